From an optimization exercise on the open Yosys and OpenROAD flow, aimed at small area; shortcuts taken in it are not production practice. Only simulation tests tie the RTL to the original design; equivalence was not proved. Runs are listed by start time; runs that overlapped did not see each other's results, and the first one shown may already differ from the original design. Not every run is shown, and edits may drop behaviour that the tests do not exercise. Power is estimated from default activity; no workload was simulated.

<file path="design/flow/config.mk">
export PLATFORM = sky130hd
export DESIGN_NAME = csi_rx_core
export DESIGN_NICKNAME = csi_rx_core
export VERILOG_FILES = /design/flow/design.v
export SDC_FILE = /design/flow/constraint.sdc
export NUM_CORES = 4
export LEC_CHECK = 0
export CAP_MARGIN = 20
export CORE_MARGIN = 2
export CORE_UTILIZATION = 40
export SLEW_MARGIN = 20
</file>
<file path="design/flow/constraint.sdc">
create_clock -name core_clock -period 5.0 [get_ports {clk}]
set_input_delay 1.0000 -clock core_clock [delete_from_list [all_inputs] [get_ports {clk}]]
set_output_delay 1.0000 -clock core_clock [all_outputs]
set_load 0.01 [all_outputs]
</file>
<file path="design/flow/design.v">
`resetall
`timescale 1ns / 1ps
`default_nettype none
module lfsr_crc #
(
    parameter LFSR_WIDTH = 32,
    parameter LFSR_POLY = 32'h04c11db7,
    parameter LFSR_INIT = {LFSR_WIDTH{1'b1}},
    parameter LFSR_CONFIG = "GALOIS",
    parameter REVERSE = 1,
    parameter INVERT = 1,
    parameter DATA_WIDTH = 8,
    parameter STYLE = "AUTO"
)
(
    input  wire                  clk,
    input  wire                  rst,
    input  wire [DATA_WIDTH-1:0] data_in,
    input  wire                  data_in_valid,
    output wire [LFSR_WIDTH-1:0] crc_out
);
function [LFSR_WIDTH-1:0] poly_rev(input [LFSR_WIDTH-1:0] p);
    integer k;
    begin
        for (k = 0; k < LFSR_WIDTH; k = k + 1)
            poly_rev[k] = p[LFSR_WIDTH-1-k];
    end
endfunction
localparam [LFSR_WIDTH-1:0] POLY_REV = poly_rev(LFSR_POLY);
reg [LFSR_WIDTH-1:0] state_reg;
reg [LFSR_WIDTH-1:0] output_reg;
reg [LFSR_WIDTH-1:0] lfsr_state;
assign crc_out = output_reg;
integer i;
reg fb;
reg [LFSR_WIDTH-1:0] s;
always @* begin
    s = state_reg;
    fb = 1'b0;
    for (i = 0; i < DATA_WIDTH; i = i + 1) begin
        if (REVERSE) begin
            fb = s[0] ^ data_in[i];
            s = s >> 1;
            if (fb)
                s = s ^ POLY_REV;
        end else begin
            fb = s[LFSR_WIDTH-1] ^ data_in[DATA_WIDTH-1-i];
            s = s << 1;
            if (fb)
                s = s ^ LFSR_POLY;
        end
    end
    lfsr_state = s;
end
always @(posedge clk) begin
    if (rst) begin
        state_reg <= LFSR_INIT;
        output_reg <= 0;
    end else begin
        if (data_in_valid) begin
            state_reg <= lfsr_state;
            if (INVERT) begin
                output_reg <= ~lfsr_state;
            end else begin
                output_reg <= lfsr_state;
            end
        end
    end
end
endmodule
`resetall
module csi_rx_align_byte (
   input         clock,          
   input         reset,          
   input         enable,         
   input   [7:0] deser_in,       
   input         wait_for_sync,  
   input         packet_done,    
   output reg       found,
   output reg [7:0] data_out,       
   output reg       data_vld        
);                                   
   reg [7:0]  curr_byte;
   reg [7:0]  last_byte;
   reg [7:0]  shifted_byte;
   reg [2:0]  offset;
   reg [2:0]  data_offs;
   always @(posedge clock or posedge reset) begin
      if (reset == 1'b1) begin
         data_vld  <= 1'b0;
         data_offs <= 0;
         curr_byte <= 8'd0;
         last_byte <= 8'd0;
         data_out  <= 8'd0;
      end
      else if (enable == 1'b1) begin
         curr_byte <= deser_in;
         last_byte <= curr_byte;
         data_out  <= shifted_byte;
         if (packet_done == 1'b1) begin
            data_vld  <= found;
         end
         else if ({wait_for_sync, found, data_vld} == 3'b110) begin
            data_vld  <= 1'b1;
            data_offs <= offset;
         end
      end
   end
   localparam [7:0] SYNC = 8'b1011_1000;
   always@* begin
      found  = 1'b0;
      offset = 3'd0;
      if ({curr_byte[0],   last_byte} == {SYNC, 1'd0}) begin
         found  = 1'b1;
         offset = 3'd0;
      end
      if ({curr_byte[1:0], last_byte} == {SYNC, 2'd0}) begin
         found  = 1'b1;
         offset = 3'd1;
      end
      if ({curr_byte[2:0], last_byte} == {SYNC, 3'd0}) begin
         found  = 1'b1;
         offset = 3'd2;
      end
      if ({curr_byte[3:0], last_byte} == {SYNC, 4'd0}) begin
         found  = 1'b1;
         offset = 3'd3;
      end
      if ({curr_byte[4:0], last_byte} == {SYNC, 5'd0}) begin
         found  = 1'b1;
         offset = 3'd4;
      end
      if ({curr_byte[5:0], last_byte} == {SYNC, 6'd0}) begin
         found  = 1'b1;
         offset = 3'd5;
      end
      if ({curr_byte[6:0], last_byte} == {SYNC, 7'd0}) begin
         found  = 1'b1;
         offset = 3'd6;
      end
      if (curr_byte[7:0] == SYNC) begin
         found  = 1'b1;
         offset = 3'd7;
      end
      case (data_offs)
         3'd7   : shifted_byte =  curr_byte;
         3'd6   : shifted_byte = {curr_byte[6:0], last_byte[7]};
         3'd5   : shifted_byte = {curr_byte[5:0], last_byte[7:6]};
         3'd4   : shifted_byte = {curr_byte[4:0], last_byte[7:5]};
         3'd3   : shifted_byte = {curr_byte[3:0], last_byte[7:4]};
         3'd2   : shifted_byte = {curr_byte[2:0], last_byte[7:3]};
         3'd1   : shifted_byte = {curr_byte[1:0], last_byte[7:2]};
         default: shifted_byte = {curr_byte[0],   last_byte[7:1]};
      endcase
   end
endmodule
module csi_rx_align_word #(
	parameter NUM_LANES = 2
)(
   input         byte_clock,       
   input         reset,            
   input         enable,           
   input         packet_done,      
   input         wait_for_sync,    
   input  [(NUM_LANES*8)-1:0] word_in,          
   input  [NUM_LANES-1:0]  valid_in,         
   output	reg packet_done_out,  
   output  reg [(NUM_LANES*8)-1:0] word_out,         
   output  reg valid_out         
);                                
   reg [(NUM_LANES*8)-1:0] word_dly_1;
   reg [(NUM_LANES*8)-1:0] word_dly_2;
   reg [NUM_LANES-1:0]  valid_dly_1;
   reg [NUM_LANES-1:0]  valid_dly_2;
   reg [1:0] taps [0:NUM_LANES-1];
   reg   valid, valid_in_all;
   reg   is_triggered;
   integer i;
   integer k;
   always@* begin
      valid_in_all = &valid_in;  
      is_triggered = 1'b0;
      for (i = 0; i <= NUM_LANES-1; i = i + 1) begin
         if ({valid_in[i], valid_dly_1[i], valid_dly_2[i]} == 3'b111) begin
            is_triggered = 1'b1;
         end
      end
      packet_done_out =  packet_done
                      | (is_triggered & ~valid_in_all);  
   end
  always @(posedge byte_clock or posedge reset) begin
	if (reset == 1'b1) begin
		valid 		 <= 1'b0;
		valid_dly_1 <= 1'b0;
		valid_dly_2 <= 1'b0;
		word_dly_1  <= 0;
		word_dly_2  <= 0;
		valid_out 	 <= 1'b0;
		for (k = 0; k <= NUM_LANES-1; k = k + 1)
			taps[k] <= 2'd0;
	end
	else begin
		word_dly_1  <= word_in;
		word_dly_2  <= word_dly_1;
		valid_dly_1 <= valid_in;
		valid_dly_2 <= valid_dly_1;
		valid_out <= valid;
		if (enable == 1'b1) begin
			if ({valid_in_all, valid, wait_for_sync} == 3'b101) begin
				valid <= 1'b1;
				for ( k = 0; k <= NUM_LANES-1; k = k + 1) begin
					if (valid_dly_2[k] == 1'b1) begin
						taps[k] <= 2'd2;
					end
					else if (valid_dly_1[k] == 1'b1) begin
						taps[k] <= 2'd1;
					end
					else begin
						taps[k] <= 2'd0;
					end
				end
			end
			else if (packet_done == 1'b1) begin
				valid <= 1'b0;
			end
		end
	end
  end
   genvar j;
   generate
      for (j = 0; j <= NUM_LANES-1; j = j + 1) begin
         always @(posedge byte_clock or posedge reset) begin
            if (reset == 1'b1)
               word_out[((j+1)*8)-1:j*8] <= 8'd0;
            else if (valid == 1'b1) begin
               case (taps[j])
                  2'd2   : word_out[((j+1)*8)-1:j*8] <= word_dly_2[((j+1)*8)-1:j*8];
                  2'd1   : word_out[((j+1)*8)-1:j*8] <= word_dly_1[((j+1)*8)-1:j*8];
                  default: word_out[((j+1)*8)-1:j*8] <= word_in   [((j+1)*8)-1:j*8];
               endcase
            end
         end
      end
   endgenerate
endmodule
`timescale 1ns / 1ps
module csi_rx_hdr_ecc (
   input [23:0] data,
   output reg [7:0]  ecc
);
   always@* begin
      ecc[7] = 1'b0;
      ecc[6] = 1'b0;
      ecc[5] = data[10] ^ data[11] ^ data[12] ^ data[13] ^ data[14] ^ data[15]
             ^ data[16] ^ data[17] ^ data[18] ^ data[19] ^ data[21] ^ data[22]
             ^ data[23];
      ecc[4] = data[4]  ^ data[5]  ^ data[6]  ^ data[7]  ^ data[8]  ^ data[9]
             ^ data[16] ^ data[17] ^ data[18] ^ data[19] ^ data[20] ^ data[22]
             ^ data[23];
      ecc[3] = data[1]  ^ data[2]  ^ data[3]  ^ data[7]  ^ data[8]  ^ data[9]
             ^ data[13] ^ data[14] ^ data[15] ^ data[19] ^ data[20] ^ data[21]
             ^ data[23];
      ecc[2] = data[0]  ^ data[2]  ^ data[3]  ^ data[5]  ^ data[6]  ^ data[9]
             ^ data[11] ^ data[12] ^ data[15] ^ data[18] ^ data[20] ^ data[21]
             ^ data[22];
      ecc[1] = data[0]  ^ data[1]  ^ data[3]  ^ data[4]  ^ data[6]  ^ data[8]
             ^ data[10] ^ data[12] ^ data[14] ^ data[17] ^ data[20] ^ data[21]
             ^ data[22] ^ data[23];
      ecc[0] = data[0]  ^ data[1]  ^ data[2]  ^ data[4]  ^ data[5]  ^ data[7]
             ^ data[10] ^ data[11] ^ data[13] ^ data[16] ^ data[20] ^ data[21]
             ^ data[22] ^ data[23];
   end
endmodule
module csi_rx_packet_handler #(
	parameter NUM_LANES = 2
)(
	input clock,
	input reset,
	input enable,
	input [15:0] data,
	input data_valid,
	output sync_wait,					 
	output packet_done,					 
	output [15:0] payload_out,
	output payload_valid,
	output [7:0] good_checksum_cnt,	 
	output [7:0] bad_checksum_cnt		 
);
	reg [2:0] state;
	reg is_hdr;
	reg [31:0] packet_data;
	reg [5:0] packet_type;
	reg [15:0] packet_len;
	reg [15:0] packet_len_q;
	reg [23:0] packet_for_ecc;
	reg long_packet;
	reg valid_packet;
	reg [15:0] bytes_read;
	reg long_packet_reg;  
	reg [15:0] checksum_rx;
	wire lfsr_rst;
	wire[15:0] checksum_calc;
	reg[15:0] checksum_calc_hold;
	reg[7:0] good_checksum_count;
	reg[7:0] bad_checksum_count;
	wire is_allowed_type;
	assign is_allowed_type = (|{packet_type == 6'h2A});	 
	wire [7:0] expected_ecc;
	always @(*) begin
		is_hdr = ({data_valid, state} == 4'hD);
		packet_type = packet_data[5:0];
		packet_len = packet_data[23:8];
		packet_for_ecc = packet_data[23:0];
		valid_packet = ((packet_data[31:24] == expected_ecc) & is_allowed_type) & (packet_data[7:6] == 2'd0);
		long_packet = (packet_type > 6'h0F) & valid_packet;
	end
	csi_rx_hdr_ecc u_ecc(
		.data(packet_for_ecc),
		.ecc(expected_ecc)
	);
	always @(posedge clock or posedge reset) begin
		if (reset == 1'b1) begin
			state <= 3'd0;
			bytes_read <= 1'b0;
			packet_data <= 1'b0;
			packet_len_q <= 1'b0;
			checksum_calc_hold <= 16'd0;
			checksum_rx <= 16'd0;
		end
		else if (enable == 1'b1) begin
			packet_data <= {data, packet_data[31:16]};
			(* full_case, parallel_case *)
			case (state)
				3'd0: state <= 3'd1;
				3'd1: begin
					bytes_read <= 1'b0;
					if (data_valid == 1'b1)
						state <= 3'd6;
				end
				3'd6: begin
					state <= 3'd5;
				end
				3'd5: begin
					packet_len_q <= packet_len;
					if (long_packet == 1'b0)
						state <= 3'd3;
					else
						state <= 3'd7;
				end
				3'd7: state <= 3'd2;
				3'd2:
					if ((bytes_read < (packet_len_q - (16'd1 * NUM_LANES))) && (bytes_read < 16'd8192))
						bytes_read <= bytes_read + (16'd1 * NUM_LANES);
					else
						state <= 3'd3;
				3'd3: begin
					state <= 3'd4;
					if (long_packet_reg) begin
						checksum_calc_hold <= checksum_calc;
						checksum_rx <= packet_data[0+:16]; 
					end
				end
				3'd4: state <= 3'd1;
				default: state <= 3'd0;
			endcase
		end
	end 
	assign sync_wait = (state == 3'd1);
	assign payload_out = (state == 3'd2 ? packet_data[0+:16] : {16 {1'b0}});
	assign packet_done = (state == 3'd3);
	assign payload_valid = (state == 3'd2);	
	assign lfsr_rst = (state == 3'd4) | reset;
	assign bad_checksum_cnt = bad_checksum_count;  
	assign good_checksum_cnt = good_checksum_count;  
	lfsr_crc#(
		.LFSR_WIDTH(16),
		.LFSR_POLY(16'h1021),
		.LFSR_INIT(16'hFFFF),
		.LFSR_CONFIG("GALOIS"),
		.REVERSE(1),
		.INVERT(0),
		.DATA_WIDTH(16),
		.STYLE("AUTO")
	) crc_inst (
		.clk(clock),
		.rst(lfsr_rst),
		.data_in(payload_out),
		.data_in_valid(payload_valid),
		.crc_out(checksum_calc)
	);
	wire count_evt = enable & (state == 3'd3);
	wire long_packet_nxt = long_packet_reg | long_packet;
	wire [15:0] checksum_rx_nxt = long_packet_reg ? packet_data[0+:16] : checksum_rx;
	wire [15:0] checksum_hold_nxt = long_packet_reg ? checksum_calc : checksum_calc_hold;
	always@(posedge clock or posedge reset) begin
		if (reset) begin
			bad_checksum_count <= 0;
			good_checksum_count <= 0;
		end
		else if (count_evt) begin
			if (long_packet_nxt) begin
				if (checksum_rx_nxt != checksum_hold_nxt) bad_checksum_count <= bad_checksum_count +1;
				else good_checksum_count <= good_checksum_count +1;
			end
		end
	end
    always@(posedge clock or posedge reset) begin
		if (reset == 1'b1) begin
			long_packet_reg <= 0;
		end
		else begin
			if (state == 3'd1) long_packet_reg <= 0; 
			else if (long_packet) long_packet_reg <= 1;
		end
    end
endmodule
`timescale 1ns / 1ps
module csi_rx_core #(
    parameter NUM_LANES = 2
)(
    input         clk,             
    input         reset,           
    input         enable,
    input  [7:0]  d0_byte,         
    input  [7:0]  d1_byte,         
    output [15:0] payload_out,     
    output        payload_valid,
    output [7:0]  good_checksum_cnt,
    output [7:0]  bad_checksum_cnt
);
    wire wait_for_sync, byte_packet_done, packet_done;
    wire [NUM_LANES-1:0] byte_valid;
    wire [(NUM_LANES*8)-1:0] byte_align_data;
    wire f0, f1;
    csi_rx_align_byte d0_align_byte_inst (
        .clock           (clk),
        .reset           (reset),
        .enable          (enable),
        .deser_in        (d0_byte),
        .wait_for_sync   (wait_for_sync),
        .packet_done     (byte_packet_done),
        .found           (f0),
        .data_out        (byte_align_data[7:0]),
        .data_vld        (byte_valid[0])
    );
    csi_rx_align_byte d1_align_byte_inst (
        .clock           (clk),
        .reset           (reset),
        .enable          (enable),
        .deser_in        (d1_byte),
        .wait_for_sync   (wait_for_sync),
        .packet_done     (byte_packet_done),
        .found           (f1),
        .data_out        (byte_align_data[15:8]),
        .data_vld        (byte_valid[1])
    );
    wire [(NUM_LANES*8)-1:0] word_data;
    wire word_valid;
    csi_rx_align_word #(
        .NUM_LANES(NUM_LANES)
    ) align_word_inst (
        .byte_clock      (clk),
        .reset           (reset),
        .enable          (enable),
        .packet_done     (packet_done),
        .wait_for_sync   (wait_for_sync),
        .word_in         (byte_align_data),
        .valid_in        (byte_valid),
        .packet_done_out (byte_packet_done),
        .word_out        (word_data),
        .valid_out       (word_valid)
    );
    csi_rx_packet_handler depacket_inst (
        .clock             (clk),
        .reset             (reset),
        .enable            (enable),
        .data              (word_data),
        .data_valid        (word_valid),
        .sync_wait         (wait_for_sync),
        .packet_done       (packet_done),
        .payload_out       (payload_out),
        .payload_valid     (payload_valid),
        .good_checksum_cnt (good_checksum_cnt),
        .bad_checksum_cnt  (bad_checksum_cnt)
    );
endmodule
</file>
<file path="design/flow/run.sh">
#!/bin/bash
# synth_recipe.tcl (not shown) runs the flow's synth.tcl, then flattens the netlist and writes it again
# the make line also repeats each setting of config.mk as NAME=value (left out here)
make -C /OpenROAD-flow-scripts/flow DESIGN_CONFIG=/design/flow/config.mk WORK_HOME=/design/flow/orfs CLKGATE_MAP_FILE= SYNTH_SCRIPT=/design/flow/synth_recipe.tcl finish
</file>
==> impl_metrics.toml, run 1 <==
[worst_setup_path]
path_max_fanout = 5
cpMostUsedCell = "a21oi_1"
arrival_ns = 4.65
cpMaxStageDelayCell = "or4b_4"
critPathBufInv = 0
crit_path_start_kind = "register"
crit_chain = "nor4_1 -> nand2_1 -> or4_1 -> xor2_1 -> ha_1 -> a21oi_1 -> nor2b_1 -> o21ai_0 -> o211ai_1 -> o21a_1 -> a21oi_1 -> or4b_4 -> mux2_1"
worstPathRequired_ns = 5.45
slowest_delay_ns = 0.56
reg2reg_depth = 13
crit_family = "simple AND/OR/NAND/NOR gates"
reg2reg_from = "depacket_inst.packet_len_q[5]$_DFFE_PP0P_"
reg2reg_to = "d1_align_byte_inst.data_offs[2]$_DFFE_PP0P_"
cp-end-kind = "register"
r2r_slack_ns = 0.81
crit_type = "register to register"

[placement]
place_inst = 1730
gp_congestion = 0.840
place_ws_ns = 0.840
dp_hpwl_mm = 21.1
io_buffers = 51

[layout]
drive_above_1_share_pct = 15.8
nets = 1359
largest_reg_flops = 32
final_common_cell = "dfrtp_1"
final_util_pct = 46.4
top_register = "depacket_inst.packet_data"
area_growth_syn_to_layout_pct = 13.8
instances_no_fill = 1786
diodes = 0
nFillCells = 3194
final_cell_mix = "dfrtp_1 (229), mux2_2 (127), xnor2_1 (98)"

[logic_synthesis]
synth-compound-area-share_pct = 11.0
synth_top_family_by_area = "simple AND/OR/NAND/NOR gates"
synth_fp_nets = 1350
ys.flop_type = "dfrtp_1"
synth_edf_count = 0
synthTopCellsByArea = "dfrtp_1 (42%), mux2_2 (10%), xnor2_1 (6.3%)"
syn_area_sq_um = 13700
syn-instance-count = 1305
synth-simple-area-share_pct = 13.3
async_flop_share_pct = 87.7
synth-seq-cells = 261
syn_avg_cell_area_sq_um = 10.5
synthMuxAreaShare_pct = 11.7
synth_area_leader_cell = "dfrtp_1"
synth-xor-area-share_pct = 11.8
synthDistinctLibCells = 71
synth_adder_area_share_pct = 2.37
yosys_warnings = 6
yosysSeqAreaShare_pct = 46.4
synth_top_area_share_pct = 41.7

[timing]
hold_slack_ns = 0.370
slew_violations = 0
rsz0062_at_grt = "no"
setup_ws_ns = 0.805
setup_violations = 0
slew_headroom_pct = 32.2
hold_viol_final = 0
fin_skew_ns = 0.0224
fin_crit_ns = 4.19
clock.fmax_ghz = 0.238
worst_slew_pin_slew_ns = 1.02
finalCritPeriodShare_pct = 83.9

[drt]
wl_per_cell_um = 17.2
drc = 0
dr.pass1.iters = 5
viasPerCell = 5.33
num_vias = 9511
drt_wl_total_mm = 30.7
first_iter_violations = 522
ant_nets = 0

[die]
fp.coreArea_sq_um = 33700
dieArea_sq_um = 35800
ios = 52
fp.dieH_um = 189
fp-row-count = 67
die_w_um = 189
start_util_pct = 40.7

[global_routing]
grt_pass1_vias = 9470
grt_max_degree = 161
top_usage_layer = "met2"
overflow = 0
grtUsageMet3_pct = 2.30
grt_pass1_wl_mm = 50.8
met2_usage_pct = 28.8
grtUsageMet1_pct = 23.9
grt_use_total_pct = 17.4
antenna_found_initial = 0

[min_path]
hold_class = "register to register"
min_to = "align_word_inst.word_dly_1[0]$_DFF_PP0_"
min-delay-start = "d0_align_byte_inst.data_out[0]$_DFFE_PP0P_"
min_path_cells = 0

[flow_run]
maxCapViolCount = 0

[clock_network]
ctsResizeCount = 0
clock-sinks = 261
htreeDepth = 1
cts_buffers = 30
root_buffer = "clkbuf_16"
clockBufferDepth = 3
hold_buffers = 0
clock_latency_ns = 0.57
clk_pin_slew_ns = 0.06
tritoncts = "yes"
post_cts_buffers = 0

[status]
outcome = "timing/DRC/antenna clean"

[pwr]
ir_drop_v = 0.000331
leakage_nw = 6.87
power_density_nw_per_um2 = 532
==> final cells by class <==
type | count | area [sq um] | area share, %
Clock buffer | 40 | 858 | 5.49
Multi-Input combinational cell | 922 | 6880 | 44.0
Inverter | 37 | 143 | 0.913
Timing Repair Buffer | 62 | 603 | 3.86
Clock inverter | 16 | 206 | 1.32
Sequential cell | 261 | 6370 | 40.8
Tap cell | 448 | 561 | 3.59
==> Yosys cell counts (all sizes together) (16+ instances only) <==
library cell	count
dfxtp	32
mux2	130
nand3	22
inv	37
dfrtp	229
clkbuf	65
buf	20
nand2b	16
xnor2	102
ha	26
a21oi	67
o21ai	78
nand2	89
nor2b	18
and2	19
nor2	94
xor2	44
==> per-stage QoR <==
step	cell area, sq um	power (mW)	setup TNS (ns)
global placement	14600	5.94	0
finish	15600	8.32	0
CTS	15600	8.40	0
global route	15600	8.86	0
floorplan	13700	5.35	-8.49
detailed placement	14600	6.04	0
==> how the worst max path moves through the flow <==
stage | end | cells past startpoint | from
finish | d1_align_byte_inst.data_offs[2]$_DFFE_PP0P_ | 13 | depacket_inst.packet_len_q[5]$_DFFE_PP0P_
global route | d1_align_byte_inst.data_offs[1]$_DFFE_PP0P_ | 13 | depacket_inst.packet_len_q[8]$_DFFE_PP0P_
CTS | d1_align_byte_inst.data_offs[0]$_DFFE_PP0P_ | 12 | depacket_inst.packet_len_q[8]$_DFFE_PP0P_
detailed placement | d1_align_byte_inst.data_offs[0]$_DFFE_PP0P_ | 13 | depacket_inst.packet_len_q[5]$_DFFE_PP0P_
global placement | d1_align_byte_inst.data_offs[1]$_DFFE_PP0P_ | 13 | depacket_inst.packet_len_q[10]$_DFFE_PP0P_
floorplan | depacket_inst.crc_inst.output_reg[0]$_SDFFE_PP0P_ | 4 | reset
==> where the power goes <==
part / switching (mW) / internal [mW] / leakage, nW / total [mW]
clock: 0.894 / 1.41 / 0.519 / 2.31
sequential: 0.535 / 2.45 / 3.24 / 2.99
combinational: 1.45 / 1.57 / 3.11 / 3.02
total: 2.88 / 5.44 / 6.87 / 8.32
==> metal layers <==
metal | vias to the layer above | share of wire [%] | wire [um]
met1 | 4662 | 47 | 14300
met4 | 0 | 2.5 | 754
met5 | - | 0 | 0
li1 | 4624 | - | -
met3 | 53 | 3.5 | 1090
met2 | 172 | 47 | 14600
==> cell families (layout without fill, tap and decap cells) <==
group,count (synthesis),count (layout)
compound gates,242,242
xor+xnor,160,160
fa+ha+maj,26,26
buf+inv,122,155
flops,261,261
mux,142,142
simple gates,352,352
==> inputs of run 2 (changes only) <==
==> design/flow/design.v (replaced) <==
`resetall
`timescale 1ns / 1ps
`default_nettype none
module lfsr_crc (
    input  wire        clk,
    input  wire        clr,
    input  wire        set,
    input  wire [15:0] data_in,
    input  wire        data_in_valid,
    output reg  [15:0] crc_out
);
reg [15:0] s;
integer i;
always @* begin
    s = crc_out ^ data_in;
    for (i = 0; i < 16; i = i + 1)
        s = s[0] ? ((s >> 1) ^ 16'h8408) : (s >> 1);
end
always @(posedge clk) begin
    if (clr)
        crc_out <= 16'h0000;
    else if (set)
        crc_out <= 16'hFFFF;
    else if (data_in_valid)
        crc_out <= s;
end
endmodule
`resetall
module csi_rx_align_byte (
   input         clock,
   input         reset,
   input         enable,
   input   [7:0] deser_in,
   input         wait_for_sync,
   input         packet_done,
   output reg       found,
   output reg [7:0] data_out,
   output reg       data_vld
);
   reg [7:0]  curr_byte;
   reg [7:0]  last_byte;
   reg [7:0]  shifted_byte;
   reg [2:0]  offset;
   reg [2:0]  data_offs;
   always @(posedge clock or posedge reset) begin
      if (reset == 1'b1) begin
         data_vld  <= 1'b0;
         data_offs <= 3'd0;
         curr_byte <= 8'd0;
      end
      else if (enable == 1'b1) begin
         curr_byte <= deser_in;
         if (packet_done == 1'b1)
            data_vld  <= found;
         else if ({wait_for_sync, found, data_vld} == 3'b110) begin
            data_vld  <= 1'b1;
            data_offs <= offset;
         end
      end
   end
   always @(posedge clock) begin
      if (enable == 1'b1) begin
         last_byte <= curr_byte;
         data_out  <= shifted_byte;
      end
   end
   wire [15:0] w = {curr_byte, last_byte};
   wire [6:0] m;
   genvar o;
   generate
      for (o = 0; o < 7; o = o + 1) begin : g_m
         assign m[o] = ({w[o+8:0]} == {8'hB8, {(o+1){1'b0}}});
      end
   endgenerate
   wire m7 = (curr_byte == 8'hB8);
   always @* begin
      found  = |{m7, m};
      offset[0] = m[1] | m[3] | m[5] | m7;
      offset[1] = m[2] | m[3] | m[6] | m7;
      offset[2] = m[4] | m[5] | m[6] | m7;
      case (data_offs)
         3'd7   : shifted_byte =  curr_byte;
         3'd6   : shifted_byte = {curr_byte[6:0], last_byte[7]};
         3'd5   : shifted_byte = {curr_byte[5:0], last_byte[7:6]};
         3'd4   : shifted_byte = {curr_byte[4:0], last_byte[7:5]};
         3'd3   : shifted_byte = {curr_byte[3:0], last_byte[7:4]};
         3'd2   : shifted_byte = {curr_byte[2:0], last_byte[7:3]};
         3'd1   : shifted_byte = {curr_byte[1:0], last_byte[7:2]};
         default: shifted_byte = {curr_byte[0],   last_byte[7:1]};
      endcase
   end
endmodule
module csi_rx_align_word #(
   parameter NUM_LANES = 2
)(
   input         byte_clock,
   input         reset,
   input         enable,
   input         packet_done,
   input         wait_for_sync,
   input  [(NUM_LANES*8)-1:0] word_in,
   input  [NUM_LANES-1:0]  valid_in,
   output reg packet_done_out,
   output reg [(NUM_LANES*8)-1:0] word_out,
   output reg valid_out
);
   reg [(NUM_LANES*8)-1:0] word_dly_1;
   reg [(NUM_LANES*8)-1:0] word_dly_2;
   reg [NUM_LANES-1:0]  valid_dly_1;
   reg [NUM_LANES-1:0]  valid_dly_2;
   reg [NUM_LANES-1:0]  tap1;       
   reg [NUM_LANES-1:0]  tap2;       
   reg   valid;
   wire  valid_in_all = &valid_in;
   wire  is_triggered = |(valid_in & valid_dly_1 & valid_dly_2);
   always @* packet_done_out = packet_done | (is_triggered & ~valid_in_all);
   always @(posedge byte_clock or posedge reset) begin
      if (reset == 1'b1) begin
         valid       <= 1'b0;
         valid_dly_1 <= {NUM_LANES{1'b0}};
         valid_dly_2 <= {NUM_LANES{1'b0}};
         valid_out   <= 1'b0;
      end
      else begin
         valid_dly_1 <= valid_in;
         valid_dly_2 <= valid_dly_1;
         valid_out   <= valid;
         if (enable == 1'b1) begin
            if ({valid_in_all, valid, wait_for_sync} == 3'b101)
               valid <= 1'b1;
            else if (packet_done == 1'b1)
               valid <= 1'b0;
         end
      end
   end
   always @(posedge byte_clock) begin
      word_dly_1 <= word_in;
      word_dly_2 <= word_dly_1;
      if (enable == 1'b1 && {valid_in_all, valid, wait_for_sync} == 3'b101) begin
         tap2 <= valid_dly_2;
         tap1 <= valid_dly_1;
      end
   end
   genvar j;
   generate
      for (j = 0; j < NUM_LANES; j = j + 1) begin : g_lane
         always @(posedge byte_clock or posedge reset) begin
            if (reset == 1'b1)
               word_out[j*8 +: 8] <= 8'd0;
            else if (valid == 1'b1)
               word_out[j*8 +: 8] <= tap2[j] ? word_dly_2[j*8 +: 8] :
                                     tap1[j] ? word_dly_1[j*8 +: 8] :
                                               word_in[j*8 +: 8];
         end
      end
   endgenerate
endmodule
`timescale 1ns / 1ps
module csi_rx_packet_handler (
	input clock,
	input reset,
	input enable,
	input [15:0] data,
	input data_valid,
	output sync_wait,
	output packet_done,
	output [15:0] payload_out,
	output payload_valid,
	output reg [7:0] good_checksum_cnt,
	output reg [7:0] bad_checksum_cnt
);
	reg [2:0] state;
	reg [31:0] packet_data;
	reg [12:0] cnt;           
	reg cnt_e;                
	reg long_packet_reg;
	reg hold_bad;             
	wire s1 = (state == 3'd1);
	wire s2 = (state == 3'd2);
	wire s3 = (state == 3'd3);
	wire s4 = (state == 3'd4);
	wire s5 = (state == 3'd5);
	wire s7 = (state == 3'd7);
	function [5:0] hdr_ecc(input [23:0] d);
		begin
			hdr_ecc[5] = d[10]^d[11]^d[12]^d[13]^d[14]^d[15]^d[16]^d[17]^d[18]^d[19]^d[21]^d[22]^d[23];
			hdr_ecc[4] = d[4]^d[5]^d[6]^d[7]^d[8]^d[9]^d[16]^d[17]^d[18]^d[19]^d[20]^d[22]^d[23];
			hdr_ecc[3] = d[1]^d[2]^d[3]^d[7]^d[8]^d[9]^d[13]^d[14]^d[15]^d[19]^d[20]^d[21]^d[23];
			hdr_ecc[2] = d[0]^d[2]^d[3]^d[5]^d[6]^d[9]^d[11]^d[12]^d[15]^d[18]^d[20]^d[21]^d[22];
			hdr_ecc[1] = d[0]^d[1]^d[3]^d[4]^d[6]^d[8]^d[10]^d[12]^d[14]^d[17]^d[20]^d[21]^d[22]^d[23];
			hdr_ecc[0] = d[0]^d[1]^d[2]^d[4]^d[5]^d[7]^d[10]^d[11]^d[13]^d[16]^d[20]^d[21]^d[22]^d[23];
		end
	endfunction
	wire [5:0] ecc_exp = hdr_ecc({packet_data[23:8], 8'h2A});
	wire long_packet = (packet_data[7:0] == 8'h2A) & (packet_data[31:30] == 2'd0)
	                 & (packet_data[29:24] == ecc_exp);
	wire [14:0] wc_u = packet_data[23:9];
	wire wc_e = ~packet_data[8];
	wire wc_sat = (wc_u == 15'd0) | wc_u[14] | wc_u[13] | (wc_u[12] & (|wc_u[11:0]));
	wire cnt_more = (cnt != {12'd0, cnt_e});
	always @(posedge clock or posedge reset) begin
		if (reset == 1'b1)
			state <= 3'd0;
		else if (enable == 1'b1) begin
			case (state)
				3'd0: state <= 3'd1;
				3'd1: if (data_valid) state <= 3'd6;
				3'd6: state <= 3'd5;
				3'd5: state <= long_packet ? 3'd7 : 3'd3;
				3'd7: state <= 3'd2;
				3'd2: if (!cnt_more) state <= 3'd3;
				3'd3: state <= 3'd4;
				default: state <= 3'd1;
			endcase
		end
	end
	always @(posedge clock) begin
		if (enable == 1'b1) begin
			packet_data <= {data, packet_data[31:16]};
			if (s5) begin
				cnt   <= wc_sat ? {1'b1, 11'd0, wc_e} : wc_u[12:0];
				cnt_e <= wc_e;
			end
			else if (s2 & cnt_more)
				cnt <= cnt - 13'd1;
		end
		if (s1) long_packet_reg <= 1'b0;
		else if (long_packet) long_packet_reg <= 1'b1;
	end
	wire [15:0] checksum_calc;
	lfsr_crc crc_inst (
		.clk(clock),
		.clr(s4 | reset),
		.set(s7 & enable),
		.data_in(packet_data[15:0]),
		.data_in_valid(s2),
		.crc_out(checksum_calc)
	);
	wire mism = (packet_data[15:0] != checksum_calc);
	wire count_evt = enable & s3;
	wire cnt_bad = long_packet_reg ? mism : hold_bad;
	always @(posedge clock or posedge reset) begin
		if (reset) begin
			hold_bad <= 1'b0;
			good_checksum_cnt <= 8'd0;
			bad_checksum_cnt <= 8'd0;
		end
		else if (count_evt) begin
			if (long_packet_reg) hold_bad <= mism;
			if (long_packet_reg | long_packet) begin
				if (cnt_bad) bad_checksum_cnt <= bad_checksum_cnt + 8'd1;
				else good_checksum_cnt <= good_checksum_cnt + 8'd1;
			end
		end
	end
	assign sync_wait = s1;
	assign packet_done = s3;
	assign payload_out = packet_data[15:0];
	assign payload_valid = s2;
endmodule
`timescale 1ns / 1ps
module csi_rx_core #(
    parameter NUM_LANES = 2
)(
    input         clk,             
    input         reset,           
    input         enable,
    input  [7:0]  d0_byte,         
    input  [7:0]  d1_byte,         
    output [15:0] payload_out,     
    output        payload_valid,
    output [7:0]  good_checksum_cnt,
    output [7:0]  bad_checksum_cnt
);
    wire wait_for_sync, byte_packet_done, packet_done;
    wire [NUM_LANES-1:0] byte_valid;
    wire [(NUM_LANES*8)-1:0] byte_align_data;
    wire f0, f1;
    csi_rx_align_byte d0_align_byte_inst (
        .clock           (clk),
        .reset           (reset),
        .enable          (enable),
        .deser_in        (d0_byte),
        .wait_for_sync   (wait_for_sync),
        .packet_done     (byte_packet_done),
        .found           (f0),
        .data_out        (byte_align_data[7:0]),
        .data_vld        (byte_valid[0])
    );
    csi_rx_align_byte d1_align_byte_inst (
        .clock           (clk),
        .reset           (reset),
        .enable          (enable),
        .deser_in        (d1_byte),
        .wait_for_sync   (wait_for_sync),
        .packet_done     (byte_packet_done),
        .found           (f1),
        .data_out        (byte_align_data[15:8]),
        .data_vld        (byte_valid[1])
    );
    wire [(NUM_LANES*8)-1:0] word_data;
    wire word_valid;
    csi_rx_align_word #(
        .NUM_LANES(NUM_LANES)
    ) align_word_inst (
        .byte_clock      (clk),
        .reset           (reset),
        .enable          (enable),
        .packet_done     (packet_done),
        .wait_for_sync   (wait_for_sync),
        .word_in         (byte_align_data),
        .valid_in        (byte_valid),
        .packet_done_out (byte_packet_done),
        .word_out        (word_data),
        .valid_out       (word_valid)
    );
    csi_rx_packet_handler depacket_inst (
        .clock             (clk),
        .reset             (reset),
        .enable            (enable),
        .data              (word_data),
        .data_valid        (word_valid),
        .sync_wait         (wait_for_sync),
        .packet_done       (packet_done),
        .payload_out       (payload_out),
        .payload_valid     (payload_valid),
        .good_checksum_cnt (good_checksum_cnt),
        .bad_checksum_cnt  (bad_checksum_cnt)
    );
endmodule
==> run 2 against run 1 <==
  * Still clean on timing, DRC and antenna
  * Sequential power shrank 23%
  * Fmax is 22% higher
  * Critical path depth fell by 10
  * Clock-buffer cell count decreased by 21
  * Area after synthesis fell by 29%
  * Wire length down 35%
  * Die area decreased by 28%
  * Design area decreased by 30%
  * Via count shrank 31%
  * Power is 39% lower
  * Clock skew shrank 0.013 ns
  * First-iteration DRC count shrank 6.3%
  * Largest power group is now registers
  * Highest routed layer unchanged
==> impl_metrics.toml, run 2 <==
[global_routing]
overflow = 0
antenna_found_initial = 0
grt_pass1_vias = 6244
grt_pass1_wl_mm = 33.5
grt_use_total_pct = 16.1
grt_max_degree = 67

[pwr]
leakage_nw = 4.24
power_density_nw_per_um2 = 461
ir_drop_v = 0.000210

[clock_network]
post_cts_buffers = 0
tritoncts = "yes"
root_buffer = "clkbuf_16"
clockBufferDepth = 2
hold_buffers = 0
ctsResizeCount = 0
clock_latency_ns = 0.43
clock-sinks = 197
cts_buffers = 17
clk_pin_slew_ns = 0.07
htreeDepth = 4

[layout]
nets = 917
top_register = "depacket_inst.packet_data"
largest_reg_flops = 32
area_growth_syn_to_layout_pct = 12.5
drive_above_1_share_pct = 10.8
final_common_cell = "edfxtp_1"
nFillCells = 2258
diodes = 0
final_util_pct = 45.5
final_cell_mix = "edfxtp_1 (82), nand2_1 (74), dfrtp_1 (66)"

[die]
dieArea_sq_um = 25700
ios = 52
die_w_um = 160
fp-row-count = 57
start_util_pct = 40.4
fp.coreArea_sq_um = 24200
fp.dieH_um = 160

[placement]
io_buffers = 51
dp_hpwl_mm = 13.8
gp_congestion = 0.852

[status]
outcome = "timing/DRC/antenna clean"

[timing]
slew_violations = 0
clock.fmax_ghz = 0.290
fin_skew_ns = 0.00909
rsz0062_at_grt = "no"
hold_viol_final = 0
slew_headroom_pct = 32.5
fin_crit_ns = 3.45
setup_violations = 0
finalSetupTns_ns = 0
worst_slew_pin_slew_ns = 1.01
finalCritPeriodShare_pct = 69.0

[drt]
drc = 0
dr_wl_met2_mm = 9.49
wl_met3_um = 802
wl_per_cell_um = 16.2
num_vias = 6557
dr.pass1.iters = 5
drt_wl_total_mm = 20.0
first_iter_violations = 489
routed.top_layer = "met4"
ant_nets = 0
drt-met1-wl_mm = 9.34
viasPerCell = 5.32

[logic_synthesis]
syn_area_sq_um = 9770
yosysSeqAreaShare_pct = 52.1
async_flop_share_pct = 33.5
synthDistinctLibCells = 73
syn_avg_cell_area_sq_um = 11.0
ys.flop_type = "edfxtp_1"
synth-seq-cells = 197
synth_edf_count = 82
syn-instance-count = 891
synth_fp_nets = 913
synth_area_leader_cell = "edfxtp_1"
synth_top_area_share_pct = 25.2
yosys_warnings = 4
ys_top_cells_by_count = "edfxtp_1 (82), nand2_1 (74), dfrtp_1 (66), o21ai_0 (60), xnor2_1 (53)"
synthTopCellsByArea = "edfxtp_1 (25%), dfrtp_1 (17%), dfxtp_1 (10%)"
synthMostInstantiatedCell = "edfxtp_1"

[worst_setup_path]
path_max_fanout = 14
crit_family = "buffers and inverters"
crit_path_start_kind = "register"
reg2reg_depth = 7
cpMaxStageDelayCell = "clkdlybuf4s50_1"
crit_chain = "or3_1 -> clkinv_1 -> clkdlybuf4s50_1"
critPathBufInv = 2
worstPathRequired_ns = 4.00
reg2reg_from = "depacket_inst.packet_data[12]$_DFFE_PP_"
crit_type = "register to primary output"
r2r_slack_ns = 2.14
arrival_ns = 2.45
slowest_delay_ns = 0.57
cp-end-kind = "primary output"
reg2reg_to = "depacket_inst.good_checksum_cnt[1]$_DFFE_PP0P_"
cp-startpoint = "depacket_inst.state[0]$_DFFE_PP0P_"

[flow_run]
maxCapViolCount = 0

[min_path]
min-delay-start = "align_word_inst.word_dly_1[13]$_DFF_P_"
min_path_cells = 0
min_to = "align_word_inst.word_dly_2[13]$_DFF_P_"
hold_class = "register to register"
## run 2: cell count changes after synthesis, moves of 15 or more
cell,change
dfrtp_1,-163
mux2_2,-93
edfxtp_1,+82
xnor2_1,-45
nor2_1,-44
a21oi_1,-26
ha_1,-23
and2_1,-18
clkbuf_1,-17
dfxtp_1,+17
inv_1,-17
nand2_1,-15
o21ai_0,-15
## run 2: area by class of cell
cell class | count | area, sq um | area share (%)
flip-flops and latches | 197 | 5090 | 46.4
multi-input cells | 602 | 4260 | 38.7
repair buffers | 56 | 546 | 4.96
clock buffers | 19 | 454 | 4.13
well taps | 324 | 405 | 3.69
clock inverters | 13 | 153 | 1.39
inverters | 21 | 78.8 | 0.717
## run 2: kinds of logic (layout without fill, tap and decap cells)
| family | Yosys count | in the layout | synth area share, % |
|---|---|---|---|
| multiplexers | 64 | 64 | 7.48 |
| AND/OR/NAND/NOR | 256 | 256 | 13.5 |
| buffers and inverters | 92 | 109 | 4.28 |
| AO/OA/AOI/OAI | 176 | 176 | 10.9 |
| adder cells (fa/ha/maj) | 3 | 3 | 0.384 |
| flip-flops | 197 | 197 | 52.1 |
| XOR/XNOR | 103 | 103 | 11.3 |
## run 2: through the flow
step	total power [mW]	worst slack (ns)	instances	hold WS, ns	instance area [sq um]
floorplan	3.39	1.69	891	0.331	9770
global placement	3.69	2.06	1200	0.332	10400
detailed placement	3.70	2.04	1200	0.337	10400
CTS	5.10	1.54	1232	0.353	11000
global route	5.34	1.36	1232	0.357	11000
finish	5.06	1.55	1232	0.350	11000
## run 2: how the worst max path moves through the flow
stage,to,cells past startpoint
2_1_floorplan,depacket_inst.crc_inst.crc_out[7]$_SDFFE_PP0P_,4
3_3_place_gp,depacket_inst.cnt[2]$_DFFE_PP_,5
3_5_place_dp,payload_valid,3
4_1_cts,payload_valid,4
5_1_grt,payload_valid,4
6_report,payload_valid,3
## run 2: per-layer routing
| layer | up-vias | global-route usage (%) |
|---|---|---|
| met5 | - | 0 |
| met4 | 0 | 5.45 |
| met3 | 22 | 3.23 |
| met2 | 143 | 26.0 |
| met1 | 3158 | 22.0 |
| li1 | 3234 | - |
## run 2: where the power goes
part / switching, mW / total (mW) / internal [mW]
Combinational: 0.621 / 1.36 / 0.742
Sequential: 0.305 / 2.31 / 2.01
Clock: 0.682 / 1.39 / 0.704
==> inputs of run 3 (changes only) <==
--- a/design/flow/design.v
+++ b/design/flow/design.v
@@ -4,6 +4,5 @@
 module lfsr_crc (
     input  wire        clk,
-    input  wire        clr,
-    input  wire        set,
+    input  wire        init,
     input  wire [15:0] data_in,
     input  wire        data_in_valid,
@@ -18,7 +17,5 @@
 end
 always @(posedge clk) begin
-    if (clr)
-        crc_out <= 16'h0000;
-    else if (set)
+    if (init)
         crc_out <= 16'hFFFF;
     else if (data_in_valid)
@@ -142,17 +139,24 @@
       end
    end
-   genvar j;
-   generate
-      for (j = 0; j < NUM_LANES; j = j + 1) begin : g_lane
-         always @(posedge byte_clock or posedge reset) begin
-            if (reset == 1'b1)
-               word_out[j*8 +: 8] <= 8'd0;
-            else if (valid == 1'b1)
-               word_out[j*8 +: 8] <= tap2[j] ? word_dly_2[j*8 +: 8] :
-                                     tap1[j] ? word_dly_1[j*8 +: 8] :
-                                               word_in[j*8 +: 8];
-         end
+   reg [(NUM_LANES*8)-1:0] word_nxt;
+   integer j;
+   always @* begin
+      for (j = 0; j < NUM_LANES; j = j + 1)
+         word_nxt[j*8 +: 8] = tap2[j] ? word_dly_2[j*8 +: 8] :
+                              tap1[j] ? word_dly_1[j*8 +: 8] :
+                                        word_in[j*8 +: 8];
+   end
+   always @(posedge byte_clock) begin
+      if (valid == 1'b1) begin
+         word_out[(NUM_LANES*8)-1:2] <= word_nxt[(NUM_LANES*8)-1:2];
+         word_out[0] <= word_nxt[0];
       end
-   endgenerate
+   end
+   always @(posedge byte_clock or posedge reset) begin
+      if (reset == 1'b1)
+         word_out[1] <= 1'b0;
+      else if (valid == 1'b1)
+         word_out[1] <= word_nxt[1];
+   end
 endmodule
 `timescale 1ns / 1ps
@@ -170,4 +174,7 @@
 	output reg [7:0] bad_checksum_cnt
 );
+	localparam [2:0] ST_DONE = 3'b000, ST_WAIT = 3'b001, ST_PAY  = 3'b010,
+	                 ST_ENDL = 3'b011, ST_HDR1 = 3'b100, ST_HDR2 = 3'b101,
+	                 ST_LONG = 3'b110, ST_ENDS = 3'b111;
 	reg [2:0] state;
 	reg [31:0] packet_data;
@@ -176,10 +183,10 @@
 	reg long_packet_reg;
 	reg hold_bad;             
-	wire s1 = (state == 3'd1);
-	wire s2 = (state == 3'd2);
-	wire s3 = (state == 3'd3);
-	wire s4 = (state == 3'd4);
-	wire s5 = (state == 3'd5);
-	wire s7 = (state == 3'd7);
+	wire s_wait = (state == ST_WAIT);
+	wire s_pay  = (state == ST_PAY);
+	wire s_end  = (state[1:0] == 2'b11);
+	wire s_ends = (state == ST_ENDS);
+	wire s_done = (state == ST_DONE);
+	wire s_hdr2 = (state == ST_HDR2);
 	function [5:0] hdr_ecc(input [23:0] d);
 		begin
@@ -201,15 +208,14 @@
 	always @(posedge clock or posedge reset) begin
 		if (reset == 1'b1)
-			state <= 3'd0;
+			state <= ST_DONE;
 		else if (enable == 1'b1) begin
 			case (state)
-				3'd0: state <= 3'd1;
-				3'd1: if (data_valid) state <= 3'd6;
-				3'd6: state <= 3'd5;
-				3'd5: state <= long_packet ? 3'd7 : 3'd3;
-				3'd7: state <= 3'd2;
-				3'd2: if (!cnt_more) state <= 3'd3;
-				3'd3: state <= 3'd4;
-				default: state <= 3'd1;
+				ST_WAIT: if (data_valid) state <= ST_HDR1;
+				ST_HDR1: state <= ST_HDR2;
+				ST_HDR2: state <= long_packet ? ST_LONG : ST_ENDS;
+				ST_LONG: state <= ST_PAY;
+				ST_PAY:  if (!cnt_more) state <= ST_ENDL;
+				ST_DONE: state <= ST_WAIT;
+				default: state <= ST_DONE;    
 			endcase
 		end
@@ -218,12 +224,12 @@
 		if (enable == 1'b1) begin
 			packet_data <= {data, packet_data[31:16]};
-			if (s5) begin
+			if (s_hdr2) begin
 				cnt   <= wc_sat ? {1'b1, 11'd0, wc_e} : wc_u[12:0];
 				cnt_e <= wc_e;
 			end
-			else if (s2 & cnt_more)
+			else if (s_pay & cnt_more)
 				cnt <= cnt - 13'd1;
 		end
-		if (s1) long_packet_reg <= 1'b0;
+		if (s_wait) long_packet_reg <= 1'b0;
 		else if (long_packet) long_packet_reg <= 1'b1;
 	end
@@ -231,12 +237,11 @@
 	lfsr_crc crc_inst (
 		.clk(clock),
-		.clr(s4 | reset),
-		.set(s7 & enable),
+		.init(s_done),
 		.data_in(packet_data[15:0]),
-		.data_in_valid(s2),
+		.data_in_valid(s_pay),
 		.crc_out(checksum_calc)
 	);
-	wire mism = (packet_data[15:0] != checksum_calc);
-	wire count_evt = enable & s3;
+	wire mism = s_ends ? (|packet_data[15:0]) : (packet_data[15:0] != checksum_calc);
+	wire count_evt = enable & s_end;
 	wire cnt_bad = long_packet_reg ? mism : hold_bad;
 	always @(posedge clock or posedge reset) begin
@@ -254,8 +259,8 @@
 		end
 	end
-	assign sync_wait = s1;
-	assign packet_done = s3;
+	assign sync_wait = s_wait;
+	assign packet_done = s_end;
 	assign payload_out = packet_data[15:0];
-	assign payload_valid = s2;
+	assign payload_valid = s_pay;
 endmodule
 `timescale 1ns / 1ps
==> run 3 against run 2 <==
  * Critical path type unchanged
  * Largest power group unchanged
  * Wire length shrank 5.4%
  * Largest cell class unchanged
  * Still clean on timing, DRC and antenna
  * Critical endpoint unchanged
  * Synthesized cell count is 4.7% lower
  * Combinational power grew 4%
  * Power is 1.9% lower
  * Register-to-register slack worse by 0.33 ns
  * Global-route usage is 0.74 points lower
  * Core utilization increased by 0.32 points
==> impl_metrics.toml, run 3 <==
[status]
outcome = "timing/DRC/antenna clean"

[worst_setup_path]
slowest_delay_ns = 0.61
worstPathRequired_ns = 4.00
crit_family = "buffers and inverters"
path_max_fanout = 19
r2r_slack_ns = 1.81
cpMaxStageDelayCell = "clkdlybuf4s50_1"
crit_path_start_kind = "register"
arrival_ns = 2.46
critPathBufInv = 3
cp-end-kind = "primary output"
crit_chain = "nor2_1 -> buf_4 -> nand2_1 -> inv_1 -> clkdlybuf4s50_1"
crit_type = "register to primary output"

[placement]
gp_congestion = 0.817
dp_hpwl_mm = 12.8
place_inst = 1159
dpl_cell_area_sq_um = 10200
io_buffers = 51
place_ws_ns = 1.81

[timing]
setup_ws_ns = 1.54
slew_headroom_pct = 33.9
clock.fmax_ghz = 0.289
slew_violations = 0
finalCritPeriodShare_pct = 69.2
hold_slack_ns = 0.350
setup_violations = 0
rsz0062_at_grt = "no"
finalSetupTns_ns = 0
hold_viol_final = 0
worst_slew_pin_slew_ns = 0.991
fin_skew_ns = 0.0106
fin_crit_ns = 3.46

[clock_network]
htreeDepth = 4
ctsResizeCount = 0
root_buffer = "clkbuf_16"
clockBufferDepth = 2
clock-sinks = 197
clock_latency_ns = 0.45
hold_buffers = 0
clk_pin_slew_ns = 0.07
tritoncts = "yes"
cts_buffers = 17
post_cts_buffers = 0

[drt]
num_vias = 6196
wl_per_cell_um = 15.9
ant_nets = 0
dr.pass1.iters = 6
viasPerCell = 5.20
drc = 0
first_iter_violations = 424
drt_wl_total_mm = 18.9

[logic_synthesis]
synth-compound-area-share_pct = 9.51
synthMostInstantiatedCell = "edfxtp_1"
synth_adder_area_share_pct = 0.646
yosysSeqAreaShare_pct = 53.4
syn_avg_cell_area_sq_um = 11.4
synthDistinctLibCells = 74
syn-instance-count = 849
async_flop_share_pct = 25.9
synthTopCellsByArea = "edfxtp_1 (30%), dfrtp_1 (13%), dfxtp_1 (10%)"
synth-xor-area-share_pct = 10.4
synth_edf_count = 97
synth_top_area_share_pct = 30.1
synthMuxAreaShare_pct = 7.23
yosys_warnings = 4
synth-simple-area-share_pct = 14.2
syn_area_sq_um = 9690
synth-seq-cells = 197
ys.flop_type = "edfxtp_1"
synth_area_leader_cell = "edfxtp_1"
synth_top_family_by_area = "simple AND/OR/NAND/NOR gates"
synth_fp_nets = 873
ys_top_cells_by_count = "edfxtp_1 (97), nand2_1 (93), xnor2_1 (61), o21ai_0 (57), dfrtp_1 (51)"

[layout]
post-route-cell-area_sq_um = 10800
top_register = "depacket_inst.packet_data"
drive_above_1_share_pct = 10.8
diodes = 0
nFillCells = 2209
nets = 883
final_cell_mix = "edfxtp_1 (97), nand2_1 (93), xnor2_1 (61)"
final_common_cell = "edfxtp_1"
final_util_pct = 45.8
regArea_sq_um = 5170
largest_reg_flops = 32
multi_input_area_sq_um = 4070
area_growth_syn_to_layout_pct = 11.6
instances_no_fill = 1191

[pwr]
power_density_nw_per_um2 = 460
leakage_nw = 4.03
power_frac_comb_pct = 28.3
clock_power_share_pct = 27.4
seqPwrFrac_pct = 44.3
intPower_mw = 3.31
power_mw = 4.97
p_sw_mw = 1.66
ir_drop_v = 0.000259
p_sw_share_pct = 33.4

[flow_run]
maxCapViolCount = 0

[global_routing]
grt_pass1_vias = 6123
overflow = 0
grt_max_degree = 68
grt_pass1_wl_mm = 31.8
antenna_found_initial = 0
grt_use_total_pct = 15.4

[die]
start_util_pct = 41.0
ios = 52
die_w_um = 160
fp.coreArea_sq_um = 23600
dieArea_sq_um = 25500
fp.dieH_um = 160
fp-row-count = 56

[min_path]
hold_class = "register to register"
-- run 3: cell count changes after synthesis, moves of 7 or more --
| cell | delta |
|---|---|
| nor2b_1 | +13 |
| a21oi_1 | -10 |
| nand2_1 | +19 |
| edfxtp_1 | +15 |
| nor4_1 | -7 |
| mux2_2 | -11 |
| nand3_1 | -7 |
| dfrtp_1 | -15 |
| nor2_1 | -17 |
| clkbuf_8 | +8 |
| o211ai_1 | +7 |
| xnor2_1 | +8 |
| clkbuf_1 | -12 |
| nor3_1 | -7 |
-- run 3: final timing paths --
| path | start | endpoint | cells past startpoint |
|---|---|---|---|
| max | depacket_inst.state[0]$_DFFE_PP0P_ | payload_valid | 5 |
| min | align_word_inst.word_dly_1[7]$_DFF_P_ | align_word_inst.word_dly_2[7]$_DFF_P_ | 0 |
| max reg2reg | depacket_inst.packet_data[10]$_DFFE_PP_ | depacket_inst.good_checksum_cnt[1]$_DFFE_PP0P_ | 9 |
| min reg2reg | align_word_inst.word_dly_1[7]$_DFF_P_ | align_word_inst.word_dly_2[7]$_DFF_P_ | 0 |
| max in group asynchronous | reset | depacket_inst.state[1]$_DFFE_PP0P_ | 3 |
| min in group asynchronous | reset | d0_align_byte_inst.curr_byte[1]$_DFFE_PP0P_ | 3 |
-- run 3: cell type report --
class / count / share of cell area [%]
Inverter: 16 / 0.556
Tap cell: 319 / 3.69
Timing Repair Buffer: 54 / 4.91
Clock buffer: 18 / 4.06
Multi-Input combinational cell: 573 / 37.6
Clock inverter: 14 / 1.34
Sequential cell: 197 / 47.8
-- run 3: worst reg2reg max path: cells and delay by family (launching register included) --
| kind | cells | cell delay (ns) |
|---|---|---|
| AO/OA/AOI/OAI | 1 | 0.68 |
| buffers and inverters | 1 | 0.08 |
| adder cells (fa/ha/maj) | 1 | 0.34 |
| XOR/XNOR | 3 | 0.77 |
| AND/OR/NAND/NOR | 1 | 0.17 |
| flip-flops | 1 | 0.50 |
| multiplexers | 2 | 0.54 |
-- run 3: metal layers --
metal	track usage [%]	share of wire, %
met5	0	0
met1	20.2	47
met2	25.6	48
met4	6.24	2.1
met3	2.36	3.5
-- run 3: power by group through the flow --
stage          sequential (mW)  clock [mW]  combinational, mW
3_5_place_dp              2.24           0               1.40
4_1_cts                   2.20        1.40               1.41
2_1_floorplan             2.12           0               1.19
5_1_grt                   2.24        1.45               1.55
3_3_place_gp              2.23           0               1.38
6_report                  2.20        1.36               1.41
-- run 3: cell families (layout without fill, tap and decap cells) --
group,count (synthesis),after routing
AO/OA/AOI/OAI,150,150
XOR/XNOR,102,102
adder cells (fa/ha/maj),5,5
buffers and inverters,79,102
flip-flops,197,197
multiplexers,59,59
AND/OR/NAND/NOR,257,257
==> inputs of run 4 (changes only) <==
--- a/design/flow/design.v
+++ b/design/flow/design.v
@@ -4,21 +4,27 @@
 module lfsr_crc (
     input  wire        clk,
-    input  wire        init,
+    input  wire        clr,
+    input  wire        set,
     input  wire [15:0] data_in,
     input  wire        data_in_valid,
-    output reg  [15:0] crc_out
+    output reg  [15:0] crc_out,
+    output reg  [15:0] crc_next
 );
-reg [15:0] s;
-integer i;
-always @* begin
-    s = crc_out ^ data_in;
-    for (i = 0; i < 16; i = i + 1)
-        s = s[0] ? ((s >> 1) ^ 16'h8408) : (s >> 1);
-end
+function [15:0] crc_byte(input [15:0] c, input [7:0] d);
+    reg [7:0] x;
+    begin
+        x = c[7:0] ^ d;
+        x = x ^ {x[3:0], 4'd0};
+        crc_byte = {8'd0, c[15:8]} ^ {x, 8'd0} ^ {5'd0, x, 3'd0} ^ {12'd0, x[7:4]};
+    end
+endfunction
+always @* crc_next = crc_byte(crc_byte(crc_out, data_in[7:0]), data_in[15:8]);
 always @(posedge clk) begin
-    if (init)
+    if (set)
         crc_out <= 16'hFFFF;
+    else if (clr)
+        crc_out <= 16'h0000;
     else if (data_in_valid)
-        crc_out <= s;
+        crc_out <= crc_next;
 end
 endmodule
@@ -40,4 +46,6 @@
    reg [2:0]  offset;
    reg [2:0]  data_offs;
+   reg [10:0] win4;
+   reg [8:0]  win2;
    always @(posedge clock or posedge reset) begin
       if (reset == 1'b1) begin
@@ -64,8 +72,13 @@
    wire [15:0] w = {curr_byte, last_byte};
    wire [6:0] m;
+   wire [15:0] nz;             
+   assign nz[0] = w[0];
    genvar o;
    generate
+      for (o = 1; o < 16; o = o + 1) begin : g_nz
+         assign nz[o] = nz[o-1] | w[o];
+      end
       for (o = 0; o < 7; o = o + 1) begin : g_m
-         assign m[o] = ({w[o+8:0]} == {8'hB8, {(o+1){1'b0}}});
+         assign m[o] = ~nz[o+3] & w[o+4] & w[o+5] & w[o+6] & ~w[o+7] & w[o+8];
       end
    endgenerate
@@ -76,14 +89,7 @@
       offset[1] = m[2] | m[3] | m[6] | m7;
       offset[2] = m[4] | m[5] | m[6] | m7;
-      case (data_offs)
-         3'd7   : shifted_byte =  curr_byte;
-         3'd6   : shifted_byte = {curr_byte[6:0], last_byte[7]};
-         3'd5   : shifted_byte = {curr_byte[5:0], last_byte[7:6]};
-         3'd4   : shifted_byte = {curr_byte[4:0], last_byte[7:5]};
-         3'd3   : shifted_byte = {curr_byte[3:0], last_byte[7:4]};
-         3'd2   : shifted_byte = {curr_byte[2:0], last_byte[7:3]};
-         3'd1   : shifted_byte = {curr_byte[1:0], last_byte[7:2]};
-         default: shifted_byte = {curr_byte[0],   last_byte[7:1]};
-      endcase
+      win4 = data_offs[2] ? {curr_byte[7:0], last_byte[7:5]} : {curr_byte[3:0], last_byte[7:1]};
+      win2 = data_offs[1] ? win4[10:2] : win4[8:0];
+      shifted_byte = data_offs[0] ? win2[8:1] : win2[7:0];
    end
 endmodule
@@ -175,6 +181,6 @@
 );
 	localparam [2:0] ST_DONE = 3'b000, ST_WAIT = 3'b001, ST_PAY  = 3'b010,
-	                 ST_ENDL = 3'b011, ST_HDR1 = 3'b100, ST_HDR2 = 3'b101,
-	                 ST_LONG = 3'b110, ST_ENDS = 3'b111;
+	                 ST_END  = 3'b011, ST_HDR1 = 3'b100, ST_HDR2 = 3'b101,
+	                 ST_LONG = 3'b110;
 	reg [2:0] state;
 	reg [31:0] packet_data;
@@ -185,6 +191,6 @@
 	wire s_wait = (state == ST_WAIT);
 	wire s_pay  = (state == ST_PAY);
-	wire s_end  = (state[1:0] == 2'b11);
-	wire s_ends = (state == ST_ENDS);
+	wire s_end  = (state[1:0] == 2'b11);    
+	wire s_long = (state == ST_LONG);
 	wire s_done = (state == ST_DONE);
 	wire s_hdr2 = (state == ST_HDR2);
@@ -213,7 +219,7 @@
 				ST_WAIT: if (data_valid) state <= ST_HDR1;
 				ST_HDR1: state <= ST_HDR2;
-				ST_HDR2: state <= long_packet ? ST_LONG : ST_ENDS;
+				ST_HDR2: state <= long_packet ? ST_LONG : ST_END;
 				ST_LONG: state <= ST_PAY;
-				ST_PAY:  if (!cnt_more) state <= ST_ENDL;
+				ST_PAY:  if (!cnt_more) state <= ST_END;
 				ST_DONE: state <= ST_WAIT;
 				default: state <= ST_DONE;    
@@ -234,13 +240,15 @@
 		else if (long_packet) long_packet_reg <= 1'b1;
 	end
-	wire [15:0] checksum_calc;
+	wire [15:0] checksum_calc, checksum_next;
 	lfsr_crc crc_inst (
 		.clk(clock),
-		.init(s_done),
+		.clr(s_done),
+		.set(s_long),
 		.data_in(packet_data[15:0]),
 		.data_in_valid(s_pay),
-		.crc_out(checksum_calc)
+		.crc_out(checksum_calc),
+		.crc_next(checksum_next)
 	);
-	wire mism = s_ends ? (|packet_data[15:0]) : (packet_data[15:0] != checksum_calc);
+	wire mism = |checksum_next;
 	wire count_evt = enable & s_end;
 	wire cnt_bad = long_packet_reg ? mism : hold_bad;
--- a/design/flow/config.mk
+++ b/design/flow/config.mk
@@ -8,4 +8,5 @@
 export CAP_MARGIN = 20
 export CORE_MARGIN = 2
-export CORE_UTILIZATION = 40
+export CORE_UTILIZATION = 70
+export CTS_BUF_LIST = sky130_fd_sc_hd__clkbuf_8
 export SLEW_MARGIN = 20
==> run 4 against run 3 <==
  * Still clean
  * Register-to-register slack worse by 0.08 ns
  * Wire length is 4.3% lower
  * Combinational power is 22% higher
  * Fmax is 1.0% higher
  * Die area is 43% lower
  * Clock skew hardly changed
  * First-iteration DRC count is 26% higher
  * Critical path depth is 2 lower
  * Highest routed layer unchanged
==> impl_metrics.toml, run 4 <==
[status]
outcome = "timing/DRC/antenna clean"

[layout]
final_cell_mix = "edfxtp_1 (97), xnor2_1 (64), nand2_1 (59)"
top_register = "depacket_inst.packet_data"
nets = 834
largest_reg_flops = 32
nFillCells = 869
diodes = 0
final_util_pct = 78.1
drive_above_1_share_pct = 10.9
instances_no_fill = 1001
area_growth_syn_to_layout_pct = 9.26
final_common_cell = "edfxtp_1"

[logic_synthesis]
yosysSeqAreaShare_pct = 54.6
yosys_warnings = 4
async_flop_share_pct = 25.9
syn_avg_cell_area_sq_um = 12.0
synthTopCellsByArea = "edfxtp_1 (31%), dfrtp_1 (13%), dfxtp_1 (10%)"
synth-seq-cells = 197
synth_fp_nets = 812
ys.flop_type = "edfxtp_1"
ys_top_cells_by_count = "edfxtp_1 (97), xnor2_1 (64), nand2_1 (59), o21ai_0 (52), dfrtp_1 (51)"
synth_top_area_share_pct = 30.8
synth_area_leader_cell = "edfxtp_1"
synthMostInstantiatedCell = "edfxtp_1"
synthDistinctLibCells = 74
syn-instance-count = 790
syn_area_sq_um = 9460
synth_edf_count = 97

[flow_run]
maxCapViolCount = 0

[drt]
ant_nets = 0
drt_wl_total_mm = 18.1
dr.pass1.iters = 5
num_vias = 5995
wl_per_cell_um = 18.1
first_iter_violations = 535
drc = 0
viasPerCell = 5.99

[timing]
slew_headroom_pct = 27.4
rsz0062_at_grt = "no"
finalSetupTns_ns = 0
hold_viol_final = 0
worst_slew_pin_slew_ns = 1.09
finalCritPeriodShare_pct = 68.5
fin_skew_ns = 0.0108
clock.fmax_ghz = 0.292
fin_crit_ns = 3.43
setup_violations = 0
slew_violations = 0

[clock_network]
post_cts_buffers = 0
cts_buffers = 17
ctsResizeCount = 0
clk_pin_slew_ns = 0.09
root_buffer = "clkbuf_8"
clockBufferDepth = 2
hold_buffers = 0
htreeDepth = 4
clock-sinks = 197
clock_latency_ns = 0.47
tritoncts = "yes"

[global_routing]
grt_pass1_wl_mm = 29.3
overflow = 0
grt_max_degree = 52
antenna_found_initial = 0
grt_use_total_pct = 26.3
grt_pass1_vias = 5961

[placement]
dp_hpwl_mm = 13.1
io_buffers = 51
place_inst = 969
gp_congestion = 0.928

[pwr]
p_sw_mw = 1.68
clock_power_share_pct = 20.9
p_sw_share_pct = 34.2
ir_drop_v = 0.000338
power_mw = 4.91
seqPwrFrac_pct = 44.1
power_density_nw_per_um2 = 475
intPower_mw = 3.23
power_frac_comb_pct = 34.9
leakage_nw = 3.89

[die]
fp-row-count = 42
dieArea_sq_um = 14500
ios = 52
start_util_pct = 71.4
fp.dieH_um = 120
die_w_um = 120
fp.coreArea_sq_um = 13200

[worst_setup_path]
r2r_slack_ns = 1.73
worstPathRequired_ns = 4.00
cpMaxStageDelayCell = "dfrtp_1"
arrival_ns = 2.43
reg2reg_from = "depacket_inst.packet_data[0]$_DFFE_PP_"
crit_chain = "inv_1 -> nor2_1 -> clkdlybuf4s50_1"
slowest_delay_ns = 0.77
crit_type = "register to primary output"
crit_path_start_kind = "register"
crit_family = "buffers and inverters"
path_max_fanout = 20
cp-startpoint = "depacket_inst.state[1]$_DFFE_PP0P_"
cp-end-kind = "primary output"
critPathBufInv = 2

[min_path]
min-delay-start = "align_word_inst.word_dly_1[4]$_DFF_P_"
hold_class = "register to register"
[run 4: area by class of cell]
cell class	count	area, sq um	share of cell area [%]
clock buffers	17	234	2.26
clock inverters	15	168	1.62
inverters	17	65.1	0.629
multi-input cells	525	3950	38.2
flip-flops and latches	197	5170	50.0
well taps	176	220	2.13
repair buffers	54	531	5.13
[run 4: logic make-up (layout without fill, tap and decap cells)]
kind of cell    count (synthesis)  count (layout)  share of synthesized area [%]
compound gates                121             121                           7.96
buf+inv                        68             103                           3.66
simple gates                  219             219                           11.9
mux                            73              73                           8.23
xor+xnor                      109             109                           13.2
flops                         197             197                           54.6
fa+ha+maj                       3               3                          0.397
[run 4: worst register-to-register path: stages, from the launching register on]
cell	delay, ns
edfxtp_1	0.47
xor2_2	0.35
xnor3_4	0.60
xnor2_1	0.38
a21boi_0	0.32
o2111ai_2	0.23
a211oi_4	0.45
mux2_1	0.36
[run 4: power groups by stage]
stage	clock, mW	combinational (mW)	sequential [mW]
after CTS	1.05	1.70	2.17
after floorplan	0	1.44	2.10
after global routing	1.10	1.86	2.20
after detailed placement	0	1.69	2.20
final	1.03	1.72	2.17
after global placement	0	1.66	2.18
[run 4: worst paths after layout]
check / end / cells past startpoint
setup / recovery: payload_valid / 3
hold / removal: align_word_inst.word_dly_2[4]$_DFF_P_ / 0
setup reg to reg: depacket_inst.good_checksum_cnt[1]$_DFFE_PP0P_ / 7
hold reg to reg: align_word_inst.word_dly_2[4]$_DFF_P_ / 0
max in group asynchronous: depacket_inst.state[0]$_DFFE_PP0P_ / 2
min in group asynchronous: d0_align_byte_inst.curr_byte[5]$_DFFE_PP0P_ / 2
[run 4: metrics by stage]
step / hold WS [ns] / area [sq um] / worst slack, ns
final: 0.354 / 10300 / 1.57
after global routing: 0.359 / 10300 / 1.44
after CTS: 0.355 / 10300 / 1.61
after detailed placement: 0.337 / 9930 / 1.77
after global placement: 0.331 / 9930 / 1.86
after floorplan: 0.331 / 9460 / 2.07
[run 4: layer usage]
metal  vias up  share of wire (%)  global-route usage, %
met2       229                 53                   46.8
li1       2868                  -                      -
met5         -                  0                      0
met1      2862                 39                   31.6
met3        36                5.2                   5.42
met4         0                2.6                   10.2
==> inputs of run 5 (changes only) <==
==> design/flow/flow/run.sh (new file) <==
#!/bin/bash
# Standard ORFS layout, with smaller port buffers and a clock tree
# without dummy loads. Make's full output goes to run_standard.log.
set -euo pipefail
export BUFFER_PORTS_ARGS="-buffer_cell sky130_fd_sc_hd__buf_1"
export CTS_ARGS="-sink_clustering_enable -repair_clock_nets -dont_use_dummy_load -buf_list sky130_fd_sc_hd__clkbuf_8"
bash standard.sh > run_standard.log 2>&1
==> design/flow/standard.sh (new file) <==
#!/bin/bash
# synth_recipe.tcl (not shown) runs the flow's synth.tcl, then flattens the netlist and writes it again
# the make line also repeats each setting of config.mk as NAME=value (left out here)
make -C /OpenROAD-flow-scripts/flow DESIGN_CONFIG=/design/flow/config.mk WORK_HOME=/design/flow/orfs CLKGATE_MAP_FILE= SYNTH_SCRIPT=/design/flow/synth_recipe.tcl "${@:-finish}"
removed: design/flow/run.sh
==> run 5 against run 4 <==
  * Wire length fell by 3.0%
  * Core utilization is 3.5 points lower
  * Still clean on timing, DRC and antenna
  * Critical path depth grew 1
  * Combinational power hardly changed
  * Sequential power is essentially flat
==> impl_metrics.toml, run 5 <==
[worst_setup_path]
crit_type = "register to primary output"
crit_chain = "inv_1 -> nand2_1 -> nor2_1 -> buf_1"
crit_cells = 4
path_max_fanout = 14
arrival_ns = 2.30
slowest_delay_ns = 0.54
r2r_slack_ns = 1.72
crit_family = "simple AND/OR/NAND/NOR gates"
critPathCapture = "payload_valid"
cp-end-kind = "primary output"
cp-startpoint = "depacket_inst.state[0]$_DFFE_PP0P_"
cpMaxStageDelayCell = "dfrtp_1"
crit_path_start_kind = "register"
critPathBufInv = 2
worstPathRequired_ns = 4.00
reg2reg_to = "depacket_inst.good_checksum_cnt[1]$_DFFE_PP0P_"
reg2reg_depth = 7
reg2reg_from = "depacket_inst.packet_data[1]$_DFFE_PP_"

[die]
fp.coreArea_sq_um = 13200
ios = 52
fp-row-count = 42
die_w_um = 120
start_util_pct = 71.4
fp.dieH_um = 120
dieArea_sq_um = 14500

[timing]
setup_violations = 0
slew_violations = 0
fin_crit_ns = 3.30
hold_viol_final = 0
rsz0062_at_grt = "no"
fin_skew_ns = 0.0185
finalCritPeriodShare_pct = 66.1
finalSetupTns_ns = 0
clock.fmax_ghz = 0.303
hold_slack_ns = 0.329
slew_headroom_pct = 40.0
worst_slew_pin_slew_ns = 0.897

[logic_synthesis]
async_flop_share_pct = 25.9
ys_top_cells_by_count = "edfxtp_1 (97), xnor2_1 (64), nand2_1 (59), o21ai_0 (52), dfrtp_1 (51)"
synth_area_leader_cell = "edfxtp_1"
synth_top_area_share_pct = 30.8
synthMostInstantiatedCell = "edfxtp_1"
syn-instance-count = 790
synthDistinctLibCells = 74
synth_fp_nets = 812
synthTopCellsByArea = "edfxtp_1 (31%), dfrtp_1 (13%), dfxtp_1 (10%)"
ys.flop_type = "edfxtp_1"
syn_avg_cell_area_sq_um = 12.0
synth-seq-cells = 197
synth_edf_count = 97
syn_area_sq_um = 9460
yosysSeqAreaShare_pct = 54.6
yosys_warnings = 4

[layout]
largest_reg_flops = 32
drive_above_1_share_pct = 9.73
final_cell_mix = "edfxtp_1 (97), xnor2_1 (64), nand2_1 (59)"
nFillCells = 920
diodes = 0
area_growth_syn_to_layout_pct = 4.35
nets = 836
final_util_pct = 74.5
final_common_cell = "edfxtp_1"
top_register = "depacket_inst.packet_data"

[clock_network]
tritoncts = "yes"
clk_pin_slew_ns = 0.09
cts_buffers = 17
clockBufferDepth = 2
hold_buffers = 0
clock-sinks = 197
ctsResizeCount = 0
post_cts_buffers = 0
htreeDepth = 4
clock_latency_ns = 0.46
root_buffer = "clkbuf_8"

[global_routing]
grt_max_degree = 52
grt_use_total_pct = 25.6
antenna_found_initial = 0
grt_pass1_wl_mm = 28.9
grt_pass1_vias = 5955
overflow = 0

[pwr]
power_frac_comb_pct = 36.7
seqPwrFrac_pct = 46.9
leakage_nw = 3.69
power_density_nw_per_um2 = 468
p_sw_share_pct = 33.7
ir_drop_v = 0.000297
p_sw_mw = 1.55
clock_power_share_pct = 16.4
intPower_mw = 3.06

[drt]
num_vias = 5924
drt-met1-wl_mm = 7.28
ant_nets = 0
dr_wl_met2_mm = 9.22
dr.pass1.iters = 5
routed.top_layer = "met4"
drt_wl_total_mm = 17.6
first_iter_violations = 523
wl_per_cell_um = 17.8
drc = 0
viasPerCell = 6.00
wl_met3_um = 706

[placement]
io_buffers = 51
gp_congestion = 0.893
dp_hpwl_mm = 12.6

[min_path]
min_path_cells = 0
hold_class = "register to register"

[status]
outcome = "timing/DRC/antenna clean"

[flow_run]
maxCapViolCount = 0
[run 5: cell counts after synthesis]
No cell type changed its count.
[run 5: worst min-delay path by stage]
stage | from | to | slack (ns)
finish | align_word_inst.word_dly_1[15]$_DFF_P_ | align_word_inst.word_dly_2[15]$_DFF_P_ | 0.33
detailed placement | align_word_inst.word_dly_1[14]$_DFF_P_ | align_word_inst.word_dly_2[14]$_DFF_P_ | 0.34
floorplan | align_word_inst.word_dly_1[0]$_DFF_P_ | align_word_inst.word_dly_2[0]$_DFF_P_ | 0.33
global placement | align_word_inst.word_dly_1[12]$_DFF_P_ | align_word_inst.word_dly_2[12]$_DFF_P_ | 0.33
CTS | align_word_inst.word_dly_1[15]$_DFF_P_ | align_word_inst.word_dly_2[15]$_DFF_P_ | 0.33
global route | align_word_inst.word_dly_1[15]$_DFF_P_ | align_word_inst.word_dly_2[15]$_DFF_P_ | 0.34
[run 5: layer usage]
layer | GRT usage (%) | vias up
met5 | 0 | -
met4 | 9.59 | 0
met3 | 4.53 | 33
met2 | 45.6 | 171
met1 | 31.4 | 2862
li1 | - | 2858
[run 5: cells by family (layout without fill, tap and decap cells)]
| group | count (synthesis) | count (layout) | synth area share, % |
|---|---|---|---|
| AO/OA/AOI/OAI | 121 | 121 | 7.96 |
| XOR/XNOR | 109 | 109 | 13.2 |
| adder cells (fa/ha/maj) | 3 | 3 | 0.397 |
| buffers and inverters | 68 | 90 | 3.66 |
| flip-flops | 197 | 197 | 54.6 |
| multiplexers | 73 | 73 | 8.23 |
| AND/OR/NAND/NOR | 219 | 219 | 11.9 |
[run 5: cell type report]
cell class	instances	area (sq um)	area share, %
multi-input cells	525	3950	40.0
repair buffers	56	233	2.36
inverters	17	63.8	0.646
well taps	176	220	2.23
clock buffers	17	234	2.37
flip-flops and latches	197	5170	52.4
[run 5: metrics by stage]
| step | cells | area, sq um | total power [mW] | setup WS [ns] |
|---|---|---|---|---|
| 6_report | 988 | 9870 | 4.62 | 1.70 |
| 5_1_grt | 988 | 9870 | 4.87 | 1.50 |
| 4_1_cts | 988 | 9870 | 4.63 | 1.72 |
| 3_5_place_dp | 971 | 9640 | 3.88 | 1.74 |
| 3_3_place_gp | 971 | 9640 | 3.85 | 1.87 |
| 2_1_floorplan | 790 | 9460 | 3.54 | 2.07 |
[run 5: power groups by stage]
stage	logic [mW]	registers (mW)	clock network, mW
2_1_floorplan	1.44	2.10	0
3_3_place_gp	1.66	2.19	0
3_5_place_dp	1.67	2.20	0
4_1_cts	1.69	2.17	0.777
5_1_grt	1.84	2.20	0.830
6_report	1.70	2.17	0.755
==> inputs of run 6 (changes only) <==
--- a/design/flow/flow/run.sh
+++ b/design/flow/flow/run.sh
@@ -5,3 +5,4 @@
 export BUFFER_PORTS_ARGS="-buffer_cell sky130_fd_sc_hd__buf_1"
 export CTS_ARGS="-sink_clustering_enable -repair_clock_nets -dont_use_dummy_load -buf_list sky130_fd_sc_hd__clkbuf_8"
+export RECOVER_POWER=100
 bash standard.sh > run_standard.log 2>&1
==> run 6 against run 5 <==
  * Now fails the layout checks on capacitance limit, slew limit
  * Combinational power is essentially flat
  * Wire length shrank 0.14%
  * Worst hold slack lost 0.0016 ns
  * Critical path depth grew 3
  * Non-clock buffer count is the same
  * Final cell count is the same
  * Largest cell class unchanged
==> impl_metrics.toml, run 6 <==
[worst_setup_path]
crit_path_start_kind = "input port"
slowest_delay_ns = 1.44
worstPathRequired_ns = 5.34
arrival_ns = 4.17
cpMostUsedCell = "clkbuf_1"
path_max_fanout = 38
r2r_slack_ns = 1.59
crit_type = "input port to register"
reg2reg_to = "depacket_inst.good_checksum_cnt[1]$_DFFE_PP0P_"
cpMaxStageDelayCell = "clkbuf_1"
reg2reg_from = "depacket_inst.packet_data[1]$_DFFE_PP_"
reg2reg_depth = 7
crit_chain = "clkbuf_1 -> nand2_1 -> nor3_1 -> clkbuf_1 -> nand2b_1 -> or3_1 -> mux2_2"
cp-end-kind = "register"

[global_routing]
antenna_found_initial = 0
grt_max_degree = 52
grt_pass1_vias = 5955
grt_pass1_wl_mm = 28.9
overflow = 0
grt_use_total_pct = 25.6

[layout]
area_growth_syn_to_layout_pct = 4.05
final_common_cell = "edfxtp_1"
nets = 836
drive_above_1_share_pct = 8.13
largest_reg_flops = 32
top_register = "depacket_inst.packet_data"
final_cell_mix = "edfxtp_1 (97), xnor2_1 (65), nand2_1 (59)"
nFillCells = 929
diodes = 0

[timing]
worst_slew_pin_slew_ns = 2.82
rsz0062_at_grt = "no"
slew_violations = 91
hold_viol_final = 0
fin_skew_ns = 0.0198
finalCritPeriodShare_pct = 76.6
slew_headroom_pct = -87.9
setup_violations = 0
fin_crit_ns = 3.83
clock.fmax_ghz = 0.261
finalSetupTns_ns = 0
hold_slack_ns = 0.328

[logic_synthesis]
syn_avg_cell_area_sq_um = 12.0
synth_edf_count = 97
synth_top_area_share_pct = 30.8
ys.flop_type = "edfxtp_1"
synth_area_leader_cell = "edfxtp_1"
synthMostInstantiatedCell = "edfxtp_1"
yosysSeqAreaShare_pct = 54.6
synth-seq-cells = 197
ys_top_cells_by_count = "edfxtp_1 (97), xnor2_1 (64), nand2_1 (59), o21ai_0 (52), dfrtp_1 (51)"
async_flop_share_pct = 25.9
synthDistinctLibCells = 74
syn_area_sq_um = 9460
yosys_warnings = 4
syn-instance-count = 790
synthTopCellsByArea = "edfxtp_1 (31%), dfrtp_1 (13%), dfxtp_1 (10%)"
synth_fp_nets = 812

[clock_network]
clock-sinks = 197
post_cts_buffers = 0
htreeDepth = 4
ctsResizeCount = 0
cts_buffers = 17
clock_latency_ns = 0.46
clockBufferDepth = 2
clk_pin_slew_ns = 0.09
hold_buffers = 0
tritoncts = "yes"
root_buffer = "clkbuf_8"

[die]
fp.dieH_um = 120
fp-row-count = 42
start_util_pct = 71.4
ios = 52
die_w_um = 120
fp.coreArea_sq_um = 13200
dieArea_sq_um = 14500

[pwr]
ir_drop_v = 0.000298
leakage_nw = 3.66
power_density_nw_per_um2 = 468
power_mw = 4.61

[flow_run]
maxCapViolCount = 2

[drt]
num_vias = 5904
dr.pass1.iters = 5
ant_nets = 0
drt_wl_total_mm = 17.6
viasPerCell = 5.98
wl_per_cell_um = 17.8
drc = 0
first_iter_violations = 514

[status]
failed_checks = "capacitance limit, slew limit"
outcome = "finished with violations"

[placement]
gp_congestion = 0.893
dp_hpwl_mm = 12.6
io_buffers = 51

[min_path]
hold_class = "register to register"
min_path_cells = 0
min-delay-start = "align_word_inst.word_dly_1[15]$_DFF_P_"
min_to = "align_word_inst.word_dly_2[15]$_DFF_P_"
run 6: routing by layer:
metal | routed length, um | vias to the layer above | global-route usage, %
met4 | 410 | 0 | 9.59
met3 | 659 | 42 | 4.53
met1 | 7240 | 2852 | 31.4
li1 | - | 2850 | -
met5 | 0 | - | 0
met2 | 9240 | 160 | 45.6
run 6: final cells by class:
class	count	area (sq um)	area share, %
multi-input combinational	525	3940	40.0
timing repair buffer	56	215	2.19
sequential	197	5170	52.5
clock buffer	17	234	2.38
inverter	17	63.8	0.648
tap	176	220	2.24
run 6: logic make-up after synthesis:
family | synth area share, %
buffers and inverters | 3.66
DFF | 54.6
muxes | 8.23
adders and majority gates | 0.397
and+or+nand+nor | 11.9
xor gates and xnor gates | 13.2
AOI/OAI and AO/OA | 7.96
run 6: worst max path at each step:
stage | startpoint | end | slack (ns) | depth (start not counted)
after global placement | depacket_inst.packet_data[1]$_DFFE_PP_ | depacket_inst.good_checksum_cnt[1]$_DFFE_PP0P_ | 1.87 | 7
after detailed placement | depacket_inst.packet_data[1]$_DFFE_PP_ | depacket_inst.good_checksum_cnt[1]$_DFFE_PP0P_ | 1.74 | 7
after CTS | depacket_inst.state[0]$_DFFE_PP0P_ | payload_valid | 1.72 | 4
final | enable | d0_align_byte_inst.data_offs[2]$_DFFE_PP0P_ | 1.17 | 7
after floorplan | depacket_inst.packet_data[1]$_DFFE_PP_ | depacket_inst.good_checksum_cnt[1]$_DFFE_PP0P_ | 2.07 | 7
after global routing | enable | d0_align_byte_inst.data_offs[2]$_DFFE_PP0P_ | 0.85 | 7
run 6: critical path: cells and delay by family:
kind                   cells  cell delay [ns]
buffers and inverters      2             1.69
multiplexers               1             0.29
AND/OR/NAND/NOR            4             1.18
run 6: through the flow:
step	cells	worst slack, ns	util, %	instance area [sq um]
after global placement	971	1.87	72.8	9640
final	988	1.17	74.3	9840
after floorplan	790	2.07	-	9460
after CTS	988	1.72	74.5	9870
after global routing	988	0.850	74.3	9840
after detailed placement	971	1.74	72.8	9640
run 6: where the power goes:
group | switching (mW) | internal (mW) | total [mW]
combinational | 0.882 | 0.803 | 1.69
clock | 0.453 | 0.301 | 0.754
sequential | 0.216 | 1.95 | 2.17
==> inputs of run 7 (changes only) <==
--- a/design/flow/flow/run.sh
+++ b/design/flow/flow/run.sh
@@ -5,4 +5,3 @@
 export BUFFER_PORTS_ARGS="-buffer_cell sky130_fd_sc_hd__buf_1"
 export CTS_ARGS="-sink_clustering_enable -repair_clock_nets -dont_use_dummy_load -buf_list sky130_fd_sc_hd__clkbuf_8"
-export RECOVER_POWER=100
 bash standard.sh > run_standard.log 2>&1
--- a/design/flow/config.mk
+++ b/design/flow/config.mk
@@ -8,5 +8,5 @@
 export CAP_MARGIN = 20
 export CORE_MARGIN = 2
-export CORE_UTILIZATION = 70
+export CORE_UTILIZATION = 85
 export CTS_BUF_LIST = sky130_fd_sc_hd__clkbuf_8
 export SLEW_MARGIN = 20
==> run 7 against run 6 <==
  * The run now finishes clean
  * Worst hold slack gained 0.025 ns
  * First-iteration DRC count grew 38%
  * Non-clock buffer count shrank 2
  * Via count grew 13%
  * Wire length grew 22%
  * Power grew 2.7%
  * Critical endpoint is now payload_valid
  * Largest power group unchanged
==> impl_metrics.toml, run 7 <==
[worst_setup_path]
reg2reg_depth = 8
crit_path_start_kind = "register"
cpMaxStageDelayCell = "dfrtp_1"
crit_cells = 3
critPathBufInv = 2
critPathCapture = "payload_valid"
worstPathRequired_ns = 4.00
slowest_delay_ns = 0.92
crit_type = "register to primary output"
path_max_fanout = 20
reg2reg_from = "depacket_inst.packet_data[1]$_DFFE_PP_"
crit_family = "flip-flops"
cp-startpoint = "depacket_inst.state[1]$_DFFE_PP0P_"
cp-end-kind = "primary output"
r2r_slack_ns = 1.61
crit_chain = "inv_1 -> nor2_1 -> buf_1"
reg2reg_to = "depacket_inst.good_checksum_cnt[4]$_DFFE_PP0P_"
arrival_ns = 2.48

[clock_network]
clock-sinks = 197
clockBufferDepth = 2
clock_latency_ns = 0.49
ctsResizeCount = 0
post_cts_buffers = 0
cts_buffers = 17
tritoncts = "yes"
clk_pin_slew_ns = 0.09
hold_buffers = 0
htreeDepth = 4
root_buffer = "clkbuf_8"

[timing]
setup_violations = 0
setup_ws_ns = 1.52
finalCritPeriodShare_pct = 69.6
finalSetupTns_ns = 0
hold_viol_final = 0
worst_slew_pin_slew_ns = 0.947
rsz0062_at_grt = "no"
slew_headroom_pct = 36.6
clock.fmax_ghz = 0.287
fin_skew_ns = 0.0283
fin_crit_ns = 3.48
hold_slack_ns = 0.353
slew_violations = 0

[drt]
dr.pass1.iters = 7
first_iter_violations = 707
ant_nets = 0
viasPerCell = 6.99
drc = 0
wl_per_cell_um = 22.6
drt_wl_total_mm = 21.5
num_vias = 6642

[logic_synthesis]
synthMostInstantiatedCell = "edfxtp_1"
syn_area_sq_um = 9460
syn-instance-count = 790
syn_avg_cell_area_sq_um = 12.0
synth_area_leader_cell = "edfxtp_1"
ys_top_cells_by_count = "edfxtp_1 (97), xnor2_1 (64), nand2_1 (59), o21ai_0 (52), dfrtp_1 (51)"
synth-seq-cells = 197
synth_fp_nets = 812
async_flop_share_pct = 25.9
ys.flop_type = "edfxtp_1"
synthTopCellsByArea = "edfxtp_1 (31%), dfrtp_1 (13%), dfxtp_1 (10%)"
yosysSeqAreaShare_pct = 54.6
yosys_warnings = 4
synth_edf_count = 97
synth_top_area_share_pct = 30.8
synthDistinctLibCells = 74

[die]
fp.dieH_um = 109
start_util_pct = 87.3
fp-row-count = 38
dieArea_sq_um = 12000
ios = 52
die_w_um = 109
fp.coreArea_sq_um = 10800

[layout]
final_cell_mix = "edfxtp_1 (97), xnor2_1 (64), nand2_1 (59)"
area_growth_syn_to_layout_pct = 3.73
largest_reg_flops = 32
instances_no_fill = 950
nets = 834
diodes = 0
drive_above_1_share_pct = 9.51
top_register = "depacket_inst.packet_data"
nFillCells = 408
final_common_cell = "edfxtp_1"

[global_routing]
grt_use_total_pct = 38.1
grt_max_degree = 52
grt_pass1_vias = 6528
grt_pass1_wl_mm = 33.6
antenna_found_initial = 0
overflow = 0

[pwr]
power_density_nw_per_um2 = 482
leakage_nw = 3.68
ir_drop_v = 0.000611

[placement]
dp_hpwl_mm = 14.4
gp_congestion = 1.00
place_ws_ns = 1.76
place_inst = 933
io_buffers = 51

[status]
outcome = "timing/DRC/antenna clean"

[flow_run]
maxCapViolCount = 0

[min_path]
hold_class = "register to register"
-- run 7: cell counts after synthesis --
Identical to the previous run, type by type.
-- run 7: power breakdown --
| part | switching, mW | internal (mW) |
|---|---|---|
| registers | 0.243 | 1.95 |
| logic | 0.952 | 0.810 |
| clock network | 0.472 | 0.301 |
-- run 7: cells by family after synthesis --
group | synth area share [%]
AO/OA/AOI/OAI | 7.96
buffers and inverters | 3.66
flip-flops | 54.6
multiplexers | 8.23
XOR/XNOR | 13.2
adder cells (fa/ha/maj) | 0.397
AND/OR/NAND/NOR | 11.9
-- run 7: worst min-delay path by stage --
stage	startpoint	end	slack [ns]	cells after the start
3_5_place_dp	align_word_inst.word_dly_1[4]$_DFF_P_	align_word_inst.word_dly_2[4]$_DFF_P_	0.34	0
3_3_place_gp	align_word_inst.word_dly_1[12]$_DFF_P_	align_word_inst.word_dly_2[12]$_DFF_P_	0.33	0
5_1_grt	align_word_inst.word_dly_1[13]$_DFF_P_	align_word_inst.word_dly_2[13]$_DFF_P_	0.35	0
6_report	align_word_inst.word_dly_1[13]$_DFF_P_	align_word_inst.word_dly_2[13]$_DFF_P_	0.35	0
2_1_floorplan	align_word_inst.word_dly_1[0]$_DFF_P_	align_word_inst.word_dly_2[0]$_DFF_P_	0.33	0
4_1_cts	align_word_inst.word_dly_1[13]$_DFF_P_	align_word_inst.word_dly_2[13]$_DFF_P_	0.36	0
-- run 7: layer usage --
metal	global-route usage [%]	share of wire [%]	wire length [um]	vias up
met3	10.2	8.6	1850	176
met4	24.0	6.9	1490	0
li1	-	-	-	2859
met5	0	0	0	-
met1	41.8	33	7190	3126
met2	65.6	51	11000	481
-- run 7: final cells by class --
cell class	instances	area [sq um]	share of cell area [%]
Multi-Input combinational cell	525	3950	40.3
Inverter	17	65.1	0.663
Tap cell	140	175	1.79
Sequential cell	197	5170	52.7
Clock buffer	17	234	2.38
Timing Repair Buffer	54	218	2.22
-- run 7: metrics by stage --
stage | util [%] | cell area, sq um | power, mW
finish | 90.5 | 9810 | 4.73
detailed placement | 88.3 | 9580 | 3.90
floorplan | - | 9460 | 3.54
global route | 90.5 | 9810 | 4.91
CTS | 90.5 | 9810 | 4.67
global placement | 88.3 | 9580 | 3.81
==> inputs of run 8 (changes only) <==
--- a/design/flow/design.v
+++ b/design/flow/design.v
@@ -195,17 +195,23 @@
 	wire s_done = (state == ST_DONE);
 	wire s_hdr2 = (state == ST_HDR2);
-	function [5:0] hdr_ecc(input [23:0] d);
-		begin
-			hdr_ecc[5] = d[10]^d[11]^d[12]^d[13]^d[14]^d[15]^d[16]^d[17]^d[18]^d[19]^d[21]^d[22]^d[23];
-			hdr_ecc[4] = d[4]^d[5]^d[6]^d[7]^d[8]^d[9]^d[16]^d[17]^d[18]^d[19]^d[20]^d[22]^d[23];
-			hdr_ecc[3] = d[1]^d[2]^d[3]^d[7]^d[8]^d[9]^d[13]^d[14]^d[15]^d[19]^d[20]^d[21]^d[23];
-			hdr_ecc[2] = d[0]^d[2]^d[3]^d[5]^d[6]^d[9]^d[11]^d[12]^d[15]^d[18]^d[20]^d[21]^d[22];
-			hdr_ecc[1] = d[0]^d[1]^d[3]^d[4]^d[6]^d[8]^d[10]^d[12]^d[14]^d[17]^d[20]^d[21]^d[22]^d[23];
-			hdr_ecc[0] = d[0]^d[1]^d[2]^d[4]^d[5]^d[7]^d[10]^d[11]^d[13]^d[16]^d[20]^d[21]^d[22]^d[23];
-		end
-	endfunction
-	wire [5:0] ecc_exp = hdr_ecc({packet_data[23:8], 8'h2A});
+	wire t0 = packet_data[21] ^ packet_data[22];
+	wire t1 = packet_data[20] ^ packet_data[23];
+	wire t2 = packet_data[10] ^ t0;
+	wire t3 = packet_data[8] ^ t1;
+	wire t4 = packet_data[11] ^ packet_data[12];
+	wire t5 = packet_data[13] ^ packet_data[14];
+	wire t6 = packet_data[15] ^ packet_data[18];
+	wire t7 = packet_data[16] ^ packet_data[17];
+	wire t8 = packet_data[19] ^ t5;
+	wire t9 = t4 ^ t6;
+	wire t10 = packet_data[9] ^ t3;
+	wire syn0 = packet_data[11] ^ packet_data[13] ^ packet_data[16] ^ packet_data[24] ^ t1 ^ t2;
+	wire syn1 = packet_data[12] ^ packet_data[14] ^ packet_data[17] ^ packet_data[25] ^ t2 ^ t3;
+	wire syn2 = packet_data[20] ^ packet_data[9] ^ packet_data[26] ^ t0 ^ t9;
+	wire syn3 = packet_data[15] ^ packet_data[21] ^ packet_data[27] ^ t10 ^ t8;
+	wire syn4 = packet_data[18] ^ packet_data[19] ^ packet_data[22] ^ packet_data[28] ^ t10 ^ t7;
+	wire syn5 = packet_data[23] ^ packet_data[29] ^ t2 ^ t7 ^ t8 ^ t9;
 	wire long_packet = (packet_data[7:0] == 8'h2A) & (packet_data[31:30] == 2'd0)
-	                 & (packet_data[29:24] == ecc_exp);
+	                 & ({syn5, syn4, syn3, syn2, syn1, syn0} == 6'h10);
 	wire [14:0] wc_u = packet_data[23:9];
 	wire wc_e = ~packet_data[8];
--- a/design/flow/config.mk
+++ b/design/flow/config.mk
@@ -8,5 +8,5 @@
 export CAP_MARGIN = 20
 export CORE_MARGIN = 2
-export CORE_UTILIZATION = 85
+export CORE_UTILIZATION = 70
 export CTS_BUF_LIST = sky130_fd_sc_hd__clkbuf_8
 export SLEW_MARGIN = 20
==> run 8 against run 7 <==
  * Combinational power fell by 6%
  * Sequential share of layout area rose by 1.2 points
  * Via count fell by 13%
  * Area after synthesis fell by 3.0%
  * Power fell by 1.2%
  * Clock power fell by 2.6%
  * Still clean
  * Worst setup slack got worse by 0.29 ns
  * Largest power group unchanged
  * Critical endpoint is now depacket_inst.bad_checksum_cnt[1]$_DFFE_PP0P_
  * Critical path depth rose by 6
==> impl_metrics.toml, run 8 <==
[global_routing]
grt_pass1_vias = 5610
grt_pass1_wl_mm = 28.1
grt_max_degree = 53
grt_use_total_pct = 25.4
antenna_found_initial = 0
overflow = 0

[timing]
clock.fmax_ghz = 0.265
rsz0062_at_grt = "no"
fin_skew_ns = 0.0244
finalCritPeriodShare_pct = 75.4
slew_headroom_pct = 32.1
hold_viol_final = 0
finalSetupTns_ns = 0
slew_violations = 0
fin_crit_ns = 3.77
setup_violations = 0
worst_slew_pin_slew_ns = 1.02

[logic_synthesis]
ys.flop_type = "edfxtp_1"
syn-instance-count = 763
synth_top_family_by_area = "simple AND/OR/NAND/NOR gates"
synth_edf_count = 97
ys_top_cells_by_count = "edfxtp_1 (97), nand2_1 (61), xnor2_1 (59), dfrtp_1 (51), dfxtp_1 (49)"
synthMostInstantiatedCell = "edfxtp_1"
synth_top_area_share_pct = 31.7
synthTopCellsByArea = "edfxtp_1 (32%), dfrtp_1 (14%), dfxtp_1 (11%)"
synth-seq-cells = 197
yosys_warnings = 4
yosysSeqAreaShare_pct = 56.3
synth_fp_nets = 788
syn_area_sq_um = 9180
async_flop_share_pct = 25.9
synth_area_leader_cell = "edfxtp_1"
synthDistinctLibCells = 67
syn_avg_cell_area_sq_um = 12.0
synth-simple-area-share_pct = 12.0
synth-xor-area-share_pct = 11.1
synth-compound-area-share_pct = 7.46
synthMuxAreaShare_pct = 8.92
synth_adder_area_share_pct = 0.818

[drt]
drt_wl_total_mm = 16.8
ant_nets = 0
num_vias = 5786
drc = 0
wl_per_cell_um = 17.5
dr.pass1.iters = 4
viasPerCell = 6.05
first_iter_violations = 522

[clock_network]
post_cts_buffers = 0
hold_buffers = 0
clk_pin_slew_ns = 0.09
tritoncts = "yes"
root_buffer = "clkbuf_8"
ctsResizeCount = 0
cts_buffers = 17
clockBufferDepth = 2
clock-sinks = 197
clock_latency_ns = 0.46
htreeDepth = 4

[placement]
dp_hpwl_mm = 11.9
dpl_cell_area_sq_um = 9350
gp_congestion = 0.951
io_buffers = 51

[pwr]
leakage_nw = 3.57
intPower_mw = 3.09
p_sw_mw = 1.58
power_density_nw_per_um2 = 487
p_sw_share_pct = 33.9
seqPwrFrac_pct = 48.4
power_frac_comb_pct = 35.5
clock_power_share_pct = 16.1
ir_drop_v = 0.000261

[worst_setup_path]
worstPathRequired_ns = 5.34
path_max_fanout = 7
cp-end-kind = "register"
arrival_ns = 4.11
crit_type = "register to register"
crit_path_start_kind = "register"

[layout]
area_growth_syn_to_layout_pct = 4.51
final_cell_mix = "edfxtp_1 (97), nand2_1 (61), xnor2_1 (59)"
final_common_cell = "edfxtp_1"
top_register = "depacket_inst.packet_data"
post-route-cell-area_sq_um = 9590
nets = 812
drive_above_1_share_pct = 9.55
nFillCells = 855
largest_reg_flops = 32
diodes = 0

[min_path]
hold_class = "register to register"

[die]
die_w_um = 118
dieArea_sq_um = 14000
start_util_pct = 72.1
fp-row-count = 41
fp.coreArea_sq_um = 12700
fp.dieH_um = 118
ios = 52

[status]
outcome = "timing/DRC/antenna clean"

[flow_run]
maxCapViolCount = 0
-- run 8: cell types whose count changed after synthesis, moves of 5 or more --
cell	previous run	this run
nor4_1	5	12
nand3_1	27	21
o21a_1	2	7
xnor2_1	64	59
nor4b_1	5	0
clkbuf_1	28	23
nor3_1	22	14
-- run 8: layer usage --
metal,vias to the layer above,part of all wire (%),global-route usage (%)
li1,2765,-,-
met4,0,1.9,9.82
met5,-,0,0
met2,191,52,43.7
met3,29,4.3,5.26
met1,2801,42,31.6
-- run 8: metrics by stage --
stage	hold WS [ns]	worst slack [ns]	util [%]	std cells	power, mW
final	0.349	1.23	75.4	957	4.67
after global routing	0.353	1.10	75.4	957	4.95
after floorplan	0.331	1.79	-	763	3.61
after CTS	0.356	1.29	75.3	957	4.67
after global placement	0.333	1.49	73.5	940	3.87
after detailed placement	0.339	1.30	73.5	940	3.92
-- run 8: critical path, cell delays in order (launching register included) --
cell and delay (ns):
edfxtp_1 0.45, inv_1 0.07, ha_1 0.32, xnor3_2 0.46, xnor3_1 0.39, or3_1 0.39
a222oi_1 0.73, a21oi_2 0.27, nor3_2 0.23, mux2_1 0.34
-- run 8: area by class of cell --
cell class                 instances  area (sq um)  share of cell area, %
clock buffer                      17           234                   2.44
inverter                          16          61.3                  0.639
multi-input combinational        502          3700                   38.6
sequential                       197          5170                   53.9
tap                              172           215                   2.24
timing repair buffer              53           210                   2.19
-- run 8: logic make-up (layout without fill, tap and decap cells) --
logic type	after synthesis	in the layout
simple gates	208	208
flops	197	197
compound gates	115	115
xor+xnor	97	97
mux	76	76
buf+inv	64	86
fa+ha+maj	6	6
-- run 8: power by group through the flow --
stage	logic, mW	registers (mW)	clock network, mW
floorplan	1.43	2.18	0
global placement	1.60	2.28	0
detailed placement	1.63	2.30	0
CTS	1.64	2.26	0.772
global route	1.81	2.30	0.834
finish	1.66	2.26	0.753
-- run 8: final timing paths --
check                                                             start                                            end  slack [ns]  cells past startpoint
worst max-delay path            depacket_inst.packet_data[21]$_DFFE_PP_  depacket_inst.bad_checksum_cnt[1]$_DFFE_PP0P_        1.23                      9
max in group asynchronous                                         reset            align_word_inst.valid_out$_DFF_PP0_        3.78                      2
min in group asynchronous                                         reset              align_word_inst.valid$_DFFE_PP0P_        0.69                      2
worst max register to register  depacket_inst.packet_data[21]$_DFFE_PP_  depacket_inst.bad_checksum_cnt[1]$_DFFE_PP0P_        1.23                      9
worst min-delay path             align_word_inst.word_dly_1[15]$_DFF_P_         align_word_inst.word_dly_2[15]$_DFF_P_        0.35                      0
worst min register to register   align_word_inst.word_dly_1[15]$_DFF_P_         align_word_inst.word_dly_2[15]$_DFF_P_        0.35                      0
==> inputs of run 9 (changes only) <==
==> design/flow/flow/run.sh (replaced) <==
#!/bin/bash
# Standard ORFS layout, with smaller port buffers and a clock tree
# without dummy loads. Make's full output goes to run_standard.log.
set -euo pipefail
export BUFFER_PORTS_ARGS="-buffer_cell sky130_fd_sc_hd__buf_1"
export CTS_ARGS='-sink_clustering_enable -repair_clock_nets -dont_use_dummy_load -buf_list {sky130_fd_sc_hd__clkbuf_4 sky130_fd_sc_hd__clkbuf_8}'
bash standard.sh > run_standard.log 2>&1
==> run 9 against run 8 <==
  * Still clean on timing, DRC and antenna
  * Worst hold slack is the same
  * Power is the same
  * Critical path depth is the same
  * Clock power is essentially flat
  * Largest power group unchanged
  * Highest routed layer unchanged
==> impl_metrics.toml, run 9 <==
[logic_synthesis]
synth_area_leader_cell = "edfxtp_1"
syn_avg_cell_area_sq_um = 12.0
yosys_warnings = 4
synth_fp_nets = 788
synth-xor-area-share_pct = 11.1
synth_edf_count = 97
synthMostInstantiatedCell = "edfxtp_1"
ys_top_cells_by_count = "edfxtp_1 (97), nand2_1 (61), xnor2_1 (59), dfrtp_1 (51), dfxtp_1 (49)"
synth-seq-cells = 197
synthTopCellsByArea = "edfxtp_1 (32%), dfrtp_1 (14%), dfxtp_1 (11%)"
synth-simple-area-share_pct = 12.0
synth_top_family_by_area = "simple AND/OR/NAND/NOR gates"
async_flop_share_pct = 25.9
syn_area_sq_um = 9180
syn-instance-count = 763
synth-compound-area-share_pct = 7.46
yosysSeqAreaShare_pct = 56.3
synth_top_area_share_pct = 31.7
ys.flop_type = "edfxtp_1"
synth_adder_area_share_pct = 0.818
synthMuxAreaShare_pct = 8.92
synthDistinctLibCells = 67

[layout]
top_register = "depacket_inst.packet_data"
instances_no_fill = 957
nets = 812
drive_above_1_share_pct = 9.55
final_cell_mix = "edfxtp_1 (97), nand2_1 (61), xnor2_1 (59)"
largest_reg_flops = 32
area_growth_syn_to_layout_pct = 4.51
nFillCells = 855
final_common_cell = "edfxtp_1"
diodes = 0
post-route-cell-area_sq_um = 9590

[drt]
routed.top_layer = "met4"
num_vias = 5786
first_iter_violations = 522
drt-met1-wl_mm = 6.96
dr_wl_met2_mm = 8.76
viasPerCell = 6.05
drt_wl_total_mm = 16.8
drc = 0
dr.pass1.iters = 4
ant_nets = 0
wl_met3_um = 722
wl_per_cell_um = 17.5

[clock_network]
ctsResizeCount = 0
htreeDepth = 4
cts_buffers = 17
clk_pin_slew_ns = 0.09
hold_buffers = 0
root_buffer = "clkbuf_8"
tritoncts = "yes"
post_cts_buffers = 0
clock-sinks = 197
clock_latency_ns = 0.46
clockBufferDepth = 2

[timing]
finalSetupTns_ns = 0
fin_skew_ns = 0.0244
finalCritPeriodShare_pct = 75.4
hold_slack_ns = 0.349
clock.fmax_ghz = 0.265
rsz0062_at_grt = "no"
slew_headroom_pct = 32.1
slew_violations = 0
worst_slew_pin_slew_ns = 1.02
hold_viol_final = 0
fin_crit_ns = 3.77
setup_violations = 0

[die]
fp.coreArea_sq_um = 12700
ios = 52
dieArea_sq_um = 14000
die_w_um = 118
fp-row-count = 41
start_util_pct = 72.1
fp.dieH_um = 118

[worst_setup_path]
crit_family = "compound AO/OA/AOI/OAI gates"
reg2reg_from = "depacket_inst.packet_data[21]$_DFFE_PP_"
crit_chain = "inv_1 -> ha_1 -> xnor3_2 -> xnor3_1 -> or3_1 -> a222oi_1 -> a21oi_2 -> nor3_2 -> mux2_1"
crit_path_start_kind = "register"
cp-end-kind = "register"
crit_cells = 9
worstPathRequired_ns = 5.34
cpMaxStageDelayCell = "a222oi_1"
arrival_ns = 4.11
slowest_delay_ns = 0.73
critPathBufInv = 1
crit_type = "register to register"
path_max_fanout = 7
reg2reg_depth = 9
cp-startpoint = "depacket_inst.packet_data[21]$_DFFE_PP_"

[status]
outcome = "timing/DRC/antenna clean"

[placement]
place_inst = 940
dpl_cell_area_sq_um = 9350
io_buffers = 51
dp_hpwl_mm = 11.9
gp_congestion = 0.951

[flow_run]
maxCapViolCount = 0

[pwr]
seqPwrFrac_pct = 48.4
ir_drop_v = 0.000261
leakage_nw = 3.57
p_sw_share_pct = 33.9
power_frac_comb_pct = 35.5
power_mw = 4.67
clock_power_share_pct = 16.1
power_density_nw_per_um2 = 487
intPower_mw = 3.09
p_sw_mw = 1.58

[global_routing]
grt_use_total_pct = 25.4
antenna_found_initial = 0
overflow = 0
grt_pass1_wl_mm = 28.1
grt_max_degree = 53
grt_pass1_vias = 5610

[min_path]
min-delay-start = "align_word_inst.word_dly_1[15]$_DFF_P_"
hold_class = "register to register"
min_path_cells = 0
run 9: cell counts after synthesis:
No cell type changed its count.
run 9: path summary, 6_finish.rpt:
kind | end | slack (ns)
hold / removal | align_word_inst.word_dly_2[15]$_DFF_P_ | 0.35
hold reg to reg | align_word_inst.word_dly_2[15]$_DFF_P_ | 0.35
max in group asynchronous | align_word_inst.valid_out$_DFF_PP0_ | 3.78
min in group asynchronous | align_word_inst.valid$_DFFE_PP0P_ | 0.69
setup / recovery | depacket_inst.bad_checksum_cnt[1]$_DFFE_PP0P_ | 1.23
setup reg to reg | depacket_inst.bad_checksum_cnt[1]$_DFFE_PP0P_ | 1.23
run 9: through the flow:
step	setup WS [ns]	util (%)
2_1_floorplan	1.79	-
3_3_place_gp	1.49	73.5
3_5_place_dp	1.30	73.5
4_1_cts	1.29	75.3
5_1_grt	1.10	75.4
6_report	1.23	75.4
run 9: logic make-up (layout without fill, tap and decap cells):
| family | Yosys count | in the layout |
|---|---|---|
| adder cells (fa/ha/maj) | 6 | 6 |
| multiplexers | 76 | 76 |
| AO/OA/AOI/OAI | 115 | 115 |
| XOR/XNOR | 97 | 97 |
| flip-flops | 197 | 197 |
| buffers and inverters | 64 | 86 |
| AND/OR/NAND/NOR | 208 | 208 |
run 9: area by class of cell:
cell class	count	area (sq um)	area share, %
sequential	197	5170	53.9
multi-input combinational	502	3700	38.6
clock buffer	17	234	2.44
tap	172	215	2.24
timing repair buffer	53	210	2.19
inverter	16	61.3	0.639
run 9: power by group through the flow:
stage                     Combinational, mW  Clock (mW)  Sequential, mW
after floorplan                        1.43           0            2.18
after global placement                 1.60           0            2.28
after detailed placement               1.63           0            2.30
after CTS                              1.64       0.772            2.26
after global routing                   1.81       0.834            2.30
final                                  1.66       0.753            2.26
run 9: layer usage:
metal / vias up / track usage [%]
li1: 2765 / -
met1: 2801 / 31.6
met2: 191 / 43.7
met3: 29 / 5.26
met4: 0 / 9.82
met5: - / 0

## static timing again, ports no longer ideal
Ports are ideal in the flow. The routed layouts listed here were re-timed in OpenROAD.
Step 1: set_driving_cell puts a clkbuf_16 on clk and a buf_2 on each other input, an assumption about the parent block.
Step 2 adds t to the input delays and takes it off the output delays; t is the mean of the earliest and latest rising clock arrival at the registers after step 1. Input paths then give back, and output paths get back, about the clock's delay inside the block.
Slacks: no drivers / after step 1 / after step 2; pairs: no drivers / after step 1.
| run | t, ns | slack for setup (ns) | worst hold slack (ns) |
|---|---|---|---|
| run 1 | 0.607 | 0.805 / 0.805 / 0.805 | 0.370 / 0.370 / 0.370 |
| run 2 | 0.473 | 1.549 / 1.505 / 1.978 | 0.350 / 0.350 / 0.350 |
| run 3 | 0.483 | 1.539 / 1.496 / 1.810 | 0.350 / 0.350 / 0.350 |
| run 4 | 0.500 | 1.574 / 1.541 / 1.729 | 0.354 / 0.354 / 0.354 |
| run 5 | 0.488 | 1.696 / 1.658 / 1.723 | 0.329 / 0.329 / 0.329 |
| run 6 | 0.485 | 1.169 / 1.160 / 0.675 | 0.328 / 0.328 / 0.328 |
| run 7 | 0.510 | 1.519 / 1.482 / 1.612 | 0.353 / 0.353 / 0.353 |
| run 8 | 0.486 | 1.232 / 1.232 / 1.232 | 0.349 / 0.349 / 0.349 |
| run 9 | 0.486 | 1.232 / 1.232 / 1.232 | 0.349 / 0.349 / 0.349 |
For run 6, which loses most, drivers alone change the setup slack by -0.009 ns; drivers and shift together by -0.494 ns.
